From an optimization exercise on the open Yosys and OpenROAD flow, aimed at small area; shortcuts taken in it are not production practice. Function was checked by simulation only, so behaviour that the tests miss may differ from the original. The runs stand in the order in which they began. Some may have run side by side, so a run need not build on the results above it, and the first need not be the original design. Some runs may be left out. An edit can pass the tests and still lose a function that they never use. Power and IR drop assume default switching activity.

<file path="flow/constraint.sdc">
create_clock -name core_clock -period 25.0 [get_ports {clk}]
set_input_delay 5.0000 -clock core_clock [delete_from_list [all_inputs] [get_ports {clk}]]
set_output_delay 5.0000 -clock core_clock [all_outputs]
set_load 0.01 [all_outputs]
</file>
<file path="flow/run.sh">
#!/bin/bash
# synth_recipe.tcl (not shown) runs the flow's synth.tcl, then flattens the netlist and writes it again
# the make line also repeats each setting of config.mk as NAME=value (left out here)
make -C /OpenROAD-flow-scripts/flow DESIGN_CONFIG=/design/flow/config.mk WORK_HOME=/design/flow/orfs CLKGATE_MAP_FILE= SYNTH_SCRIPT=/design/flow/synth_recipe.tcl finish
</file>
<file path="flow/design.v">
`timescale 1ns / 1ns
module hexDecoder(input [3:0]binIn, output [6:0]HEX);
	wire [0:3]c = binIn;
	assign HEX[0] = ((~c[0] & ~c[1] & ~c[2] & c[3]) | (~c[0] & c[1] & ~c[2] & ~c[3]) | (c[0] & ~c[1] & c[2] & c[3]) | (c[0] & c[1] & ~c[2] & c[3]));
	assign HEX[1] = ((~c[0] & c[1] & ~c[2] & c[3]) | (~c[0] & c[1] & c[2] & ~c[3]) | (c[0] & ~c[1] & c[2] & c[3]) | (c[0] & c[1] & ~c[2] & ~c[3])| (c[0] & c[1] & c[2] & ~c[3]) | (c[0] & c[1] & c[2] & c[3]));
	assign HEX[2] = ((~c[0] & ~c[1] & c[2] & ~c[3]) | (c[0] & c[1] & ~c[2] & ~c[3]) | (c[0] & c[1] & c[2] & ~c[3]) | (c[0] & c[1] & c[2] & c[3]));
	assign HEX[3] = ((~c[0] & ~c[1] & ~c[2] & c[3]) | (~c[0] & c[1] & ~c[2] & ~c[3]) | (~c[0] & c[1] & c[2] & c[3]) | (c[0] & ~c[1] & ~c[2] & c[3])| (c[0] & ~c[1] & c[2] & ~c[3]) | (c[0] & c[1] & c[2] & c[3]));
	assign HEX[4] = ((~c[0] & ~c[1] & ~c[2] & c[3]) | (~c[0] & ~c[1] & c[2] & c[3]) | (~c[0] & c[1] & ~c[2] & ~c[3]) | (~c[0] & c[1] & ~c[2] & c[3])| (~c[0] & c[1] & c[2] & c[3]) | (c[0] & ~c[1] & ~c[2] & c[3]));
	assign HEX[5] = ((~c[0] & ~c[1] & ~c[2] & c[3]) | (~c[0] & ~c[1] & c[2] & ~c[3]) | (~c[0] & ~c[1] & c[2] & c[3]) | (~c[0] & c[1] & c[2] & c[3])| (c[0] & c[1] & ~c[2] & c[3]));
	assign HEX[6] = ((~c[0] & ~c[1] & ~c[2] & ~c[3]) | (~c[0] & ~c[1] & ~c[2] & c[3]) | (~c[0] & c[1] & c[2] & c[3]) | (c[0] & c[1] & ~c[2] & ~c[3]));
endmodule
module binaryToBCD(
    binaryIn,
	Millions,
	HundredThousands,
	TenThousands,
	Thousands,
	Hundreds,
	Tens,
	Ones
    );
    input [39:0] binaryIn;
    output reg[3:0] Ones;
	output reg[3:0] Tens;
	output reg[3:0] Hundreds;
	output reg[3:0] Thousands;
	output reg[3:0] TenThousands;
	output reg[3:0] HundredThousands;
	output reg[3:0] Millions;
    integer i;   
     always @(binaryIn)
        begin
			Millions= 4'd0;
			HundredThousands= 4'd0;
			TenThousands= 4'd0;
			Thousands= 4'd0;
			Hundreds= 4'd0;
			Tens= 4'd0;
			Ones= 4'd0;
            for (i = 21; i >=0; i = i-1)  
            begin
				if(Millions>=5)
					Millions = Millions +3;
				if(HundredThousands>=5)
					HundredThousands = HundredThousands +3;
				if(TenThousands>=5)
					TenThousands = TenThousands +3;
				if(Thousands>=5)
					Thousands = Thousands +3;
				if(Hundreds>=5)
					Hundreds = Hundreds +3;
				if(Tens>=5)
					Tens = Tens +3;
				if(Ones>=5)
					Ones = Ones +3;
				Millions = Millions<<1;
				Millions[0] = HundredThousands[3];
				HundredThousands = HundredThousands<<1;
				HundredThousands[0] = TenThousands[3];
				TenThousands = TenThousands<<1;
				TenThousands[0] = Thousands[3];
				Thousands = Thousands<<1;
				Thousands[0] = Hundreds[3];
				Hundreds = Hundreds<<1;
				Hundreds[0] = Tens[3];
				Tens = Tens<<1;
				Tens[0] = Ones[3];
				Ones = Ones<<1;
				Ones[0] = binaryIn[i];
            end
        end     
endmodule
`timescale 1ns / 1ns
module prevData(clock, reset, received_data_en, received_data, prev_data);
	input clock, reset, received_data_en;
	input [7:0]received_data;
	output reg [7:0] prev_data;
	reg [7:0] current_data;
	always@(posedge clock)begin
		if(reset)begin
			prev_data <= 0;
			current_data <= 0;
		end
		else if(received_data_en)begin
			prev_data <= current_data;
			current_data <= received_data;
		end
		else
			prev_data <= 0;
	end
endmodule
`timescale 1ns / 1ns
module logicController(clock, reset, received_data, received_data_en, click, buy, one, two, three, four, five, six, seven, eight, selection, upgradeClick);
	input clock, reset, received_data_en;
	input [7:0]received_data;
	output reg click, buy, one, two, three, four, five, six, seven, eight, selection, upgradeClick;
	localparam IDLE = 0, CLICK = 1, BUY = 2, ONE = 3, TWO = 4, THREE = 5, FOUR = 6, FIVE = 7, SIX = 8, SEVEN = 9, EIGHT = 10, UPGRADECLICK = 11;
	reg [4:0] currentState;
	reg [4:0] nextState;
	always@(*)begin
		case(currentState)
			IDLE:	begin
						if(received_data_en)begin
							if(received_data == 'h29)
								nextState = CLICK;
							else if(received_data == 'h5A)
								nextState = BUY;
							else if(received_data == 'h16)
								nextState = ONE;
							else if(received_data == 'h1E)
								nextState = TWO;
							else if(received_data == 'h26)
								nextState = THREE;
							else if(received_data == 'h25)
								nextState = FOUR;
							else if(received_data == 'h2E)
								nextState = FIVE;
							else if(received_data == 'h36)
								nextState = SIX;
							else if(received_data == 'h3D)
								nextState = SEVEN;
							else if(received_data == 'h3E)
								nextState = EIGHT;
							else if(received_data == 'h21)
								nextState = UPGRADECLICK;
							else
								nextState = IDLE;
						end
						else
							nextState = IDLE;
					end		
			CLICK: nextState = IDLE;
			BUY: nextState = IDLE;
			ONE: nextState = IDLE;
			TWO: nextState = IDLE;
			THREE: nextState = IDLE;
			FOUR: nextState = IDLE;
			FIVE: nextState = IDLE;
			SIX: nextState = IDLE;
			SEVEN: nextState = IDLE;
			EIGHT: nextState = IDLE;
			UPGRADECLICK: nextState = IDLE;
			default: nextState = IDLE;
		endcase
	end
	always@(*)begin
		click = 0;
		buy = 0; 
		one = 0; 
		two = 0; 
		three = 0; 
		four = 0; 
		five = 0; 
		six = 0; 
		seven = 0; 
		eight = 0;
		selection = 0;
		upgradeClick = 0;
		case(currentState)
			CLICK: click = 1;
			BUY: buy = 1;
			ONE:	begin
						one = 1;
						selection = 1;
					end
			TWO:	begin
						two = 1;
						selection = 1;
					end
			THREE:begin
						three = 1;
						selection = 1;
					end
			FOUR:	begin
						four = 1;
						selection = 1;
					end
			FIVE: begin
						five = 1;
						selection = 1;
					end
			SIX:	begin
						six = 1;
						selection = 1;
					end
			SEVEN:begin 
						seven = 1;
						selection = 1;
					end
			EIGHT:begin 
						eight = 1;
						selection = 1;
					end
			UPGRADECLICK: upgradeClick = 1;
			default: begin
				click = 0;
				buy = 0; 
				one = 0; 
				two = 0; 
				three = 0; 
				four = 0; 
				five = 0; 
				six = 0; 
				seven = 0; 
				eight = 0;
				selection = 0;
				upgradeClick = 0;
			end
		endcase
	end
	always@(posedge clock)begin
		if(reset)
			currentState <= IDLE;
		else
			currentState <= nextState;
	end
endmodule
`timescale 1ns / 1ns
module logicDatapath(clock, reset, pulse, money, prev_data, selectedAsset, click, buy, upgradeClick, one, two, three, four, five, six, seven, eight);
	input clock, reset, pulse, click, buy, upgradeClick, one, two, three, four, five, six, seven, eight;
	input[7:0] prev_data;
	output reg [39:0] money;
	localparam ONE = 0, TWO = 1, THREE = 2, FOUR = 3, FIVE = 4, SIX = 5, SEVEN = 6, EIGHT = 7, BREAK = 'hF0;
	output reg [7:0] selectedAsset;
	reg[29:0] rate; 
	reg[29:0] clickRate;
	reg[29:0] clickRateCost;
	reg[23:0] assetCost[7:0];
	reg[23:0] assetRates[7:0];
	wire enoughMoney = (money>= assetCost[selectedAsset]);
	wire enoughMoneyClick = (money >= clickRateCost);
	always@(*)begin
			assetCost[ONE] = 10;
			assetCost[TWO] = 40;
			assetCost[THREE] = 250;
			assetCost[FOUR] = 2000;
			assetCost[FIVE] = 10000;
			assetCost[SIX] = 100000;
			assetCost[SEVEN] = 1000000;
			assetCost[EIGHT] = 10000000;
			assetRates[ONE] = 1;
			assetRates[TWO] = 5;
			assetRates[THREE] = 15;
			assetRates[FOUR] = 60;
			assetRates[FIVE] = 800;
			assetRates[SIX] = 10000;
			assetRates[SEVEN] = 50000;
			assetRates[EIGHT] = 500000;
	end
	always@(posedge clock)begin
		if(reset)
			selectedAsset <= ONE;
		else if(prev_data == BREAK)
			selectedAsset <= selectedAsset;
		else if(one)
			selectedAsset <= ONE;
		else if(two)
			selectedAsset <= TWO;
		else if(three)
			selectedAsset <= THREE;
		else if(four)
			selectedAsset <= FOUR;
		else if(five)
			selectedAsset <= FIVE;
		else if(six)
			selectedAsset <= SIX;
		else if(seven)
			selectedAsset <= SEVEN;
		else if(eight)
			selectedAsset <= EIGHT;
		else 
			selectedAsset <= selectedAsset;
	end
	always@(posedge clock)begin
		if(reset)
			money <= 10;
		else if(prev_data == BREAK)
			money <= money;
		else if(click)
			money <= money + clickRate;
		else if(buy && enoughMoney)
			money <= money - assetCost[selectedAsset];
		else if(upgradeClick && enoughMoneyClick)
			money <= money - clickRateCost;
		else if(pulse)
			money <= money + rate;
		else
			money <= money;
	end
	always@(posedge clock)begin
		if(reset)
			rate <= 0;
		else if(prev_data == BREAK)
			rate <= rate;
		else if(buy && enoughMoney)
			rate <= rate + assetRates[selectedAsset];
		else
			rate <= rate;
	end
	always@(posedge clock)begin
		if(reset)begin
			clickRate <= 1;
			clickRateCost <= 10;
		end
		else if(prev_data == BREAK)begin
			clickRate <= clickRate;
			clickRateCost <= clickRateCost;
		end
		else if(upgradeClick && enoughMoneyClick)begin
			clickRate <= clickRate * 2;
			clickRateCost <= clickRateCost * 2;
		end
		else begin 
			clickRate <= clickRate;
			clickRateCost <= clickRateCost;
		end
	end
endmodule
`timescale 1ns / 1ns
module money_clicker(clk, rst, key_data, key_valid, tick, money, asset, HEX0, HEX1, HEX2, HEX3, HEX4, HEX5);
	input clk;
	input rst;
	input [7:0] key_data;
	input key_valid;
	input tick;
	output [39:0] money;
	output [7:0] asset;
	output [6:0] HEX0, HEX1, HEX2, HEX3, HEX4, HEX5;
	wire [3:0] Millions;
	wire [3:0] HundredThousands;
	wire [3:0] TenThousands;
	wire [3:0] Thousands;
	wire [3:0] Hundreds;
	wire [3:0] Tens;
	wire [3:0] Ones;
	wire click, buy, upgradeClick, one, two, three, four, five, six, seven, eight;
	wire [7:0] prev_data;
	wire selection;
	binaryToBCD convert (money[39:0], Millions[3:0], HundredThousands[3:0], TenThousands[3:0], Thousands[3:0], Hundreds[3:0], Tens[3:0], Ones[3:0]);
	hexDecoder H0(Ones[3:0], HEX0);
	hexDecoder H1(Tens[3:0], HEX1);
	hexDecoder H2(Hundreds[3:0], HEX2);
	hexDecoder H3(Thousands[3:0], HEX3);
	hexDecoder H4(TenThousands[3:0], HEX4);
	hexDecoder H5(HundredThousands[3:0], HEX5);
	prevData prev(clk, rst, key_valid, key_data, prev_data);
	logicController control(clk, rst, key_data, key_valid, click, buy, one, two, three, four, five, six, seven, eight, selection, upgradeClick);
	logicDatapath datapath(clk, rst, tick, money, prev_data, asset, click, buy, upgradeClick, one, two, three, four, five, six, seven, eight);
endmodule
</file>
<file path="flow/config.mk">
export PLATFORM = sky130hd
export DESIGN_NAME = money_clicker
export DESIGN_NICKNAME = money_clicker
export VERILOG_FILES = /design/flow/design.v
export SDC_FILE = /design/flow/constraint.sdc
export NUM_CORES = 4
export LEC_CHECK = 0
export CAP_MARGIN = 20
export CORE_MARGIN = 2
export CORE_UTILIZATION = 40
export SLEW_MARGIN = 20
</file>
==> results.toml, run 1 <==
[run_status]
run_status = "complete, no violations"

[yosys]
synth_cells = 3572
ys.flop_type = "dfxtp_1"
synth_top_area_share_pct = 12.2
ys_seq_area_share_pct = 12.2
synthTopCellsByArea = "dfxtp_1 (12%), ha_1 (9.1%), a21oi_1 (6.4%)"
synthArstFlopShare_pct = 0
syn_avg_cell_area_um2 = 6.88
ys_types = 140
synth-edff-count = 0
yosys_register_bits = 150
yosysTopAreaCell = "dfxtp_1"
ys_warn_count = 6
synth_common_cells = "nand2_1 (373), nor2_1 (355), a21oi_1 (313)"
synthesis.area_um2 = 24600
post-synth-top-count-cell = "nand2_1"

[clock_tree]
ctsHoldBuffers = 0
cts-root-buf = "clkbuf_16"
insertion_delay_ns = 0.46
numCtsBuffers = 17
clockBufferDepth = 2
cts_sinks = 150
cts_max_level = 4
cts_tree = "done"
clk_pin_slew_ns = 0.07

[timing]
skew_ns = 0.0142
drv_slew = 0
worstMarginPinSlew_ns = 1.03
hold_violations = 0
relSlewSlack_pct = 31.1
whs_ns = 0.459
fmax_mhz = 42.3
period_needed_ns = 23.63
tns_ns = 0
setup_viol = 0
fin_crit_sh_pct = 94.5

[floorplanning]
fp.dieW_um = 252
rows = 90
die_area_um2 = 63400
ioPinCount = 102
start_util_pct = 40.6
core_area_um2 = 60600
die_h_um = 252

[global_route]
grt_overflow_total = 0
grt_pass1_vias = 23300
grt.met1_usage_pct = 28.1
grt_pass1_wl_um = 112000
antenna_found_initial = 0
groute.layer.met3.usage_pct = 1.38
grt_max_degree = 73
track_usage_pct = 20.4
busiest_layer = "met2"
use_met2_pct = 34.6

[run]
cap_violations = 0

[placement]
portBuffers = 96
gp_congestion = 0.899
dp_hpwl_um = 50100

[cells_and_area]
fin_util_pct = 44.5
drive_gt1_share_pct = 8.40
multiInputGateArea_um2 = 20200
diodes = 0
nFillCells = 6245
nets = 3764
seq_area_um2 = 3010
area_growth_pct = 9.77

[route]
drt-initial-drc-count = 2024
vias_per_cell = 5.90
first_pass_iters = 5
vias = 25700
drc = 0
avgRoutedWirePerCell_um = 15.5
ant_nets = 0
drt_wl_total_um = 67800

[critical_path]
worstSetupPathType = "flop to output pin"
max_stage_delay_ns = 0.57
end_kind = "output pin"
arrival_ns = 18.63
startpoint_type = "flop"
crit_top_cell = "ha_1"
required_ns = 20.00
slowest_stage = "clkdlybuf4s50_1"
crit_fanout = 11

[min_path]
hold_class = "flop to flop"
## layout make-up
class	count	share of cell area, %
clock buffers	17	1.58
clock inverters	15	0.561
inverters	247	3.44
multi-input cells	3015	74.9
flip-flops and latches	150	11.1
well taps	782	3.63
repair buffers	138	4.72
## sequential cells by signal, indices dropped and copies added (netlist names)
register                count
datapath.selectedAsset      3
control.currentState        4
datapath.clickRate         30
prev.prev_data              8
datapath.clickRateCost     27
datapath.rate              30
datapath.money             40
prev.current_data           8
## per-stage QoR
stage	cells	setup WS (ns)	instance area (µm²)
after floorplan	3576	2.78	24600
after global placement	4323	0.650	26100
after detailed placement	4323	0.250	26100
after CTS	4355	0.0652	26700
after global routing	4364	-0.0843	27000
final	4364	1.37	27000
## worst max-delay path, delay by kind of cell (launching register included)
family | cells | cell delay [ns]
flip-flops | 1 | 0.39
XOR/XNOR | 3 | 0.62
AO/OA/AOI/OAI | 36 | 6.96
multiplexers | 2 | 0.54
adder cells (fa/ha/maj) | 16 | 3.82
AND/OR/NAND/NOR | 22 | 4.35
buffers and inverters | 10 | 1.48
## path summary, 6_finish.rpt
path,endpoint,slack (ns),depth (start not counted),startpoint
worst max-delay path,HEX5[4],1.37,89,datapath.money[20]
worst min-delay path,datapath.clickRateCost[29],0.46,2,datapath.clickRateCost[29]
worst max register to register,datapath.money[34],16.25,37,datapath.money[2]
worst min register to register,datapath.clickRateCost[29],0.46,2,datapath.clickRateCost[29]
## kinds of logic (layout without fill, tap and decap cells)
| family | Yosys count | in the layout | share of synthesized area, % |
|---|---|---|---|
| buffers and inverters | 411 | 417 | 6.74 |
| adder cells (fa/ha/maj) | 186 | 186 | 9.57 |
| other | 1 | 5 | 0.0153 |
| flip-flops | 150 | 150 | 12.2 |
| AO/OA/AOI/OAI | 1309 | 1309 | 37.2 |
| AND/OR/NAND/NOR | 1299 | 1299 | 25.7 |
| multiplexers | 83 | 83 | 3.62 |
| XOR/XNOR | 133 | 133 | 4.95 |
## metal layers
layer  vias to the layer above  part of all wire [%]
li1                      13300                     -
met1                     11900                    49
met2                       494                    46
met3                        57                   2.8
met4                         0                   1.7
met5                         -                     0
## placed cells by master, fill, tap and decap left out, types with 33 or more instances in the layout
| master | instances |
|---|---|
| o22ai_1 | 33 |
| dfxtp_1 | 149 |
| a21oi_1 | 308 |
| inv_1 | 220 |
| a211oi_1 | 90 |
| o21ai_0 | 233 |
| a21o_1 | 54 |
| nor2b_1 | 38 |
| xor2_1 | 42 |
| nand2b_1 | 58 |
| nor2_1 | 353 |
| and2_1 | 55 |
| mux2i_1 | 58 |
| o211ai_1 | 45 |
| nand2_1 | 372 |
| or3_1 | 35 |
| nand3_1 | 89 |
| o21a_1 | 41 |
| a31oi_1 | 36 |
| nor3_1 | 107 |
| buf_4 | 43 |
| clkdlybuf4s50_1 | 95 |
| a21boi_0 | 45 |
| xnor2_1 | 80 |
| ha_1 | 173 |
## timing repair
action | in CTS | in global routing
setup endpoints to repair | 14 | 35
gates resized for setup | 6 | 46
pin swaps | 0 | 10
buffers inserted | 0 | 9
Power of run 1 is not shown: default switching activity piles up to over one toggle a cycle in this logic, so the estimate is an artifact.
==> run 2, diff against run 1 <==
==> flow/design.v (replaced) <==
`timescale 1ns / 1ns
module hexDecoder(input [3:0] binIn, output reg [6:0] HEX);
	always @(*) begin
		case (binIn)
			4'd0: HEX = 7'b1000000;
			4'd1: HEX = 7'b1111001;
			4'd2: HEX = 7'b0100100;
			4'd3: HEX = 7'b0110000;
			4'd4: HEX = 7'b0011001;
			4'd5: HEX = 7'b0010010;
			4'd6: HEX = 7'b0000010;
			4'd7: HEX = 7'b1111000;
			4'd8: HEX = 7'b0000000;
			default: HEX = 7'b0011000;
		endcase
	end
endmodule
`timescale 1ns / 1ns
module add3(input [3:0] i, output [3:0] o);
	wire a = i[3], b = i[2], c = i[1], d = i[0];
	assign o[3] = a | (b & (c | d));
	assign o[2] = (b & ~c & ~d) | (a & d);
	assign o[1] = (~b & c) | (c & d) | (a & ~d);
	assign o[0] = (~a & ~b & d) | (b & c & ~d) | (a & ~d);
endmodule
module binaryToBCD(binaryIn, bcd);
	input [21:0] binaryIn;
	output [23:0] bcd;
	wire [23:0] st [0:22];
	assign st[0] = 24'd0;
	genvar s, dg;
	generate for (s = 0; s < 22; s = s + 1) begin : stg
		wire [23:0] adj;
		for (dg = 0; dg < 6; dg = dg + 1) begin : dig
			if (s >= 3 + 3*dg) begin : a
				add3 u(st[s][4*dg+3:4*dg], adj[4*dg+3:4*dg]);
			end else begin : n
				assign adj[4*dg+3:4*dg] = st[s][4*dg+3:4*dg];
			end
		end
		assign st[s+1] = {adj[22:0], binaryIn[21-s]};
	end endgenerate
	assign bcd = st[22];
endmodule
`timescale 1ns / 1ns
module prevData(clock, reset, received_data_en, received_data, hold);
	input clock, reset, received_data_en;
	input [7:0] received_data;
	output reg hold;
	reg curBreak;
	always @(posedge clock) begin
		if (reset) begin
			hold <= 1'b0;
			curBreak <= 1'b0;
		end
		else begin
			hold <= received_data_en & curBreak;
			if (received_data_en)
				curBreak <= (received_data == 8'hF0);
		end
	end
endmodule
`timescale 1ns / 1ns
module logicController(clock, reset, received_data, received_data_en, click, buy, upgradeClick, selection, selIndex);
	input clock, reset, received_data_en;
	input [7:0] received_data;
	output click, buy, upgradeClick, selection;
	output [2:0] selIndex;
	reg [3:0] state;
	reg [3:0] decoded;
	always @(*) begin
		case (received_data)
			8'h29: decoded = 4'b0001;
			8'h5A: decoded = 4'b0010;
			8'h21: decoded = 4'b0011;
			8'h16: decoded = 4'b1000;
			8'h1E: decoded = 4'b1001;
			8'h26: decoded = 4'b1010;
			8'h25: decoded = 4'b1011;
			8'h2E: decoded = 4'b1100;
			8'h36: decoded = 4'b1101;
			8'h3D: decoded = 4'b1110;
			8'h3E: decoded = 4'b1111;
			default: decoded = 4'b0000;
		endcase
	end
	wire idle = ~state[3] & ~state[1] & ~state[0];
	always @(posedge clock) begin
		if (reset)
			state <= 4'b0000;
		else if (idle & received_data_en)
			state <= decoded;
		else
			state <= 4'b0000;
	end
	assign selection = state[3];
	assign selIndex = state[2:0];
	assign click = ~state[3] & ~state[1] & state[0];
	assign buy = ~state[3] & state[1] & ~state[0];
	assign upgradeClick = ~state[3] & state[1] & state[0];
endmodule
`timescale 1ns / 1ns
module logicDatapath(clock, reset, pulse, hold, click, buy, upgradeClick, selection, selIndex, money, selectedAsset);
	input clock, reset, pulse, hold, click, buy, upgradeClick, selection;
	input [2:0] selIndex;
	output reg [39:0] money;
	output reg [2:0] selectedAsset;
	reg [29:0] rate;
	reg [4:0] level;
	reg [23:0] assetCost;
	reg [18:0] assetRate;
	always @(*) begin
		case (selectedAsset)
			3'd0: begin assetCost = 24'd10;       assetRate = 19'd1;      end
			3'd1: begin assetCost = 24'd40;       assetRate = 19'd5;      end
			3'd2: begin assetCost = 24'd250;      assetRate = 19'd15;     end
			3'd3: begin assetCost = 24'd2000;     assetRate = 19'd60;     end
			3'd4: begin assetCost = 24'd10000;    assetRate = 19'd800;    end
			3'd5: begin assetCost = 24'd100000;   assetRate = 19'd10000;  end
			3'd6: begin assetCost = 24'd1000000;  assetRate = 19'd50000;  end
			default: begin assetCost = 24'd10000000; assetRate = 19'd500000; end
		endcase
	end
	wire [29:0] clickRate;
	wire [29:0] clickCost;
	genvar i;
	generate for (i = 0; i < 30; i = i + 1) begin : oh
		assign clickRate[i] = (level == i);
	end endgenerate
	assign clickCost = {clickRate[28:0], 1'b0} | {clickRate[26:0], 3'b000};
	wire [40:0] above;    
	assign above[40] = 1'b0;
	generate for (i = 39; i >= 0; i = i - 1) begin : sfx
		assign above[i] = above[i+1] | money[i];
	end endgenerate
	reg enoughClick;
	integer j;
	always @(*) begin
		enoughClick = 1'b0;
		for (j = 0; j <= 26; j = j + 1)
			if (level == j)
				enoughClick = above[j+4] | (money[j+3] & (money[j+2] | money[j+1]));
		if (level == 27) enoughClick = above[28];
		if (level == 28) enoughClick = above[29];
		if (level >= 29) enoughClick = 1'b1;
	end
	wire enoughMoney = above[24] | (money[23:0] >= assetCost);
	wire doClick = ~hold & click;
	wire doBuy = ~hold & buy & enoughMoney;
	wire doUpgrade = ~hold & upgradeClick & enoughClick;
	wire doTick = ~hold & pulse & ~click & ~(buy & enoughMoney) & ~(upgradeClick & enoughClick);
	wire subtract = doBuy | doUpgrade;
	wire [29:0] addLow = ({30{doClick}} & clickRate) | ({30{doBuy}} & ~{6'b0, assetCost}) |
	                     ({30{doUpgrade}} & ~clickCost) | ({30{doTick}} & rate);
	wire [39:0] addend = {{10{subtract}}, addLow};
	wire [40:0] sum = {money, 1'b1} + {addend, subtract};
	always @(posedge clock) begin
		if (reset) begin
			money <= 40'd10;
			rate <= 30'd0;
			level <= 5'd0;
			selectedAsset <= 3'd0;
		end
		else begin
			money <= sum[40:1];
			rate <= rate + ({19{doBuy}} & assetRate);
			if (doUpgrade & ~&level)
				level <= level + 5'd1;
			if (~hold & selection)
				selectedAsset <= selIndex;
		end
	end
endmodule
`timescale 1ns / 1ns
module money_clicker(clk, rst, key_data, key_valid, tick, money, asset, HEX0, HEX1, HEX2, HEX3, HEX4, HEX5);
	input clk;
	input rst;
	input [7:0] key_data;
	input key_valid;
	input tick;
	output [39:0] money;
	output [7:0] asset;
	output [6:0] HEX0, HEX1, HEX2, HEX3, HEX4, HEX5;
	wire [23:0] bcd;
	wire hold;
	wire click, buy, upgradeClick, selection;
	wire [2:0] selIndex;
	wire [2:0] selectedAsset;
	binaryToBCD convert(money[21:0], bcd);
	hexDecoder H0(bcd[3:0], HEX0);
	hexDecoder H1(bcd[7:4], HEX1);
	hexDecoder H2(bcd[11:8], HEX2);
	hexDecoder H3(bcd[15:12], HEX3);
	hexDecoder H4(bcd[19:16], HEX4);
	hexDecoder H5(bcd[23:20], HEX5);
	prevData prev(clk, rst, key_valid, key_data, hold);
	logicController control(clk, rst, key_data, key_valid, click, buy, upgradeClick, selection, selIndex);
	logicDatapath datapath(clk, rst, tick, hold, click, buy, upgradeClick, selection, selIndex, money, selectedAsset);
	assign asset = {5'b00000, selectedAsset};
endmodule
==> run 2 against run 1 <==
Effect of this change:
- synthesized area decreased by 32%
- die area fell by 32%
- non-clock buffer count shrank 20
- critical path depth is 56 lower
- final area down 33%
- synthesized cell count shrank 33%
- clock skew shrank 0.0035 ns
- cell count decreased by 33%
- critical endpoint is now HEX4[3]
==> results.toml, run 2 <==
[placement]
dp_hpwl_um = 37400
dp_slack_ns = 9.26
placed_area_um2 = 17800
gp_congestion = 0.910
portBuffers = 96

[yosys]
synthTopCellsByArea = "dfxtp_1 (10%), ha_1 (7.8%), nor2_1 (6.1%)"
yosysTopAreaCell = "dfxtp_1"
syn_avg_cell_area_um2 = 6.95
ys_types = 133
ys_warn_count = 5
ys_seq_area_share_pct = 10.1
ys.flop_type = "dfxtp_1"
yosys_register_bits = 84
post-synth-top-count-cell = "nor2_1"
synthArstFlopShare_pct = 0
synth_common_cells = "nor2_1 (272), nand2_1 (218), a21oi_1 (163)"
synth-edff-count = 0
synth_top_area_share_pct = 10.1
synth_cells = 2403
synthesis.area_um2 = 16700

[power]
clockPowerShare_pct = 5.3
pwr-share-seq_pct = 5.0
comb_power_share_pct = 89.7
p_leak_nw = 7.10
power_density_nw_per_um2 = 152
p_total_mw = 2.76
internal_power_mw = 1.36
p_sw_mw = 1.40
peakVddDrop_mv = 0.261
p_sw_share_pct = 50.7

[critical_path]
slowest_stage = "dfxtp_1"
startpoint_type = "flop"
crit_fanout = 27
worstSetupPathType = "flop to output pin"
end_kind = "output pin"
arrival_ns = 11.17
required_ns = 20.00
max_stage_delay_ns = 0.98

[global_route]
antenna_found_initial = 0
grt_max_degree = 81
track_usage_pct = 22.1
grt_pass1_wl_um = 83500
grt_pass1_vias = 16900
grt_overflow_total = 0

[clock_tree]
cts_resized = 0
clk_pin_slew_ns = 0.07
clockBufferDepth = 2
cts_sinks = 84
cts-root-buf = "clkbuf_16"
insertion_delay_ns = 0.35
cts_tree = "done"
ctsHoldBuffers = 0
cts_setup_buffers = 0
cts_max_level = 3
numCtsBuffers = 9

[timing]
relSlewSlack_pct = 30.6
hold_violations = 0
worstMarginPinSlew_ns = 1.03
timing.final.ws_setup_ns = 8.83
fmax_mhz = 61.8
setup_viol = 0
period_needed_ns = 16.17
skew_ns = 0.0107
drv_slew = 0
rsz0062_at_grt = "no"
fin_crit_sh_pct = 64.7
tns_ns = 0

[floorplanning]
rows = 74
ioPinCount = 102
fp.dieW_um = 208
start_util_pct = 40.7
core_area_um2 = 41000
die_area_um2 = 43400
die_h_um = 208

[cells_and_area]
drive_gt1_share_pct = 7.10
nets = 2506
largest_reg_flops = 40
area_growth_pct = 8.74
top_regs = "datapath.money x40, datapath.rate x30, datapath.level x5"
final_cell_mix = "nor2_1 (272), nand2_1 (218), a21oi_1 (163)"
diodes = 0
final_common_cell = "nor2_1"
regMostFlops = "datapath.money"
final_area_um2 = 18200

[run_status]
run_status = "complete, no violations"

[route]
drt_wl_total_um = 50200
first_pass_iters = 6
vias_per_cell = 6.30
drt-initial-drc-count = 1542
drc = 0
ant_nets = 0
vias = 18400
avgRoutedWirePerCell_um = 17.2

[min_path]
hold_class = "flop to flop"

[run]
cap_violations = 0
[run 2: cell families after synthesis]
family          count (synthesis)  share of synthesized area, %
simple gates                  936                          27.6
buf+inv                       242                          6.14
compound gates                887                          39.6
xor+xnor                       78                          4.14
mux                            56                          3.57
other cells                     1                        0.0225
fa+ha+maj                     119                          8.86
flops                          84                          10.1
[run 2: area by class of cell]
| type | instances | area (µm²) |
|---|---|---|
| Fill cell | 4222 | 22900 |
| Multi-Input combinational cell | 2081 | 14000 |
| Sequential cell | 84 | 1680 |
| Timing Repair Buffer | 118 | 1120 |
| Tap cell | 532 | 666 |
| Inverter | 94 | 353 |
| Clock buffer | 12 | 256 |
| Clock inverter | 4 | 55.1 |
[run 2: metal layers]
layer,share of wire (%),wire (µm),track usage (%),up-vias
met3,4.5,2240,1.74,52
met1,49,24500,31.7,8761
met4,1.4,724,4.96,0
met2,45,22800,35.8,520
li1,-,-,-,9098
met5,0,0,0,-
[run 2: worst max-delay path: cells and delay by family (launching register included)]
| kind | cells | cell delay (ns) |
|---|---|---|
| AO/OA/AOI/OAI | 18 | 5.63 |
| AND/OR/NAND/NOR | 10 | 2.38 |
| flip-flops | 1 | 0.98 |
| adder cells (fa/ha/maj) | 3 | 0.91 |
| buffers and inverters | 1 | 0.55 |
| multiplexers | 1 | 0.36 |
[run 2: through the flow]
step           std cells  utilization, %  hold WS (ns)
2_1_floorplan       2407               -         0.408
3_3_place_gp        2909            43.5         0.429
3_5_place_dp        2909            43.5         0.426
4_1_cts             2925            44.2         0.439
5_1_grt             2925            44.3         0.478
6_report            2925            44.3         0.432
[run 2: path summary, 6_finish.rpt]
path / start / to / slack (ns) / cells past startpoint
max reg2reg: datapath.money[33] / datapath.money[39] / 13.43 / 52
max: datapath.money[16] / HEX4[3] / 8.83 / 33
min reg2reg: prev.curBreak / prev.hold / 0.43 / 2
min: prev.curBreak / prev.hold / 0.43 / 2
[run 2: power by group through the flow]
stage	clock (mW)	sequential, mW	combinational [mW]
2_1_floorplan	0	0.140	1.70
3_3_place_gp	0	0.142	2.42
3_5_place_dp	0	0.142	2.47
4_1_cts	0.149	0.139	2.48
5_1_grt	0.153	0.139	2.72
6_report	0.147	0.139	2.48
==> run 3, diff against run 2 <==
--- a/flow/design.v
+++ b/flow/design.v
@@ -1,45 +1,204 @@
 `timescale 1ns / 1ns
-module hexDecoder(input [3:0] binIn, output reg [6:0] HEX);
-	always @(*) begin
-		case (binIn)
-			4'd0: HEX = 7'b1000000;
-			4'd1: HEX = 7'b1111001;
-			4'd2: HEX = 7'b0100100;
-			4'd3: HEX = 7'b0110000;
-			4'd4: HEX = 7'b0011001;
-			4'd5: HEX = 7'b0010010;
-			4'd6: HEX = 7'b0000010;
-			4'd7: HEX = 7'b1111000;
-			4'd8: HEX = 7'b0000000;
-			default: HEX = 7'b0011000;
-		endcase
-	end
-endmodule
-`timescale 1ns / 1ns
-module add3(input [3:0] i, output [3:0] o);
-	wire a = i[3], b = i[2], c = i[1], d = i[0];
-	assign o[3] = a | (b & (c | d));
-	assign o[2] = (b & ~c & ~d) | (a & d);
-	assign o[1] = (~b & c) | (c & d) | (a & ~d);
-	assign o[0] = (~a & ~b & d) | (b & c & ~d) | (a & ~d);
-endmodule
-module binaryToBCD(binaryIn, bcd);
-	input [21:0] binaryIn;
-	output [23:0] bcd;
-	wire [23:0] st [0:22];
-	assign st[0] = 24'd0;
-	genvar s, dg;
-	generate for (s = 0; s < 22; s = s + 1) begin : stg
-		wire [23:0] adj;
-		for (dg = 0; dg < 6; dg = dg + 1) begin : dig
-			if (s >= 3 + 3*dg) begin : a
-				add3 u(st[s][4*dg+3:4*dg], adj[4*dg+3:4*dg]);
-			end else begin : n
-				assign adj[4*dg+3:4*dg] = st[s][4*dg+3:4*dg];
-			end
-		end
-		assign st[s+1] = {adj[22:0], binaryIn[21-s]};
-	end endgenerate
-	assign bcd = st[22];
+module hexDecoder(input [2:0] c, input e, output [6:0] h);
+	assign h[0] = (~e & ~c[0] & c[2]) | (e & ~c[0] & ~c[2]);
+	assign h[1] = (~e & c[0] & ~c[1] & c[2]) | (e & ~c[0] & c[2]);
+	assign h[2] = (~e & c[0] & ~c[2]);
+	assign h[3] = (~e & ~c[0] & c[2]) | (e & ~c[0] & ~c[2]) | (e & c[0] & c[2]);
+	assign h[4] = (e) | (~c[0] & c[2]);
+	assign h[5] = (e & c[0] & ~c[1]) | (e & ~c[2]) | (c[0] & ~c[2]);
+	assign h[6] = (e & c[0] & ~c[1] & c[2]) | (~c[0] & ~c[2]);
+endmodule
+`timescale 1ns / 1ns
+module dcell(input [2:0] c, input e, output [2:0] q, output co);
+	assign q[0] = (~e & c[2]) | (e & ~c[2]) | (c[1]);
+	assign q[1] = (~e & ~c[0] & c[2]) | (e & c[1]);
+	assign q[2] = (~e & ~c[0] & c[2]) | (e & c[0]) | (c[0] & ~c[2]) | (c[1]);
+	assign co = (e & c[2]) | (c[0] & c[2]);
+endmodule
+module binaryToBCD(input [21:0] bin, output [41:0] hex);
+	wire [17:0] q0 = {6{3'd0}};
+	wire [5:0] e0 = 6'd0;
+	wire [17:0] q1; wire [5:0] e1, co0;
+	dcell c0_0(q0[2:0], e0[0], q1[2:0], co0[0]);
+	dcell c0_1(q0[5:3], e0[1], q1[5:3], co0[1]);
+	dcell c0_2(q0[8:6], e0[2], q1[8:6], co0[2]);
+	dcell c0_3(q0[11:9], e0[3], q1[11:9], co0[3]);
+	dcell c0_4(q0[14:12], e0[4], q1[14:12], co0[4]);
+	dcell c0_5(q0[17:15], e0[5], q1[17:15], co0[5]);
+	assign e1 = {co0[4:0], bin[21]};
+	wire [17:0] q2; wire [5:0] e2, co1;
+	dcell c1_0(q1[2:0], e1[0], q2[2:0], co1[0]);
+	dcell c1_1(q1[5:3], e1[1], q2[5:3], co1[1]);
+	dcell c1_2(q1[8:6], e1[2], q2[8:6], co1[2]);
+	dcell c1_3(q1[11:9], e1[3], q2[11:9], co1[3]);
+	dcell c1_4(q1[14:12], e1[4], q2[14:12], co1[4]);
+	dcell c1_5(q1[17:15], e1[5], q2[17:15], co1[5]);
+	assign e2 = {co1[4:0], bin[20]};
+	wire [17:0] q3; wire [5:0] e3, co2;
+	dcell c2_0(q2[2:0], e2[0], q3[2:0], co2[0]);
+	dcell c2_1(q2[5:3], e2[1], q3[5:3], co2[1]);
+	dcell c2_2(q2[8:6], e2[2], q3[8:6], co2[2]);
+	dcell c2_3(q2[11:9], e2[3], q3[11:9], co2[3]);
+	dcell c2_4(q2[14:12], e2[4], q3[14:12], co2[4]);
+	dcell c2_5(q2[17:15], e2[5], q3[17:15], co2[5]);
+	assign e3 = {co2[4:0], bin[19]};
+	wire [17:0] q4; wire [5:0] e4, co3;
+	dcell c3_0(q3[2:0], e3[0], q4[2:0], co3[0]);
+	dcell c3_1(q3[5:3], e3[1], q4[5:3], co3[1]);
+	dcell c3_2(q3[8:6], e3[2], q4[8:6], co3[2]);
+	dcell c3_3(q3[11:9], e3[3], q4[11:9], co3[3]);
+	dcell c3_4(q3[14:12], e3[4], q4[14:12], co3[4]);
+	dcell c3_5(q3[17:15], e3[5], q4[17:15], co3[5]);
+	assign e4 = {co3[4:0], bin[18]};
+	wire [17:0] q5; wire [5:0] e5, co4;
+	dcell c4_0(q4[2:0], e4[0], q5[2:0], co4[0]);
+	dcell c4_1(q4[5:3], e4[1], q5[5:3], co4[1]);
+	dcell c4_2(q4[8:6], e4[2], q5[8:6], co4[2]);
+	dcell c4_3(q4[11:9], e4[3], q5[11:9], co4[3]);
+	dcell c4_4(q4[14:12], e4[4], q5[14:12], co4[4]);
+	dcell c4_5(q4[17:15], e4[5], q5[17:15], co4[5]);
+	assign e5 = {co4[4:0], bin[17]};
+	wire [17:0] q6; wire [5:0] e6, co5;
+	dcell c5_0(q5[2:0], e5[0], q6[2:0], co5[0]);
+	dcell c5_1(q5[5:3], e5[1], q6[5:3], co5[1]);
+	dcell c5_2(q5[8:6], e5[2], q6[8:6], co5[2]);
+	dcell c5_3(q5[11:9], e5[3], q6[11:9], co5[3]);
+	dcell c5_4(q5[14:12], e5[4], q6[14:12], co5[4]);
+	dcell c5_5(q5[17:15], e5[5], q6[17:15], co5[5]);
+	assign e6 = {co5[4:0], bin[16]};
+	wire [17:0] q7; wire [5:0] e7, co6;
+	dcell c6_0(q6[2:0], e6[0], q7[2:0], co6[0]);
+	dcell c6_1(q6[5:3], e6[1], q7[5:3], co6[1]);
+	dcell c6_2(q6[8:6], e6[2], q7[8:6], co6[2]);
+	dcell c6_3(q6[11:9], e6[3], q7[11:9], co6[3]);
+	dcell c6_4(q6[14:12], e6[4], q7[14:12], co6[4]);
+	dcell c6_5(q6[17:15], e6[5], q7[17:15], co6[5]);
+	assign e7 = {co6[4:0], bin[15]};
+	wire [17:0] q8; wire [5:0] e8, co7;
+	dcell c7_0(q7[2:0], e7[0], q8[2:0], co7[0]);
+	dcell c7_1(q7[5:3], e7[1], q8[5:3], co7[1]);
+	dcell c7_2(q7[8:6], e7[2], q8[8:6], co7[2]);
+	dcell c7_3(q7[11:9], e7[3], q8[11:9], co7[3]);
+	dcell c7_4(q7[14:12], e7[4], q8[14:12], co7[4]);
+	dcell c7_5(q7[17:15], e7[5], q8[17:15], co7[5]);
+	assign e8 = {co7[4:0], bin[14]};
+	wire [17:0] q9; wire [5:0] e9, co8;
+	dcell c8_0(q8[2:0], e8[0], q9[2:0], co8[0]);
+	dcell c8_1(q8[5:3], e8[1], q9[5:3], co8[1]);
+	dcell c8_2(q8[8:6], e8[2], q9[8:6], co8[2]);
+	dcell c8_3(q8[11:9], e8[3], q9[11:9], co8[3]);
+	dcell c8_4(q8[14:12], e8[4], q9[14:12], co8[4]);
+	dcell c8_5(q8[17:15], e8[5], q9[17:15], co8[5]);
+	assign e9 = {co8[4:0], bin[13]};
+	wire [17:0] q10; wire [5:0] e10, co9;
+	dcell c9_0(q9[2:0], e9[0], q10[2:0], co9[0]);
+	dcell c9_1(q9[5:3], e9[1], q10[5:3], co9[1]);
+	dcell c9_2(q9[8:6], e9[2], q10[8:6], co9[2]);
+	dcell c9_3(q9[11:9], e9[3], q10[11:9], co9[3]);
+	dcell c9_4(q9[14:12], e9[4], q10[14:12], co9[4]);
+	dcell c9_5(q9[17:15], e9[5], q10[17:15], co9[5]);
+	assign e10 = {co9[4:0], bin[12]};
+	wire [17:0] q11; wire [5:0] e11, co10;
+	dcell c10_0(q10[2:0], e10[0], q11[2:0], co10[0]);
+	dcell c10_1(q10[5:3], e10[1], q11[5:3], co10[1]);
+	dcell c10_2(q10[8:6], e10[2], q11[8:6], co10[2]);
+	dcell c10_3(q10[11:9], e10[3], q11[11:9], co10[3]);
+	dcell c10_4(q10[14:12], e10[4], q11[14:12], co10[4]);
+	dcell c10_5(q10[17:15], e10[5], q11[17:15], co10[5]);
+	assign e11 = {co10[4:0], bin[11]};
+	wire [17:0] q12; wire [5:0] e12, co11;
+	dcell c11_0(q11[2:0], e11[0], q12[2:0], co11[0]);
+	dcell c11_1(q11[5:3], e11[1], q12[5:3], co11[1]);
+	dcell c11_2(q11[8:6], e11[2], q12[8:6], co11[2]);
+	dcell c11_3(q11[11:9], e11[3], q12[11:9], co11[3]);
+	dcell c11_4(q11[14:12], e11[4], q12[14:12], co11[4]);
+	dcell c11_5(q11[17:15], e11[5], q12[17:15], co11[5]);
+	assign e12 = {co11[4:0], bin[10]};
+	wire [17:0] q13; wire [5:0] e13, co12;
+	dcell c12_0(q12[2:0], e12[0], q13[2:0], co12[0]);
+	dcell c12_1(q12[5:3], e12[1], q13[5:3], co12[1]);
+	dcell c12_2(q12[8:6], e12[2], q13[8:6], co12[2]);
+	dcell c12_3(q12[11:9], e12[3], q13[11:9], co12[3]);
+	dcell c12_4(q12[14:12], e12[4], q13[14:12], co12[4]);
+	dcell c12_5(q12[17:15], e12[5], q13[17:15], co12[5]);
+	assign e13 = {co12[4:0], bin[9]};
+	wire [17:0] q14; wire [5:0] e14, co13;
+	dcell c13_0(q13[2:0], e13[0], q14[2:0], co13[0]);
+	dcell c13_1(q13[5:3], e13[1], q14[5:3], co13[1]);
+	dcell c13_2(q13[8:6], e13[2], q14[8:6], co13[2]);
+	dcell c13_3(q13[11:9], e13[3], q14[11:9], co13[3]);
+	dcell c13_4(q13[14:12], e13[4], q14[14:12], co13[4]);
+	dcell c13_5(q13[17:15], e13[5], q14[17:15], co13[5]);
+	assign e14 = {co13[4:0], bin[8]};
+	wire [17:0] q15; wire [5:0] e15, co14;
+	dcell c14_0(q14[2:0], e14[0], q15[2:0], co14[0]);
+	dcell c14_1(q14[5:3], e14[1], q15[5:3], co14[1]);
+	dcell c14_2(q14[8:6], e14[2], q15[8:6], co14[2]);
+	dcell c14_3(q14[11:9], e14[3], q15[11:9], co14[3]);
+	dcell c14_4(q14[14:12], e14[4], q15[14:12], co14[4]);
+	dcell c14_5(q14[17:15], e14[5], q15[17:15], co14[5]);
+	assign e15 = {co14[4:0], bin[7]};
+	wire [17:0] q16; wire [5:0] e16, co15;
+	dcell c15_0(q15[2:0], e15[0], q16[2:0], co15[0]);
+	dcell c15_1(q15[5:3], e15[1], q16[5:3], co15[1]);
+	dcell c15_2(q15[8:6], e15[2], q16[8:6], co15[2]);
+	dcell c15_3(q15[11:9], e15[3], q16[11:9], co15[3]);
+	dcell c15_4(q15[14:12], e15[4], q16[14:12], co15[4]);
+	dcell c15_5(q15[17:15], e15[5], q16[17:15], co15[5]);
+	assign e16 = {co15[4:0], bin[6]};
+	wire [17:0] q17; wire [5:0] e17, co16;
+	dcell c16_0(q16[2:0], e16[0], q17[2:0], co16[0]);
+	dcell c16_1(q16[5:3], e16[1], q17[5:3], co16[1]);
+	dcell c16_2(q16[8:6], e16[2], q17[8:6], co16[2]);
+	dcell c16_3(q16[11:9], e16[3], q17[11:9], co16[3]);
+	dcell c16_4(q16[14:12], e16[4], q17[14:12], co16[4]);
+	dcell c16_5(q16[17:15], e16[5], q17[17:15], co16[5]);
+	assign e17 = {co16[4:0], bin[5]};
+	wire [17:0] q18; wire [5:0] e18, co17;
+	dcell c17_0(q17[2:0], e17[0], q18[2:0], co17[0]);
+	dcell c17_1(q17[5:3], e17[1], q18[5:3], co17[1]);
+	dcell c17_2(q17[8:6], e17[2], q18[8:6], co17[2]);
+	dcell c17_3(q17[11:9], e17[3], q18[11:9], co17[3]);
+	dcell c17_4(q17[14:12], e17[4], q18[14:12], co17[4]);
+	dcell c17_5(q17[17:15], e17[5], q18[17:15], co17[5]);
+	assign e18 = {co17[4:0], bin[4]};
+	wire [17:0] q19; wire [5:0] e19, co18;
+	dcell c18_0(q18[2:0], e18[0], q19[2:0], co18[0]);
+	dcell c18_1(q18[5:3], e18[1], q19[5:3], co18[1]);
+	dcell c18_2(q18[8:6], e18[2], q19[8:6], co18[2]);
+	dcell c18_3(q18[11:9], e18[3], q19[11:9], co18[3]);
+	dcell c18_4(q18[14:12], e18[4], q19[14:12], co18[4]);
+	dcell c18_5(q18[17:15], e18[5], q19[17:15], co18[5]);
+	assign e19 = {co18[4:0], bin[3]};
+	wire [17:0] q20; wire [5:0] e20, co19;
+	dcell c19_0(q19[2:0], e19[0], q20[2:0], co19[0]);
+	dcell c19_1(q19[5:3], e19[1], q20[5:3], co19[1]);
+	dcell c19_2(q19[8:6], e19[2], q20[8:6], co19[2]);
+	dcell c19_3(q19[11:9], e19[3], q20[11:9], co19[3]);
+	dcell c19_4(q19[14:12], e19[4], q20[14:12], co19[4]);
+	dcell c19_5(q19[17:15], e19[5], q20[17:15], co19[5]);
+	assign e20 = {co19[4:0], bin[2]};
+	wire [17:0] q21; wire [5:0] e21, co20;
+	dcell c20_0(q20[2:0], e20[0], q21[2:0], co20[0]);
+	dcell c20_1(q20[5:3], e20[1], q21[5:3], co20[1]);
+	dcell c20_2(q20[8:6], e20[2], q21[8:6], co20[2]);
+	dcell c20_3(q20[11:9], e20[3], q21[11:9], co20[3]);
+	dcell c20_4(q20[14:12], e20[4], q21[14:12], co20[4]);
+	dcell c20_5(q20[17:15], e20[5], q21[17:15], co20[5]);
+	assign e21 = {co20[4:0], bin[1]};
+	wire [17:0] q22; wire [5:0] e22, co21;
+	dcell c21_0(q21[2:0], e21[0], q22[2:0], co21[0]);
+	dcell c21_1(q21[5:3], e21[1], q22[5:3], co21[1]);
+	dcell c21_2(q21[8:6], e21[2], q22[8:6], co21[2]);
+	dcell c21_3(q21[11:9], e21[3], q22[11:9], co21[3]);
+	dcell c21_4(q21[14:12], e21[4], q22[14:12], co21[4]);
+	dcell c21_5(q21[17:15], e21[5], q22[17:15], co21[5]);
+	assign e22 = {co21[4:0], bin[0]};
+	hexDecoder s0(q22[2:0], e22[0], hex[6:0]);
+	hexDecoder s1(q22[5:3], e22[1], hex[13:7]);
+	hexDecoder s2(q22[8:6], e22[2], hex[20:14]);
+	hexDecoder s3(q22[11:9], e22[3], hex[27:21]);
+	hexDecoder s4(q22[14:12], e22[4], hex[34:28]);
+	hexDecoder s5(q22[17:15], e22[5], hex[41:35]);
 endmodule
 `timescale 1ns / 1ns
@@ -182,16 +341,16 @@
 	output [7:0] asset;
 	output [6:0] HEX0, HEX1, HEX2, HEX3, HEX4, HEX5;
-	wire [23:0] bcd;
+	wire [41:0] hex;
 	wire hold;
 	wire click, buy, upgradeClick, selection;
 	wire [2:0] selIndex;
 	wire [2:0] selectedAsset;
-	binaryToBCD convert(money[21:0], bcd);
-	hexDecoder H0(bcd[3:0], HEX0);
-	hexDecoder H1(bcd[7:4], HEX1);
-	hexDecoder H2(bcd[11:8], HEX2);
-	hexDecoder H3(bcd[15:12], HEX3);
-	hexDecoder H4(bcd[19:16], HEX4);
-	hexDecoder H5(bcd[23:20], HEX5);
+	binaryToBCD convert(money[21:0], hex);
+	assign HEX0 = hex[6:0];
+	assign HEX1 = hex[13:7];
+	assign HEX2 = hex[20:14];
+	assign HEX3 = hex[27:21];
+	assign HEX4 = hex[34:28];
+	assign HEX5 = hex[41:35];
 	prevData prev(clk, rst, key_valid, key_data, hold);
 	logicController control(clk, rst, key_data, key_valid, click, buy, upgradeClick, selection, selIndex);
--- a/flow/config.mk
+++ b/flow/config.mk
@@ -6,6 +6,7 @@
 export NUM_CORES = 4
 export LEC_CHECK = 0
+export ABC_AREA = 1
 export CAP_MARGIN = 20
 export CORE_MARGIN = 2
-export CORE_UTILIZATION = 40
+export CORE_UTILIZATION = 65
 export SLEW_MARGIN = 20
==> run 3 against run 2 <==
Effect of this change:
- synthesized cell count is 11% lower
- final area shrank 23%
- synthesized area down 25%
- fmax up 11%
- core utilization increased by 30 points
- critical path type unchanged
- sequential share of layout area grew 2.8 points
- global-route usage up 12 points
- non-clock buffer count decreased by 17
- sequential cell count unchanged
- register-to-register slack improved by 0.16 ns
- wire length fell by 30%
- die area is 53% lower
==> results.toml, run 3 <==
[route]
first_pass_iters = 6
vias = 14300
wl_met1_um = 15000
drt_wl_total_um = 35300
met3WireLength_um = 2410
ant_nets = 0
drc = 0
wl_met2_um = 16800
vias_per_cell = 5.77
highest-signal-layer = "met4"
drt-initial-drc-count = 1016
avgRoutedWirePerCell_um = 14.2

[critical_path]
max_stage_delay_ns = 0.56
r2r_setup_slack_ns = 13.59
worstSetupPathType = "flop to output pin"
end_kind = "output pin"
arrival_ns = 9.53
r2r_start = "datapath.money[30]"
rr_worst_depth = 98
crit_fanout = 10
r2r-end = "datapath.money[39]"
startpoint_type = "flop"
setup.worst_path.start = "datapath.money[21]"
endpoint = "HEX4[1]"
slowest_stage = "clkdlybuf4s50_1"
required_ns = 20.00
crit_top_cell = "ha_1"

[yosys]
synthTopCellsByArea = "nand2_1 (15%), ha_1 (14%), dfxtp_1 (13%)"
ys_warn_count = 3
synthesis.area_um2 = 12600
yosys_register_bits = 84
syn_avg_cell_area_um2 = 5.87
ys_types = 60
yosysTopAreaCell = "nand2_1"
synth_cells = 2145
ys.flop_type = "dfxtp_1"
synth_top_area_share_pct = 14.9
synth_common_cells = "nand2_1 (501), inv_1 (344), nor2_1 (252)"
synthArstFlopShare_pct = 0
post-synth-top-count-cell = "nand2_1"
ys_seq_area_share_pct = 13.3
synth-edff-count = 0

[cells_and_area]
final_cell_mix = "nand2_1 (501), inv_1 (344), nor2_1 (252)"
final_common_cell = "nand2_1"
diodes = 0
drive_gt1_share_pct = 7.75
largest_reg_flops = 40
nets = 2372
top_regs = "datapath.money x40, datapath.rate x30, datapath.level x5"
area_growth_pct = 11.0
regMostFlops = "datapath.money"

[floorplanning]
start_util_pct = 66.7
die_h_um = 143
fp.dieW_um = 143
die_area_um2 = 20500
rows = 50
core_area_um2 = 18900
ioPinCount = 102

[clock_tree]
cts-root-buf = "clkbuf_16"
numCtsBuffers = 9
cts_sinks = 84
clockBufferDepth = 2
cts_max_level = 3
cts_tree = "done"
cts_setup_buffers = 0
ctsHoldBuffers = 0
clk_pin_slew_ns = 0.07
insertion_delay_ns = 0.35
cts_resized = 0

[timing]
rsz0062_at_grt = "no"
relSlewSlack_pct = 42.6
worstMarginPinSlew_ns = 0.852
tns_ns = 0
hold_violations = 0
drv_slew = 0
fmax_mhz = 68.8
period_needed_ns = 14.53
fin_crit_sh_pct = 58.1
skew_ns = 0.00964
setup_viol = 0

[global_route]
grt_pass1_vias = 13100
track_usage_pct = 33.9
grt_pass1_wl_um = 57800
grt_max_degree = 51
antenna_found_initial = 0
grt_overflow_total = 0

[min_path]
hold_path.startpoint = "prev.curBreak"
whs_path_depth = 2
hold_class = "flop to flop"

[placement]
dp_hpwl_um = 28700
portBuffers = 96
gp_congestion = 1.00

[run_status]
run_status = "complete, no violations"

[run]
cap_violations = 0
-- run 3: cell families (layout without fill, tap and decap cells) --
family	count (synthesis)	after routing	share of synthesized area, %
AND/OR/NAND/NOR	1042	1042	37.5
AO/OA/AOI/OAI	434	434	20.4
buffers and inverters	433	502	13.7
adder cells (fa/ha/maj)	147	147	14.7
flip-flops	84	84	13.3
XOR/XNOR	4	4	0.278
other	1	5	0.0298
-- run 3: through the flow --
| stage | instance area [µm²] | hold slack (ns) | worst slack (ns) | util (%) | cells |
|---|---|---|---|---|---|
| final | 14000 | 0.428 | 10.47 | 74.0 | 2478 |
| after CTS | 14000 | 0.428 | 10.53 | 74.0 | 2478 |
| after global routing | 14000 | 0.461 | 9.54 | 74.0 | 2478 |
| after floorplan | 12600 | 0.410 | 12.16 | - | 2149 |
| after detailed placement | 13700 | 0.418 | 10.91 | 72.3 | 2462 |
| after global placement | 13700 | 0.419 | 11.32 | 72.3 | 2462 |
-- run 3: layout make-up --
| cell class | count | area (µm²) |
|---|---|---|
| Multi-Input combinational cell | 1632 | 9210 |
| Fill cell | 1709 | 4910 |
| Clock buffer | 10 | 229 |
| Tap cell | 260 | 325 |
| Inverter | 385 | 1450 |
| Sequential cell | 84 | 1680 |
| Clock inverter | 6 | 95.1 |
| Timing Repair Buffer | 101 | 998 |
-- run 3: worst max-delay path: cells and delay by family (launching register included) --
kind            cells  cell delay (ns)
fa+ha+maj          12             3.09
compound gates      6             0.92
buf+inv             9             1.20
simple gates       24             3.43
flops               1             0.55
-- run 3: metal layers --
metal	global-route usage (%)	vias up
met5	0	-
met4	11.8	0
met3	3.62	93
met2	61.7	497
met1	41.4	6511
li1	-	7190
-- run 3: worst min path at each step --
stage	to	slack, ns
floorplan	prev.hold	0.41
detailed placement	prev.hold	0.42
global route	prev.hold	0.46
finish	prev.hold	0.43
CTS	prev.hold	0.43
global placement	prev.hold	0.42
Power of run 3 is not shown: default switching activity piles up to over one toggle a cycle in this logic, so the estimate is an artifact.
==> run 4, diff against run 3 <==
--- a/flow/design.v
+++ b/flow/design.v
@@ -313,5 +313,8 @@
 	                     ({30{doUpgrade}} & ~clickCost) | ({30{doTick}} & rate);
 	wire [39:0] addend = {{10{subtract}}, addLow};
-	wire [40:0] sum = {money, 1'b1} + {addend, subtract};
+	wire [39:0] sum;
+	rippleAdder #(40) moneyAdder(money, addend, subtract, sum);
+	wire [29:0] rateSum;
+	rippleAdder #(30) rateAdder(rate, {11'b0, {19{doBuy}} & assetRate}, 1'b0, rateSum);
 	always @(posedge clock) begin
 		if (reset) begin
@@ -322,6 +325,6 @@
 		end
 		else begin
-			money <= sum[40:1];
-			rate <= rate + ({19{doBuy}} & assetRate);
+			money <= sum;
+			rate <= rateSum;
 			if (doUpgrade & ~&level)
 				level <= level + 5'd1;
@@ -331,4 +334,13 @@
 	end
 endmodule
+module rippleAdder #(parameter W = 8) (input [W-1:0] a, input [W-1:0] b, input cin, output [W-1:0] s);
+	wire [W:0] c;
+	assign c[0] = cin;
+	genvar i;
+	generate for (i = 0; i < W; i = i + 1) begin : fa
+		assign s[i] = a[i] ^ b[i] ^ c[i];
+		assign c[i+1] = (a[i] & b[i]) | (c[i] & (a[i] ^ b[i]));
+	end endgenerate
+endmodule
 `timescale 1ns / 1ns
 module money_clicker(clk, rst, key_data, key_valid, tick, money, asset, HEX0, HEX1, HEX2, HEX3, HEX4, HEX5);
==> flow/flow/run.sh (new file) <==
#!/bin/bash
# Standard synthesis, then the combinational logic re-mapped for area with a
# stronger ABC script (flip-flops untouched), then the standard layout.
set -euo pipefail
W=$PWD
R=$W/orfs/results/$FLOW_PLATFORM/money_clicker/base
bash standard.sh synth > $W/1_standard_synth.log 2>&1
cp $R/1_2_yosys.v $W/standard_netlist.v
export REOPT_LIB=$FLOW_HOME/platforms/$FLOW_PLATFORM/lib/sky130_fd_sc_hd__tt_025C_1v80.lib
export REOPT_DONT_USE="sky130_fd_sc_hd__probe_p_8 sky130_fd_sc_hd__probec_p_8 sky130_fd_sc_hd__lpflow_*"
export REOPT_IN=$W/standard_netlist.v
export REOPT_OUT=$W/reopt_netlist.v
export REOPT_TOP=$FLOW_TOP
export REOPT_SCRIPT=$W/flow/reopt.abc
export REOPT_STAT=$W/reopt_stat.txt
yosys -c $W/flow/reopt.tcl > $W/2_reopt_yosys.log 2>&1
if grep -q "lpflow\|probe" $REOPT_OUT; then echo "reopt used a dont-use cell" >&2; exit 1; fi
cp $REOPT_OUT $R/1_2_yosys.v
rm -f $R/1_synth.odb $R/1_synth.sdc
bash standard.sh > $W/3_standard_layout.log 2>&1
==> flow/flow/reopt.abc (new file) <==
&get -n
&st
&deepsyn -T 60
&dch -f
&nf -a -R 1000 -E 100
&put
==> flow/flow/reopt.tcl (new file) <==
# Re-map the combinational logic of the standard synthesis netlist for area.
# The flip-flops are kept as they are (same instances, names and cells).
yosys -import
set lib $::env(REOPT_LIB)
set dont_use {}
foreach c $::env(REOPT_DONT_USE) { lappend dont_use -dont_use $c }
# every cell as its logic function, except the sequential ones, which stay black boxes
read_liberty -ignore_miss_func $lib
delete sky130_fd_sc_hd__df* sky130_fd_sc_hd__ed* sky130_fd_sc_hd__sdf* sky130_fd_sc_hd__dl* sky130_fd_sc_hd__sdl* sky130_fd_sc_hd__sed*
read_liberty -lib -ignore_redef $lib
read_verilog $::env(REOPT_IN)
hierarchy -top $::env(REOPT_TOP)
flatten
opt_clean -purge
abc -script $::env(REOPT_SCRIPT) -liberty $lib {*}$dont_use
# the cells abc placed, as black boxes again (flatten dropped their modules)
read_liberty -lib -ignore_redef $lib
opt_clean -purge
splitnets
opt_clean -purge
hilomap -singleton -hicell sky130_fd_sc_hd__conb_1 HI -locell sky130_fd_sc_hd__conb_1 LO
insbuf -buf sky130_fd_sc_hd__buf_4 A X
check -assert -mapped
tee -o $::env(REOPT_STAT) stat -liberty $lib
write_verilog -noattr -nohex -nodec $::env(REOPT_OUT)
==> flow/standard.sh (new file) <==
#!/bin/bash
# synth_recipe.tcl (not shown) runs the flow's synth.tcl, then flattens the netlist and writes it again
# the make line also repeats each setting of config.mk as NAME=value (left out here)
make -C /OpenROAD-flow-scripts/flow DESIGN_CONFIG=/design/flow/config.mk WORK_HOME=/design/flow/orfs CLKGATE_MAP_FILE= SYNTH_SCRIPT=/design/flow/synth_recipe.tcl "${@:-finish}"
removed: flow/run.sh
==> run 4 against run 3 <==
Effect of this change:
- highest routed layer unchanged
- cell count shrank 32%
- still clean on timing, DRC and antenna
- via count down 28%
- register-to-register slack worse by 13 ns
- first-iteration DRC count fell by 32%
- die area shrank 23%
- sequential share of layout area rose by 3.2 points
==> results.toml, run 4 <==
[run_status]
run_status = "complete, no violations"

[critical_path]
required_ns = 25.24
worstSetupPathType = "flop to flop"
end_kind = "flop"
startpoint_type = "flop"
slowest_stage = "a2111oi_1"
max_stage_delay_ns = 0.41
arrival_ns = 24.26
crit_fanout = 6
crit_top_cell = "o21a_1"

[placement]
gp_congestion = 0.856
placed_area_um2 = 10200
dp_hpwl_um = 17400
dp_slack_ns = -1.01
portBuffers = 96

[floorplanning]
core_area_um2 = 14500
fp.dieW_um = 126
die_h_um = 126
die_area_um2 = 15800
rows = 44
ioPinCount = 102
start_util_pct = 66.4

[cells_and_area]
drive_gt1_share_pct = 7.55
top_regs = "datapath.money x40, datapath.rate x30, datapath.level x5"
largest_reg_flops = 40
regMostFlops = "datapath.money"
final_common_cell = "nor2_1"
nets = 1503
final_area_um2 = 11100
diodes = 0
area_growth_pct = 14.9
final_cell_mix = "nor2_1 (196), nand2_1 (151), a21oi_1 (99)"

[timing]
fin_crit_sh_pct = 96.1
timing.final.ws_setup_ns = 0.981
fmax_mhz = 41.6
relSlewSlack_pct = 47.0
hold_violations = 0
worstMarginPinSlew_ns = 0.795
skew_ns = 0.00805
setup_viol = 0
drv_slew = 0
period_needed_ns = 24.02
whs_ns = 0.462

[clock_tree]
cts_max_level = 3
clockBufferDepth = 2
numCtsBuffers = 9
cts_sinks = 84
insertion_delay_ns = 0.35
cts-root-buf = "clkbuf_16"
clk_pin_slew_ns = 0.07
ctsHoldBuffers = 0
cts_tree = "done"

[yosys]
synthesis.area_um2 = 9620
ys_warn_count = 3
synth_cells = 1434
syn_avg_cell_area_um2 = 6.71

[route]
ant_nets = 0
vias = 10300
drt-initial-drc-count = 687
vias_per_cell = 6.14
avgRoutedWirePerCell_um = 14.6
first_pass_iters = 6
drc = 0
drt_wl_total_um = 24500

[min_path]
hold_class = "flop to flop"

[global_route]
track_usage_pct = 28.9
grt_overflow_total = 0
grt_max_degree = 82
grt_pass1_vias = 9127
grt_pass1_wl_um = 39800
antenna_found_initial = 0

[run]
cap_violations = 0
-- run 4: changes by cell type in the layout (fill, tap and decap cells not counted), sizes merged, moves of 58 or more --
cell / delta
xnor2: +72
nand2: -360
ha: -145
nor2: -58
a21oi: -98
inv: -385
nand3: -155
-- run 4: critical path, delay by kind of cell (launching register included) --
| family | cells | cell delay, ns |
|---|---|---|
| compound gates | 59 | 9.65 |
| xor+xnor | 4 | 0.71 |
| fa+ha+maj | 11 | 4.10 |
| flops | 1 | 0.36 |
| simple gates | 49 | 9.09 |
-- run 4: layout make-up --
type                       count  area [µm²]
timing repair buffer         132        1230
multi-input combinational   1223        7460
fill                        1204        3430
tap                          184         230
clock inverter                 4        32.5
inverter                      41         154
clock buffer                  12         256
sequential                    84        1690
-- run 4: repair_timing --
item / 4_1_cts / 5_1_grt
pin swaps: 2 / 46
setup buffers: 1 / 23
resized for setup: 19 / 72
endpoints found under the setup margin: 4 / 9
-- run 4: final timing paths --
check                     startpoint                         to  slack [ns]  cells after the start
hold reg to reg     control.state[2]  datapath.selectedAsset[2]        0.46                      2
hold / removal      control.state[2]  datapath.selectedAsset[2]        0.46                      2
setup / recovery  datapath.money[21]         datapath.money[39]        0.98                    123
setup reg to reg  datapath.money[21]         datapath.money[39]        0.98                    123
-- run 4: through the flow --
step           util [%]  TNS (ns)  instances
2_1_floorplan         -         0       1438
3_3_place_gp       70.8         0       1640
3_5_place_dp       70.8     -1.87       1640
4_1_cts            73.4         0       1657
5_1_grt            76.3    -0.596       1680
6_report           76.3         0       1680
-- run 4: layer usage --
layer / track usage (%) / vias up / wire (µm)
li1: - / 5189 / -
met1: 37.1 / 4772 / 10800
met2: 50.5 / 312 / 12000
met3: 2.89 / 46 / 1140
met4: 10.6 / 0 / 570
met5: 0 / - / 0
Power of run 4 is left out for the same reason.
==> run 5, diff against run 4 <==
--- a/flow/design.v
+++ b/flow/design.v
@@ -288,28 +288,21 @@
 	end endgenerate
 	assign clickCost = {clickRate[28:0], 1'b0} | {clickRate[26:0], 3'b000};
-	wire [40:0] above;    
-	assign above[40] = 1'b0;
-	generate for (i = 39; i >= 0; i = i - 1) begin : sfx
-		assign above[i] = above[i+1] | money[i];
+	wire [29:0] cost = upgradeClick ? clickCost : {6'b0, assetCost};
+	wire [40:0] geChain;
+	assign geChain[0] = 1'b1;
+	generate for (i = 0; i < 40; i = i + 1) begin : ge
+		if (i < 30) begin : lo
+			assign geChain[i+1] = (money[i] & ~cost[i]) | ((money[i] | ~cost[i]) & geChain[i]);
+		end else begin : hi
+			assign geChain[i+1] = money[i] | geChain[i];
+		end
 	end endgenerate
-	reg enoughClick;
-	integer j;
-	always @(*) begin
-		enoughClick = 1'b0;
-		for (j = 0; j <= 26; j = j + 1)
-			if (level == j)
-				enoughClick = above[j+4] | (money[j+3] & (money[j+2] | money[j+1]));
-		if (level == 27) enoughClick = above[28];
-		if (level == 28) enoughClick = above[29];
-		if (level >= 29) enoughClick = 1'b1;
-	end
-	wire enoughMoney = above[24] | (money[23:0] >= assetCost);
+	wire enough = geChain[40];
 	wire doClick = ~hold & click;
-	wire doBuy = ~hold & buy & enoughMoney;
-	wire doUpgrade = ~hold & upgradeClick & enoughClick;
-	wire doTick = ~hold & pulse & ~click & ~(buy & enoughMoney) & ~(upgradeClick & enoughClick);
-	wire subtract = doBuy | doUpgrade;
-	wire [29:0] addLow = ({30{doClick}} & clickRate) | ({30{doBuy}} & ~{6'b0, assetCost}) |
-	                     ({30{doUpgrade}} & ~clickCost) | ({30{doTick}} & rate);
+	wire doBuy = ~hold & buy & enough;
+	wire subtract = ~hold & (buy | upgradeClick) & enough;
+	wire doUpgrade = ~hold & upgradeClick & enough;
+	wire doTick = ~hold & pulse & ~click & ~subtract;
+	wire [29:0] addLow = ({30{doClick}} & clickRate) | ({30{subtract}} & ~cost) | ({30{doTick}} & rate);
 	wire [39:0] addend = {{10{subtract}}, addLow};
 	wire [39:0] sum;
--- a/flow/flow/run.sh
+++ b/flow/flow/run.sh
@@ -18,3 +18,3 @@
 cp $REOPT_OUT $R/1_2_yosys.v
 rm -f $R/1_synth.odb $R/1_synth.sdc
-bash standard.sh > $W/3_standard_layout.log 2>&1
+bash standard.sh "BUFFER_PORTS_ARGS=-buffer_cell sky130_fd_sc_hd__buf_1" finish > $W/3_standard_layout.log 2>&1
--- a/flow/config.mk
+++ b/flow/config.mk
@@ -10,3 +10,4 @@
 export CORE_MARGIN = 2
 export CORE_UTILIZATION = 65
+export CTS_BUF_LIST = sky130_fd_sc_hd__clkbuf_8
 export SLEW_MARGIN = 20
==> run 5 against run 4 <==
Effect of this change:
- global-route usage down 0.29 points
- synthesized cell count down 1.5%
- fmax up 39%
- hold slack better by 0.012 ns
- die area down 4.4%
- synthesized area down 4.5%
- largest cell class unchanged
==> results.toml, run 5 <==
[critical_path]
r2r-end = "datapath.money[39]"
r2r_setup_slack_ns = 8.73
worstSetupPathType = "flop to output pin"
crit_fanout = 10
rr_worst_depth = 86
slowest_stage = "dfxtp_1"
max_stage_delay_ns = 0.56
required_ns = 20.00
r2r_start = "datapath.level[0]"
arrival_ns = 12.29
startpoint_type = "flop"
end_kind = "output pin"
crit_top_cell = "nor2_1"

[clock_tree]
cts_resized = 0
ctsHoldBuffers = 0
cts-root-buf = "clkbuf_8"
cts_setup_buffers = 0
insertion_delay_ns = 0.36
cts_max_level = 3
clk_pin_slew_ns = 0.09
cts_tree = "done"
clockBufferDepth = 2
cts_sinks = 84
numCtsBuffers = 9

[timing]
rsz0062_at_grt = "no"
hold_violations = 0
drv_slew = 0
fmax_mhz = 57.8
setup_viol = 0
skew_ns = 0.00844
relSlewSlack_pct = 41.7
worstMarginPinSlew_ns = 0.867
tns_ns = 0
period_needed_ns = 17.29
fin_crit_sh_pct = 69.2
timing.final.ws_setup_ns = 7.71

[cells_and_area]
drive_gt1_share_pct = 1.25
regMostFlops = "datapath.money"
final_cell_mix = "nor2_1 (220), nand2_1 (181), a21oi_1 (115)"
top_regs = "datapath.money x40, datapath.rate x30, datapath.level x5"
fin_util_pct = 67.6
nets = 1449
diodes = 0
largest_reg_flops = 40
area_growth_pct = 1.74
final_common_cell = "nor2_1"
nFillCells = 1334

[floorplanning]
die_h_um = 123
start_util_pct = 66.4
die_area_um2 = 15100
core_area_um2 = 13800
ioPinCount = 102
fp.dieW_um = 123
rows = 43

[min_path]
whs_path_depth = 2
hold_class = "flop to flop"
hold_path.startpoint = "prev.curBreak"
hold_end = "prev.curBreak"

[global_route]
grt_pass1_wl_um = 36400
grt_max_degree = 82
grt_pass1_vias = 8302
antenna_found_initial = 0
track_usage_pct = 28.6
grt_overflow_total = 0

[route]
first_pass_iters = 7
drt-initial-drc-count = 908
vias = 9472
drt_wl_total_um = 21600
drc = 0
vias_per_cell = 5.85
avgRoutedWirePerCell_um = 13.3
ant_nets = 0

[run]
cap_violations = 0

[run_status]
run_status = "complete, no violations"

[placement]
dp_slack_ns = 8.33
dp_hpwl_um = 16600
gp_congestion = 0.995
portBuffers = 96

[yosys]
synthesis.area_um2 = 9180
syn_avg_cell_area_um2 = 6.50
ys_warn_count = 3
synth_cells = 1413
run 5: cell types whose count changed in the layout (fill, tap and decap cells not counted), sizes merged, moves of 19 or more:
cell / delta
buf: +61
nor3: -30
o21ba: -19
and2: +21
nand2: +30
a211oi: -19
clkdlybuf4s50: -95
nor2: +20
a22oi: +19
run 5: area by class of cell:
| class | instances | area (µm²) | share of cell area [%] |
|---|---|---|---|
| Multi-Input combinational cell | 1196 | 6670 | 71.4 |
| Sequential cell | 84 | 1680 | 18.0 |
| Timing Repair Buffer | 99 | 384 | 4.11 |
| Tap cell | 180 | 225 | 2.41 |
| Inverter | 47 | 176 | 1.89 |
| Clock buffer | 9 | 124 | 1.33 |
| Clock inverter | 5 | 80.1 | 0.857 |
run 5: through the flow:
| stage | instances | hold WS (ns) | cell area (µm²) |
|---|---|---|---|
| CTS | 1620 | 0.471 | 9340 |
| global placement | 1606 | 0.455 | 9140 |
| finish | 1620 | 0.473 | 9340 |
| global route | 1620 | 0.496 | 9340 |
| detailed placement | 1606 | 0.457 | 9140 |
| floorplan | 1417 | 0.435 | 9200 |
run 5: how the worst max path moves through the flow:
stage | end | depth (start not counted) | slack, ns | from
floorplan | datapath.money[39] | 62 | 9.75 | tick
global placement | HEX1[4] | 61 | 8.63 | datapath.money[18]
detailed placement | HEX1[4] | 60 | 8.33 | datapath.money[21]
CTS | HEX1[4] | 60 | 7.85 | datapath.money[21]
global route | HEX3[4] | 59 | 6.25 | datapath.money[19]
finish | HEX1[4] | 60 | 7.71 | datapath.money[21]
run 5: layer usage:
| layer | share of wire (%) | vias to the layer above | wire length, µm | global-route usage (%) |
|---|---|---|---|---|
| met5 | 0 | - | 0 | 0 |
| met4 | 1.4 | 0 | 308 | 6.11 |
| met3 | 5.5 | 38 | 1200 | 4.28 |
| met2 | 45 | 267 | 9710 | 48.2 |
| met1 | 48 | 4224 | 10400 | 38.8 |
| li1 | - | 4943 | - | - |
run 5: critical path, delay by kind of cell (launching register included):
family,cells,cell delay [ns]
XOR/XNOR,9,1.64
AND/OR/NAND/NOR,38,7.33
flip-flops,1,0.56
AO/OA/AOI/OAI,10,2.03
buffers and inverters,3,0.31
Power of run 5 is left out for the same reason.
==> run 6, diff against run 5 <==
--- a/flow/config.mk
+++ b/flow/config.mk
@@ -11,3 +11,4 @@
 export CORE_UTILIZATION = 65
 export CTS_BUF_LIST = sky130_fd_sc_hd__clkbuf_8
+export GPL_TIMING_DRIVEN = 0
 export SLEW_MARGIN = 20
==> run 6 against run 5 <==
Effect of this change:
- global-route usage grew 0.60 points
- final area up 7.6%
- first-iteration DRC count is 25% lower
- critical path depth is 1 higher
- sequential cell count unchanged
- clock-buffer cell count unchanged
- hold slack better by 0.0087 ns
- synthesized area is the same
- worst setup slack gained 0.047 ns
- largest cell class unchanged
==> results.toml, run 6 <==
[route]
vias = 9972
drc = 0
drt_wl_total_um = 22300
avgRoutedWirePerCell_um = 13.0
first_pass_iters = 5
vias_per_cell = 5.83
drt-initial-drc-count = 678
ant_nets = 0

[clock_tree]
cts_max_level = 3
cts_setup_buffers = 0
cts_tree = "done"
cts_resized = 0
insertion_delay_ns = 0.37
clockBufferDepth = 2
cts-root-buf = "clkbuf_8"
clk_pin_slew_ns = 0.09
cts_sinks = 84
numCtsBuffers = 9
ctsHoldBuffers = 0

[floorplanning]
die_h_um = 123
core_area_um2 = 13800
ioPinCount = 102
die_area_um2 = 15100
fp.dieW_um = 123
rows = 43
start_util_pct = 66.4

[critical_path]
worstSetupPathType = "flop to output pin"
critPathBufInv = 4
arrival_ns = 12.24
startpoint_type = "flop"
max_stage_delay_ns = 0.55
crit_fanout = 10
required_ns = 20.00
crit_family = "simple AND/OR/NAND/NOR gates"
r2r_setup_slack_ns = 8.00
crit_top_cell = "nor2_1"
slowest_stage = "dfxtp_1"
end_kind = "output pin"

[run]
cap_violations = 0

[timing]
skew_ns = 0.0130
drv_slew = 0
rsz0062_at_grt = "no"
fin_crit_sh_pct = 69.0
fmax_mhz = 58.0
setup_viol = 0
period_needed_ns = 17.24
whs_ns = 0.482
relSlewSlack_pct = 33.6
tns_ns = 0
worstMarginPinSlew_ns = 0.988
hold_violations = 0

[cells_and_area]
drive_gt1_share_pct = 7.12
area_growth_pct = 9.46
regMostFlops = "datapath.money"
final_area_um2 = 10000
final_cell_mix = "nor2_1 (220), nand2_1 (181), a21oi_1 (115)"
top_regs = "datapath.money x40, datapath.rate x30, datapath.level x5"
diodes = 0
largest_reg_flops = 40
nets = 1539
stdcell_count = 1711
final_common_cell = "nor2_1"

[placement]
place_inst = 1696
placed_area_um2 = 9870
gp_congestion = 0.978
dp_hpwl_um = 17300
portBuffers = 96

[yosys]
synth_cells = 1413
ys_warn_count = 3
syn_avg_cell_area_um2 = 6.50
synthesis.area_um2 = 9180

[global_route]
antenna_found_initial = 0
grt_max_degree = 44
track_usage_pct = 29.2
grt_pass1_vias = 8519
grt_pass1_wl_um = 36900
grt_overflow_total = 0

[run_status]
run_status = "complete, no violations"

[min_path]
hold_class = "flop to flop"
## run 6: layer usage
| layer | GRT usage [%] | routed length, µm | up-vias |
|---|---|---|---|
| met5 | 0 | 0 | - |
| met4 | 6.39 | 246 | 0 |
| met3 | 3.62 | 1330 | 23 |
| met2 | 51.1 | 10400 | 296 |
| met1 | 38.4 | 10300 | 4508 |
| li1 | - | - | 5145 |
## run 6: worst paths after layout
path / depth (start not counted) / endpoint / from
max reg2reg: 85 / datapath.money[39] / datapath.level[0]
min: 2 / prev.curBreak / prev.curBreak
max: 61 / HEX3[4] / datapath.money[21]
min reg2reg: 2 / prev.curBreak / prev.curBreak
## run 6: area by class of cell
class	count	area (µm²)
multi-input combinational	1196	6670
fill	1226	3780
inverter	47	176
clock buffer	9	124
sequential	84	1680
timing repair buffer	99	437
buffer	90	676
tap	180	225
clock inverter	6	58.8
## run 6: through the flow
| step | worst slack, ns | util, % |
|---|---|---|
| 4_1_cts | 7.83 | 72.7 |
| 2_1_floorplan | 9.75 | - |
| 6_report | 7.76 | 72.7 |
| 3_5_place_dp | 8.28 | 71.4 |
| 5_1_grt | 6.18 | 72.7 |
| 3_3_place_gp | 6.05 | 70.7 |
## run 6: worst register-to-register path, delay by kind of cell, from the launching register on
kind / cells / cell delay [ns]
AO/OA/AOI/OAI: 53 / 8.81
buffers and inverters: 1 / 0.33
AND/OR/NAND/NOR: 27 / 5.75
adder cells (fa/ha/maj): 3 / 1.24
flip-flops: 1 / 0.68
XOR/XNOR: 1 / 0.14
Power of run 6 is left out for the same reason.
==> run 7, diff against run 6 <==
--- a/flow/design.v
+++ b/flow/design.v
@@ -1,18 +1,18 @@
 `timescale 1ns / 1ns
 module hexDecoder(input [2:0] c, input e, output [6:0] h);
-	assign h[0] = (~e & ~c[0] & c[2]) | (e & ~c[0] & ~c[2]);
-	assign h[1] = (~e & c[0] & ~c[1] & c[2]) | (e & ~c[0] & c[2]);
-	assign h[2] = (~e & c[0] & ~c[2]);
-	assign h[3] = (~e & ~c[0] & c[2]) | (e & ~c[0] & ~c[2]) | (e & c[0] & c[2]);
-	assign h[4] = (e) | (~c[0] & c[2]);
-	assign h[5] = (e & c[0] & ~c[1]) | (e & ~c[2]) | (c[0] & ~c[2]);
-	assign h[6] = (e & c[0] & ~c[1] & c[2]) | (~c[0] & ~c[2]);
+	assign h[0] = (~e & ~c[0] & c[1]) | (e & ~c[0] & ~c[1]);
+	assign h[1] = (~e & c[0] & c[1]) | (e & ~c[0] & c[1]);
+	assign h[2] = (~e & c[0] & ~c[1] & ~c[2]);
+	assign h[3] = (~e & ~c[0] & c[1]) | (e & ~c[0] & ~c[1]) | (e & c[0] & c[1]) | (e & c[2]);
+	assign h[4] = (e) | (~c[0] & c[1]);
+	assign h[5] = (e & ~c[0] & ~c[1]) | (e & c[0] & c[1]) | (c[0] & ~c[1] & ~c[2]);
+	assign h[6] = (e & c[0] & c[1]) | (~c[0] & ~c[1]);
 endmodule
 `timescale 1ns / 1ns
 module dcell(input [2:0] c, input e, output [2:0] q, output co);
-	assign q[0] = (~e & c[2]) | (e & ~c[2]) | (c[1]);
-	assign q[1] = (~e & ~c[0] & c[2]) | (e & c[1]);
-	assign q[2] = (~e & ~c[0] & c[2]) | (e & c[0]) | (c[0] & ~c[2]) | (c[1]);
-	assign co = (e & c[2]) | (c[0] & c[2]);
+	assign q[0] = (~e & c[1]) | (e & ~c[1]) | (c[2]);
+	assign q[1] = (~e & c[0] & ~c[1]) | (e & c[0] & ~c[2]);
+	assign q[2] = (~e & ~c[0] & c[1]) | (e & c[2]);
+	assign co = (e & c[1]) | (c[0] & c[1]) | (c[2]);
 endmodule
 module binaryToBCD(input [21:0] bin, output [41:0] hex);
--- a/flow/flow/run.sh
+++ b/flow/flow/run.sh
@@ -18,3 +18,3 @@
 cp $REOPT_OUT $R/1_2_yosys.v
 rm -f $R/1_synth.odb $R/1_synth.sdc
-bash standard.sh "BUFFER_PORTS_ARGS=-buffer_cell sky130_fd_sc_hd__buf_1" finish > $W/3_standard_layout.log 2>&1
+bash standard.sh "BUFFER_PORTS_ARGS=-buffer_cell sky130_fd_sc_hd__buf_1" "CTS_ARGS=-sink_clustering_enable -repair_clock_nets -dont_use_dummy_load -buf_list sky130_fd_sc_hd__clkbuf_8" finish > $W/3_standard_layout.log 2>&1
--- a/flow/config.mk
+++ b/flow/config.mk
@@ -11,4 +11,3 @@
 export CORE_UTILIZATION = 65
 export CTS_BUF_LIST = sky130_fd_sc_hd__clkbuf_8
-export GPL_TIMING_DRIVEN = 0
 export SLEW_MARGIN = 20
==> run 7 against run 6 <==
Effect of this change:
- core utilization shrank 6.0 points
- critical path type unchanged
- synthesized cell count shrank 0.71%
- via count shrank 6.8%
- cell count shrank 6.1%
- register-to-register slack gained 2.1 ns
- clock-buffer cell count is the same
==> results.toml, run 7 <==
[timing]
skew_ns = 0.0362
fmax_mhz = 62.1
setup_viol = 0
hold_violations = 0
rsz0062_at_grt = "no"
tns_ns = 0
fin_crit_sh_pct = 64.4
worstMarginPinSlew_ns = 0.948
relSlewSlack_pct = 36.3
drv_slew = 0
period_needed_ns = 16.09

[global_route]
grt_pass1_vias = 7808
grt_max_degree = 82
grt.met1_usage_pct = 38.7
use_met2_pct = 43.7
busiest_layer = "met2"
track_usage_pct = 27.2
groute.layer.met3.usage_pct = 4.69
grt_pass1_wl_um = 34500
antenna_found_initial = 0
grt_overflow_total = 0

[yosys]
ys_warn_count = 3
syn_avg_cell_area_um2 = 6.48
synthesis.area_um2 = 9100
synth_cells = 1403

[min_path]
hold_class = "flop to flop"

[critical_path]
r2r_setup_slack_ns = 10.07
setup.worst_path.start = "datapath.money[19]"
required_ns = 20.00
arrival_ns = 11.09
slowest_stage = "dfxtp_1"
rr_worst_depth = 95
r2r_start = "control.state[3]"
r2r-end = "datapath.money[39]"
worstSetupPathType = "flop to output pin"
endpoint = "HEX5[1]"
end_kind = "output pin"
crit_fanout = 9
startpoint_type = "flop"
max_stage_delay_ns = 0.50

[placement]
gp_congestion = 0.913
portBuffers = 96
dp_hpwl_um = 15800

[run_status]
run_status = "complete, no violations"

[floorplanning]
ioPinCount = 102
die_h_um = 122
start_util_pct = 66.0
fp.dieW_um = 122
die_area_um2 = 15000
core_area_um2 = 13800
rows = 43

[cells_and_area]
final_common_cell = "nor2_1"
nFillCells = 1368
regMostFlops = "datapath.money"
drive_gt1_share_pct = 1.12
nets = 1440
diodes = 0
top_regs = "datapath.money x40, datapath.rate x30, datapath.level x5"
largest_reg_flops = 40
final_cell_mix = "nor2_1 (217), nand2_1 (185), o21ai_0 (99)"
area_growth_pct = 0.990

[route]
vias = 9295
avgRoutedWirePerCell_um = 12.9
drc = 0
first_pass_iters = 6
ant_nets = 0
drt-initial-drc-count = 765
vias_per_cell = 5.79
drt_wl_total_um = 20700

[clock_tree]
cts_sinks = 84
cts_setup_buffers = 0
cts_max_level = 3
ctsHoldBuffers = 0
clk_pin_slew_ns = 0.10
clockBufferDepth = 2
cts_resized = 0
cts_tree = "done"
numCtsBuffers = 9
insertion_delay_ns = 0.38
cts-root-buf = "clkbuf_8"

[run]
cap_violations = 0
-- run 7: layout make-up --
class	instances	area [µm²]	share of cell area (%)
Multi-Input combinational cell	1176	6550	71.3
Clock buffer	9	124	1.35
Inverter	57	214	2.33
Tap cell	180	225	2.45
Timing Repair Buffer	100	392	4.26
Sequential cell	84	1680	18.3
-- run 7: how the worst min path moves through the flow --
stage,start,end,slack (ns),cells after the start
floorplan,datapath.rate[8],datapath.rate[8],0.44,2
detailed placement,control.state[2],datapath.selectedAsset[2],0.46,2
global placement,control.state[2],datapath.selectedAsset[2],0.45,2
global route,control.state[2],datapath.selectedAsset[2],0.51,2
finish,control.state[2],datapath.selectedAsset[2],0.48,2
CTS,datapath.rate[8],datapath.rate[8],0.47,2
-- run 7: metal layers --
layer	routed length, µm	vias to the layer above
li1	-	4887
met2	8960	247
met3	1150	18
met5	0	-
met4	144	0
met1	10400	4143
-- run 7: through the flow --
step	instances	utilization [%]	hold slack (ns)	setup WS (ns)	cell area, µm²
6_report	1606	66.7	0.476	8.91	9190
5_1_grt	1606	66.7	0.508	7.49	9190
4_1_cts	1606	66.7	0.472	8.95	9190
3_5_place_dp	1597	65.8	0.458	9.37	9060
3_3_place_gp	1597	65.8	0.446	9.85	9060
2_1_floorplan	1407	-	0.439	7.85	9110
-- run 7: critical path: cells and delay by family (launching register included) --
family / cells / cell delay, ns
AND/OR/NAND/NOR: 32 / 6.29
AO/OA/AOI/OAI: 16 / 3.16
multiplexers: 1 / 0.32
flip-flops: 1 / 0.50
buffers and inverters: 5 / 0.46
Power of run 7 is left out for the same reason.
==> run 8, diff against run 7 <==
==> flow/flow/reopt.abc (replaced) <==
&get -n
&st
&deepsyn -T 60
&put
strash
dch
amap -F 20 -A 20
==> run 8 against run 7 <==
Effect of this change:
- highest routed layer unchanged
- still clean
- critical path depth rose by 9
- wire length is 1.9% higher
- synthesized cell count up 1.4%
- die area shrank 4.7%
- core utilization is 0.068 points lower
- first-iteration DRC count decreased by 12%
- final area decreased by 4.7%
- global-route usage increased by 2.5 points
- register-to-register slack better by 0.60 ns
- largest cell class unchanged
==> results.toml, run 8 <==
[timing]
drv_slew = 0
fmax_mhz = 59.5
rsz0062_at_grt = "no"
setup_viol = 0
period_needed_ns = 16.82
tns_ns = 0
hold_violations = 0
worstMarginPinSlew_ns = 1.05
fin_crit_sh_pct = 67.3
skew_ns = 0.0227
relSlewSlack_pct = 29.8

[route]
first_pass_iters = 6
vias = 9571
vias_per_cell = 5.89
ant_nets = 0
drt-initial-drc-count = 674
avgRoutedWirePerCell_um = 13.0
drc = 0
drt_wl_total_um = 21100

[floorplanning]
rows = 42
fp.dieW_um = 119
core_area_um2 = 13100
ioPinCount = 102
die_h_um = 119
die_area_um2 = 14200
start_util_pct = 65.8

[critical_path]
crit_fanout = 7
startpoint_type = "flop"
r2r_start = "control.state[0]"
max_stage_delay_ns = 0.46
arrival_ns = 11.82
end_kind = "output pin"
setup.worst_path.start = "datapath.money[21]"
r2r-end = "datapath.money[39]"
rr_worst_depth = 87
endpoint = "HEX4[6]"
worstSetupPathType = "flop to output pin"
required_ns = 20.00
crit_top_cell = "o21ai_0"
r2r_setup_slack_ns = 10.67
slowest_stage = "dfxtp_1"

[global_route]
antenna_found_initial = 0
grt_max_degree = 50
track_usage_pct = 29.7
grt_pass1_vias = 8363
grt_overflow_total = 0
grt_pass1_wl_um = 36200

[cells_and_area]
largest_reg_flops = 40
diodes = 0
final_cell_mix = "nor2_1 (326), o21ai_0 (173), clkinv_1 (139)"
area_growth_pct = 1.19
regMostFlops = "datapath.money"
nFillCells = 1344
top_regs = "datapath.money x40, datapath.rate x30, datapath.level x5"
final_common_cell = "nor2_1"
nets = 1463
drive_gt1_share_pct = 1.24

[min_path]
hold_class = "flop to flop"

[placement]
portBuffers = 96
gp_congestion = 0.986
dp_hpwl_um = 16600

[clock_tree]
ctsHoldBuffers = 0
cts_setup_buffers = 0
insertion_delay_ns = 0.37
cts_sinks = 84
numCtsBuffers = 9
cts_max_level = 3
cts_tree = "done"
cts_resized = 0
cts-root-buf = "clkbuf_8"
clk_pin_slew_ns = 0.09
clockBufferDepth = 2

[run_status]
run_status = "complete, no violations"

[yosys]
ys_warn_count = 3
synthesis.area_um2 = 8650
synth_cells = 1423
syn_avg_cell_area_um2 = 6.08

[run]
cap_violations = 0
## run 8: worst min path at each step
stage,to,cells past startpoint,slack [ns],from
floorplan,prev.hold,2,0.40,prev.curBreak
global placement,prev.hold,2,0.41,prev.curBreak
detailed placement,prev.hold,2,0.42,prev.curBreak
CTS,prev.hold,2,0.43,prev.curBreak
global route,prev.hold,2,0.45,prev.curBreak
finish,prev.hold,2,0.43,prev.curBreak
## run 8: area by class of cell
type | count | area [µm²] | area share (%)
Tap cell | 176 | 220 | 2.52
Multi-Input combinational cell | 1114 | 5790 | 66.2
Sequential cell | 84 | 1680 | 19.2
Timing Repair Buffer | 103 | 414 | 4.73
Inverter | 139 | 522 | 5.96
Clock buffer | 9 | 124 | 1.42
## run 8: stage by stage
step | std cells | instance area (µm²) | setup slack [ns] | util, % | hold WS, ns
2_1_floorplan | 1427 | 8670 | 10.28 | - | 0.402
3_3_place_gp | 1616 | 8630 | 9.38 | 65.7 | 0.409
3_5_place_dp | 1616 | 8630 | 8.71 | 65.7 | 0.419
4_1_cts | 1625 | 8750 | 8.28 | 66.6 | 0.433
5_1_grt | 1625 | 8750 | 6.12 | 66.6 | 0.455
6_report | 1625 | 8750 | 8.18 | 66.6 | 0.435
## run 8: worst max-delay path, delay by kind of cell (launching register included)
| family | cells | cell delay (ns) |
|---|---|---|
| buffers and inverters | 12 | 1.49 |
| AO/OA/AOI/OAI | 19 | 3.75 |
| flip-flops | 1 | 0.46 |
| AND/OR/NAND/NOR | 32 | 5.71 |
## run 8: per-layer routing
layer	global-route usage, %	vias up	wire [µm]
li1	-	5061	-
met2	53.9	210	10100
met5	0	-	0
met3	3.98	26	1010
met4	8.82	0	315
met1	36.6	4274	9620
Power of run 8 is left out for the same reason.
==> run 9, diff against run 8 <==
--- a/flow/design.v
+++ b/flow/design.v
@@ -1,18 +1,18 @@
 `timescale 1ns / 1ns
 module hexDecoder(input [2:0] c, input e, output [6:0] h);
-	assign h[0] = (~e & ~c[0] & c[1]) | (e & ~c[0] & ~c[1]);
-	assign h[1] = (~e & c[0] & c[1]) | (e & ~c[0] & c[1]);
-	assign h[2] = (~e & c[0] & ~c[1] & ~c[2]);
-	assign h[3] = (~e & ~c[0] & c[1]) | (e & ~c[0] & ~c[1]) | (e & c[0] & c[1]) | (e & c[2]);
-	assign h[4] = (e) | (~c[0] & c[1]);
-	assign h[5] = (e & ~c[0] & ~c[1]) | (e & c[0] & c[1]) | (c[0] & ~c[1] & ~c[2]);
-	assign h[6] = (e & c[0] & c[1]) | (~c[0] & ~c[1]);
+	assign h[0] = (~e & c[0] & c[1]) | (e & ~c[0] & ~c[2]);
+	assign h[1] = (~e & ~c[1] & c[2]) | (e & c[0] & c[1]);
+	assign h[2] = (~e & c[0] & ~c[1]);
+	assign h[3] = (~e & c[0] & c[1]) | (e & ~c[0]);
+	assign h[4] = (e) | (c[0] & c[1]);
+	assign h[5] = (e & ~c[1]) | (c[0] & ~c[1]);
+	assign h[6] = (e & ~c[0] & ~c[1]) | (~c[0] & ~c[2]);
 endmodule
 `timescale 1ns / 1ns
 module dcell(input [2:0] c, input e, output [2:0] q, output co);
-	assign q[0] = (~e & c[1]) | (e & ~c[1]) | (c[2]);
-	assign q[1] = (~e & c[0] & ~c[1]) | (e & c[0] & ~c[2]);
-	assign q[2] = (~e & ~c[0] & c[1]) | (e & c[2]);
-	assign co = (e & c[1]) | (c[0] & c[1]) | (c[2]);
+	assign q[0] = (~e & c[0] & ~c[1]) | (e & ~c[0] & ~c[1]) | (~c[1] & c[2]);
+	assign q[1] = (~e & c[0]) | (e & c[2]);
+	assign q[2] = (~e & c[1]) | (e & c[0] & ~c[1]) | (~c[0] & c[1]);
+	assign co = (e & c[1]) | (c[2]);
 endmodule
 module binaryToBCD(input [21:0] bin, output [41:0] hex);
--- a/flow/flow/run.sh
+++ b/flow/flow/run.sh
@@ -2,4 +2,5 @@
 # Standard synthesis, then the combinational logic re-mapped for area with a
 # stronger ABC script (flip-flops untouched), then the standard layout.
+# The re-mapping runs from four random seeds in parallel; the smallest result is used.
 set -euo pipefail
 W=$PWD
@@ -10,9 +11,22 @@
 export REOPT_DONT_USE="sky130_fd_sc_hd__probe_p_8 sky130_fd_sc_hd__probec_p_8 sky130_fd_sc_hd__lpflow_*"
 export REOPT_IN=$W/standard_netlist.v
-export REOPT_OUT=$W/reopt_netlist.v
 export REOPT_TOP=$FLOW_TOP
-export REOPT_SCRIPT=$W/flow/reopt.abc
-export REOPT_STAT=$W/reopt_stat.txt
-yosys -c $W/flow/reopt.tcl > $W/2_reopt_yosys.log 2>&1
+pids=()
+for S in 0 3 6 9; do
+  REOPT_SCRIPT=$W/flow/reopt_s$S.abc REOPT_OUT=$W/reopt_netlist_s$S.v REOPT_STAT=$W/reopt_stat_s$S.txt \
+    yosys -c $W/flow/reopt.tcl > $W/2_reopt_yosys_s$S.log 2>&1 &
+  pids+=($!)
+done
+for p in "${pids[@]}"; do wait $p || true; done
+best=""; bestArea=""
+for S in 0 3 6 9; do
+  f=$W/reopt_stat_s$S.txt
+  [[ -f $f && -f $W/reopt_netlist_s$S.v ]] || continue
+  a=$(grep "Chip area" $f | awk '{print $NF}')
+  if [[ -z "$best" ]] || awk -v a=$a -v b=$bestArea 'BEGIN{exit !(a<b)}'; then best=$S; bestArea=$a; fi
+done
+[[ -n "$best" ]] || { echo "no re-mapping finished" >&2; exit 1; }
+echo "re-mapping used: seed $best, area $bestArea" > $W/reopt_choice.txt
+REOPT_OUT=$W/reopt_netlist_s$best.v
 if grep -q "lpflow\|probe" $REOPT_OUT; then echo "reopt used a dont-use cell" >&2; exit 1; fi
 cp $REOPT_OUT $R/1_2_yosys.v
==> flow/flow/reopt_s0.abc (new file) <==
&get -n
&st
&deepsyn -T 60 -S 0
&put
strash
dch
amap -F 20 -A 20
==> flow/flow/reopt_s3.abc (new file) <==
&get -n
&st
&deepsyn -T 60 -S 3
&put
strash
dch
amap -F 20 -A 20
==> flow/flow/reopt_s6.abc (new file) <==
&get -n
&st
&deepsyn -T 60 -S 6
&put
strash
dch
amap -F 20 -A 20
==> flow/flow/reopt_s9.abc (new file) <==
&get -n
&st
&deepsyn -T 60 -S 9
&put
strash
dch
amap -F 20 -A 20
removed: flow/flow/reopt.abc
==> run 9 against run 8 <==
Effect of this change:
- still clean
- worst setup slack improved by 0.79 ns
- fmax increased by 4.9%
- wire length increased by 0.79%
- die area decreased by 2.5%
- global-route usage increased by 0.81 points
==> results.toml, run 9 <==
[run_status]
run_status = "complete, no violations"

[critical_path]
slowest_stage = "nor2_1"
arrival_ns = 16.32
end_kind = "flop"
max_stage_delay_ns = 0.47
startpoint_type = "flop"
required_ns = 25.29
crit_fanout = 29
crit_top_cell = "a21o_1"
worstSetupPathType = "flop to flop"

[clock_tree]
cts_sinks = 84
clk_pin_slew_ns = 0.08
numCtsBuffers = 9
ctsHoldBuffers = 0
clockBufferDepth = 2
cts-root-buf = "clkbuf_8"
cts_tree = "done"
insertion_delay_ns = 0.38
cts_setup_buffers = 0
cts_max_level = 3
cts_resized = 0

[global_route]
track_usage_pct = 30.5
grt_max_degree = 51
grt_pass1_wl_um = 36600
grt_overflow_total = 0
grt_pass1_vias = 8199
antenna_found_initial = 0

[timing]
hold_violations = 0
drv_slew = 0
fmax_mhz = 62.4
worstMarginPinSlew_ns = 0.798
setup_viol = 0
period_needed_ns = 16.03
rsz0062_at_grt = "no"
skew_ns = 0.0287
tns_ns = 0
relSlewSlack_pct = 46.6
fin_crit_sh_pct = 64.1

[cells_and_area]
final_area_um2 = 8520
final_cell_mix = "nor2_1 (295), o21ai_0 (220), a21oi_1 (127)"
nets = 1435
top_regs = "datapath.money x40, datapath.rate x30, datapath.level x5"
regMostFlops = "datapath.money"
final_common_cell = "nor2_1"
diodes = 0
largest_reg_flops = 40
area_growth_pct = 1.08
drive_gt1_share_pct = 1.06

[floorplanning]
rows = 41
fp.dieW_um = 118
start_util_pct = 66.8
die_h_um = 118
ioPinCount = 102
die_area_um2 = 13900
core_area_um2 = 12600

[placement]
gp_congestion = 0.999
dp_hpwl_um = 16800
placed_area_um2 = 8380
portBuffers = 96

[route]
avgRoutedWirePerCell_um = 13.3
drc = 0
ant_nets = 0
first_pass_iters = 8
drt-initial-drc-count = 1150
vias_per_cell = 5.96
drt_wl_total_um = 21200
vias = 9488

[yosys]
syn_avg_cell_area_um2 = 6.04
synth_cells = 1396
ys_warn_count = 3
synthesis.area_um2 = 8430

[min_path]
hold_class = "flop to flop"

[run]
cap_violations = 0
## run 9: per-layer routing
layer  part of all wire (%)  wire, µm  GRT usage, %  up-vias
met5                      0         0             0        -
met4                    1.9       405          8.51        0
met3                    8.3      1750          5.43       46
met2                     41      8790          46.4      364
met1                     48     10300          44.2     4098
li1                       -         -             -     4980
## run 9: cell type report
type	instances	area, µm²
Inverter	124	465
Fill cell	1219	4100
Timing Repair Buffer	102	413
Sequential cell	84	1680
Clock buffer	9	124
Multi-Input combinational cell	1102	5620
Tap cell	172	215
## run 9: stage by stage
| stage | util, % | hold WS, ns | setup slack, ns | std cells |
|---|---|---|---|---|
| after CTS | 67.4 | 0.439 | 8.89 | 1592 |
| after floorplan | - | 0.425 | 10.26 | 1400 |
| after global placement | 66.4 | 0.447 | 9.44 | 1583 |
| after detailed placement | 66.4 | 0.451 | 8.97 | 1583 |
| final | 67.5 | 0.433 | 8.97 | 1593 |
| after global routing | 67.5 | 0.465 | 7.19 | 1593 |
## run 9: final timing paths
| check | slack, ns | end | from | depth (start not counted) |
|---|---|---|---|---|
| min reg2reg | 0.43 | datapath.selectedAsset[2] | control.state[2] | 2 |
| max | 8.97 | datapath.money[39] | control.state[0] | 93 |
| min | 0.43 | datapath.selectedAsset[2] | control.state[2] | 2 |
| max reg2reg | 8.97 | datapath.money[39] | control.state[0] | 93 |
## run 9: critical path, delay by kind of cell, from the launching register on
family / cells / cell delay, ns
AOI/OAI and AO/OA: 60 / 10.37
buffers and inverters: 6 / 1.58
DFF: 1 / 0.37
and+or+nand+nor: 27 / 3.64
Power of run 9 is left out for the same reason.
==> run 10, diff against run 9 <==
--- a/flow/flow/run.sh
+++ b/flow/flow/run.sh
@@ -32,3 +32,3 @@
 cp $REOPT_OUT $R/1_2_yosys.v
 rm -f $R/1_synth.odb $R/1_synth.sdc
-bash standard.sh "BUFFER_PORTS_ARGS=-buffer_cell sky130_fd_sc_hd__buf_1" "CTS_ARGS=-sink_clustering_enable -repair_clock_nets -dont_use_dummy_load -buf_list sky130_fd_sc_hd__clkbuf_8" finish > $W/3_standard_layout.log 2>&1
+bash standard.sh "BUFFER_PORTS_ARGS=-buffer_cell sky130_fd_sc_hd__buf_1" "CTS_ARGS=-sink_clustering_enable -repair_clock_nets -dont_use_dummy_load -buf_list sky130_fd_sc_hd__clkbuf_8 -sink_clustering_size 20" finish > $W/3_standard_layout.log 2>&1
==> run 10 against run 9 <==
Effect of this change:
- hold slack did not move
- global-route usage did not move
- largest cell class unchanged
- non-clock buffer count did not move
- final area did not move
- critical path depth did not move
- synthesized cell count did not move
- wire length did not move
- first-iteration DRC count did not move
==> results.toml, run 10 <==
[timing]
hold_violations = 0
tns_ns = 0
setup_viol = 0
period_needed_ns = 16.03
skew_ns = 0.0287
drv_slew = 0
worstMarginPinSlew_ns = 0.798
rsz0062_at_grt = "no"
timing.final.ws_setup_ns = 8.97
fin_crit_sh_pct = 64.1
fmax_mhz = 62.4
relSlewSlack_pct = 46.6

[route]
vias_per_cell = 5.96
avgRoutedWirePerCell_um = 13.3
ant_nets = 0
drt-initial-drc-count = 1150
drt_wl_total_um = 21200
drc = 0
first_pass_iters = 8
vias = 9488

[placement]
dp_slack_ns = 8.97
placed_area_um2 = 8380
dp_hpwl_um = 16800
portBuffers = 96
gp_congestion = 0.999

[run_status]
run_status = "complete, no violations"

[cells_and_area]
nets = 1435
regMostFlops = "datapath.money"
largest_reg_flops = 40
fin_util_pct = 67.5
nFillCells = 1219
multiInputGateArea_um2 = 5620
seq_area_um2 = 1680
final_common_cell = "nor2_1"
final_area_um2 = 8520
diodes = 0
final_cell_mix = "nor2_1 (295), o21ai_0 (220), a21oi_1 (127)"
top_regs = "datapath.money x40, datapath.rate x30, datapath.level x5"
drive_gt1_share_pct = 1.06
area_growth_pct = 1.08

[critical_path]
r2r-end = "datapath.money[39]"
cp_num_cells = 93
crit_fanout = 29
crit_top_cell = "a21o_1"
required_ns = 25.29
arrival_ns = 16.32
max_stage_delay_ns = 0.47
critPathBufInv = 6
worstSetupPathType = "flop to flop"
end_kind = "flop"
r2r_start = "control.state[0]"
startpoint_type = "flop"
slowest_stage = "nor2_1"
crit_family = "compound AO/OA/AOI/OAI gates"
r2r_setup_slack_ns = 8.97
rr_worst_depth = 93

[clock_tree]
cts_setup_buffers = 0
cts_sinks = 84
cts_tree = "done"
clk_pin_slew_ns = 0.08
cts_resized = 0
numCtsBuffers = 9
ctsHoldBuffers = 0
cts-root-buf = "clkbuf_8"
clockBufferDepth = 2
insertion_delay_ns = 0.38
cts_max_level = 3

[min_path]
hold_end = "datapath.selectedAsset[2]"
hold_path.startpoint = "control.state[2]"
whs_path_depth = 2
hold_class = "flop to flop"

[yosys]
syn_avg_cell_area_um2 = 6.04
ys_warn_count = 3
synth_cells = 1396
synthesis.area_um2 = 8430

[floorplanning]
fp.dieW_um = 118
die_area_um2 = 13900
ioPinCount = 102
start_util_pct = 66.8
die_h_um = 118
core_area_um2 = 12600
rows = 41

[run]
cap_violations = 0

[global_route]
track_usage_pct = 30.5
antenna_found_initial = 0
grt_overflow_total = 0
grt_pass1_wl_um = 36600
grt_max_degree = 51
grt_pass1_vias = 8199
## run 10: final cells by class
type | count | area share (%)
inverter | 124 | 5.46
sequential | 84 | 19.7
tap | 172 | 2.53
timing repair buffer | 102 | 4.85
multi-input combinational | 1102 | 66.0
clock buffer | 9 | 1.45
## run 10: stage by stage
step | hold WS, ns | std cells
after floorplan | 0.425 | 1400
after global placement | 0.447 | 1583
after detailed placement | 0.451 | 1583
after CTS | 0.439 | 1592
after global routing | 0.465 | 1593
final | 0.433 | 1593
## run 10: worst max path at each step
| stage | startpoint | endpoint | slack [ns] |
|---|---|---|---|
| 6_report | control.state[0] | datapath.money[39] | 8.97 |
| 5_1_grt | control.state[0] | datapath.money[39] | 7.19 |
| 4_1_cts | control.state[0] | datapath.money[39] | 8.89 |
| 3_5_place_dp | control.state[0] | datapath.money[39] | 8.97 |
| 3_3_place_gp | control.state[0] | datapath.money[39] | 9.44 |
| 2_1_floorplan | control.state[0] | datapath.money[39] | 10.26 |
## run 10: layer usage
metal	vias to the layer above	wire, µm	GRT usage (%)
met1	4098	10300	44.2
met3	46	1750	5.43
met4	0	405	8.51
li1	4980	-	-
met5	-	0	0
met2	364	8790	46.4
## run 10: worst reg2reg max path, delay by kind of cell, from the launching register on
kind                   cells  cell delay (ns)
AOI/OAI and AO/OA         60            10.39
DFF                        1             0.37
buffers and inverters      6             1.58
and+or+nand+nor           27             3.64
Power of run 10 is left out for the same reason.
==> run 11, diff against run 10 <==
--- a/flow/flow/run.sh
+++ b/flow/flow/run.sh
@@ -2,5 +2,5 @@
 # Standard synthesis, then the combinational logic re-mapped for area with a
 # stronger ABC script (flip-flops untouched), then the standard layout.
-# The re-mapping runs from four random seeds in parallel; the smallest result is used.
+# The re-mapping runs from eight random seeds, four at a time; the smallest result is used.
 set -euo pipefail
 W=$PWD
@@ -12,13 +12,16 @@
 export REOPT_IN=$W/standard_netlist.v
 export REOPT_TOP=$FLOW_TOP
-pids=()
-for S in 0 3 6 9; do
-  REOPT_SCRIPT=$W/flow/reopt_s$S.abc REOPT_OUT=$W/reopt_netlist_s$S.v REOPT_STAT=$W/reopt_stat_s$S.txt \
-    yosys -c $W/flow/reopt.tcl > $W/2_reopt_yosys_s$S.log 2>&1 &
-  pids+=($!)
+SEEDS="0 3 6 9 12 15 18 21"
+for batch in "0 3 6 9" "12 15 18 21"; do
+  pids=()
+  for S in $batch; do
+    REOPT_SCRIPT=$W/flow/reopt_s$S.abc REOPT_OUT=$W/reopt_netlist_s$S.v REOPT_STAT=$W/reopt_stat_s$S.txt \
+      yosys -c $W/flow/reopt.tcl > $W/2_reopt_yosys_s$S.log 2>&1 &
+    pids+=($!)
+  done
+  for p in "${pids[@]}"; do wait $p || true; done
 done
-for p in "${pids[@]}"; do wait $p || true; done
 best=""; bestArea=""
-for S in 0 3 6 9; do
+for S in $SEEDS; do
   f=$W/reopt_stat_s$S.txt
   [[ -f $f && -f $W/reopt_netlist_s$S.v ]] || continue
@@ -32,3 +35,3 @@
 cp $REOPT_OUT $R/1_2_yosys.v
 rm -f $R/1_synth.odb $R/1_synth.sdc
-bash standard.sh "BUFFER_PORTS_ARGS=-buffer_cell sky130_fd_sc_hd__buf_1" "CTS_ARGS=-sink_clustering_enable -repair_clock_nets -dont_use_dummy_load -buf_list sky130_fd_sc_hd__clkbuf_8 -sink_clustering_size 20" finish > $W/3_standard_layout.log 2>&1
+bash standard.sh "BUFFER_PORTS_ARGS=-buffer_cell sky130_fd_sc_hd__buf_1" "CTS_ARGS=-sink_clustering_enable -repair_clock_nets -dont_use_dummy_load -buf_list sky130_fd_sc_hd__clkbuf_8" finish > $W/3_standard_layout.log 2>&1
==> flow/flow/reopt_s0.abc (replaced) <==
&get -n
&st
&deepsyn -T 60 -S 0
&deepsyn -T 60 -S 50
&put
strash
dch
amap -F 20 -A 20
==> flow/flow/reopt_s12.abc (new file) <==
&get -n
&st
&deepsyn -T 60 -S 12
&deepsyn -T 60 -S 62
&put
strash
dch
amap -F 20 -A 20
==> flow/flow/reopt_s15.abc (new file) <==
&get -n
&st
&deepsyn -T 60 -S 15
&deepsyn -T 60 -S 65
&put
strash
dch
amap -F 20 -A 20
==> flow/flow/reopt_s18.abc (new file) <==
&get -n
&st
&deepsyn -T 60 -S 18
&deepsyn -T 60 -S 68
&put
strash
dch
amap -F 20 -A 20
==> flow/flow/reopt_s21.abc (new file) <==
&get -n
&st
&deepsyn -T 60 -S 21
&deepsyn -T 60 -S 71
&put
strash
dch
amap -F 20 -A 20
==> flow/flow/reopt_s3.abc (replaced) <==
&get -n
&st
&deepsyn -T 60 -S 3
&deepsyn -T 60 -S 53
&put
strash
dch
amap -F 20 -A 20
==> flow/flow/reopt_s6.abc (replaced) <==
&get -n
&st
&deepsyn -T 60 -S 6
&deepsyn -T 60 -S 56
&put
strash
dch
amap -F 20 -A 20
==> flow/flow/reopt_s9.abc (replaced) <==
&get -n
&st
&deepsyn -T 60 -S 9
&deepsyn -T 60 -S 59
&put
strash
dch
amap -F 20 -A 20
==> run 11 against run 10 <==
Effect of this change:
- still clean on timing, DRC and antenna
- critical path depth down 6
- fmax up 5.4%
- clock skew up 0.0092 ns
- synthesized area down 0.73%
- global-route usage about the same
- wire length up 0.77%
- final area down 0.65%
- cell count down 1.7%
- sequential share of layout area up 0.13 points
- via count down 1.2%
- worst setup slack better by 0.82 ns
- core utilization down 0.16 points
==> results.toml, run 11 <==
[route]
ant_nets = 0
vias_per_cell = 5.99
drt-initial-drc-count = 997
first_pass_iters = 8
avgRoutedWirePerCell_um = 13.7
drc = 0
drt_wl_total_um = 21400
vias = 9375

[critical_path]
crit_family = "compound AO/OA/AOI/OAI gates"
r2r_setup_slack_ns = 9.80
end_kind = "flop"
crit_fanout = 30
arrival_ns = 15.48
required_ns = 25.28
critPathBufInv = 4
rr_worst_depth = 87
worstSetupPathType = "flop to flop"
max_stage_delay_ns = 0.69
r2r-end = "datapath.money[39]"
r2r_start = "datapath.level[4]"
crit_top_cell = "a21o_1"
startpoint_type = "flop"
slowest_stage = "dfxtp_1"

[global_route]
grt_max_degree = 34
grt_pass1_vias = 8077
grt_overflow_total = 0
antenna_found_initial = 0
grt_pass1_wl_um = 36400
track_usage_pct = 30.6

[clock_tree]
clockBufferDepth = 2
cts_max_level = 3
cts_resized = 0
cts-root-buf = "clkbuf_8"
numCtsBuffers = 9
cts_tree = "done"
cts_setup_buffers = 0
insertion_delay_ns = 0.37
ctsHoldBuffers = 0
cts_sinks = 84
clk_pin_slew_ns = 0.08

[timing]
fin_crit_sh_pct = 60.8
drv_slew = 0
fmax_mhz = 65.8
rsz0062_at_grt = "no"
worstMarginPinSlew_ns = 0.804
relSlewSlack_pct = 46.0
skew_ns = 0.0379
tns_ns = 0
period_needed_ns = 15.20
setup_viol = 0
hold_violations = 0

[cells_and_area]
largest_reg_flops = 40
top_regs = "datapath.money x40, datapath.rate x30, datapath.level x5"
regMostFlops = "datapath.money"
final_cell_mix = "nor2_1 (292), o21ai_0 (202), nand2_1 (116)"
nets = 1408
seq_area_um2 = 1680
multiInputGateArea_um2 = 5600
drive_gt1_share_pct = 1.22
fin_util_pct = 67.3
nFillCells = 1162
final_common_cell = "nor2_1"
area_growth_pct = 1.17
diodes = 0

[floorplanning]
die_h_um = 117
start_util_pct = 66.6
die_area_um2 = 13800
rows = 41
core_area_um2 = 12600
ioPinCount = 102
fp.dieW_um = 117

[run]
cap_violations = 0

[yosys]
ys_warn_count = 3
syn_avg_cell_area_um2 = 6.12
synth_cells = 1368
synthesis.area_um2 = 8370

[placement]
portBuffers = 96
dp_hpwl_um = 17000
gp_congestion = 0.994

[min_path]
hold_end = "datapath.selectedAsset[2]"
hold_path.startpoint = "control.state[2]"
whs_path_depth = 2
hold_class = "flop to flop"

[run_status]
run_status = "complete, no violations"
run 11: changes by cell type in the layout (fill, tap and decap cells not counted), moves of 7 or more:
cell	change
a21oi_1	-23
nand2_1	-8
nor3_1	+8
clkinv_1	-9
or2_0	+8
o21ai_0	-18
o21a_1	+7
run 11: how the worst max path moves through the flow:
stage / startpoint / to / slack [ns] / cells after the start
2_1_floorplan: control.state[1] / datapath.money[39] / 8.95 / 85
3_3_place_gp: datapath.level[4] / datapath.money[39] / 10.51 / 87
3_5_place_dp: control.state[1] / datapath.money[39] / 10.14 / 89
4_1_cts: control.state[1] / datapath.money[39] / 10.05 / 89
5_1_grt: datapath.money[19] / HEX5[0] / 8.37 / 50
6_report: datapath.level[4] / datapath.money[39] / 9.80 / 87
run 11: area by class of cell:
type                            count  share of cell area [%]
Clock buffer                        9                    1.46
Inverter                          115                    5.10
Multi-Input combinational cell   1083                    66.1
Sequential cell                    84                    19.9
Tap cell                          172                    2.54
Timing Repair Buffer              103                    4.88
run 11: routing by layer:
layer,vias to the layer above,share of wire [%],track usage [%]
met5,-,0,0
met4,0,1.2,6.10
li1,4908,-,-
met3,28,8.1,5.28
met1,4100,48,43.9
met2,339,42,48.3
run 11: per-stage QoR:
step,hold slack (ns),instances,instance area (µm²),setup slack (ns)
3_5_place_dp,0.431,1557,8340,10.14
5_1_grt,0.446,1566,8460,8.37
3_3_place_gp,0.446,1557,8340,10.51
2_1_floorplan,0.422,1372,8380,8.95
6_report,0.423,1566,8460,9.80
4_1_cts,0.428,1566,8460,10.05
run 11: worst register-to-register path: cells and delay by family (launching register included):
family / cells / cell delay (ns)
AO/OA/AOI/OAI: 56 / 10.05
buffers and inverters: 4 / 1.20
flip-flops: 1 / 0.69
AND/OR/NAND/NOR: 27 / 3.22
Power of run 11 is left out for the same reason.

port drivers added, routing unchanged:
How much do the figures lean on ideal ports? The routed layouts below were timed once more, with nothing changed but the port constraints. Step 1: set_driving_cell puts a clkbuf_16 on clk and a buf_2 on each other input, an assumption about the parent block. Step 2 adds t to the input delays and takes it off the output delays; t is the mean of the earliest and latest rising clock arrival at the registers after step 1. Input paths then give back, and output paths get back, about the clock's delay inside the block. a / b / c = no drivers / after step 1 / after step 2; a / b = the first two.
run | t (ns) | setup WS [ns] | hold WS [ns] | worst setup path at the end | cell pins on the clock port's net
run 1 | 0.504 | 1.374 / 1.323 / 1.827 | 0.459 / 0.459 / 0.459 | register to output | 1
run 2 | 0.388 | 8.829 / 8.789 / 9.177 | 0.432 / 0.432 / 0.432 | register to output | 1
run 3 | 0.387 | 10.465 / 10.420 / 10.807 | 0.428 / 0.428 / 0.428 | register to output | 1
run 4 | 0.387 | 0.981 / 0.981 / 0.981 | 0.462 / 0.462 / 0.462 | register to register | 1
run 5 | 0.397 | 7.711 / 7.674 / 8.071 | 0.473 / 0.473 / 0.473 | register to output | 1
run 6 | 0.398 | 7.758 / 7.724 / 8.003 | 0.482 / 0.482 / 0.482 | register to register | 1
run 7 | 0.399 | 8.905 / 8.870 / 9.269 | 0.476 / 0.476 / 0.476 | register to output | 1
run 8 | 0.394 | 8.181 / 8.146 / 8.540 | 0.435 / 0.435 / 0.435 | register to output | 1
run 9 | 0.398 | 8.973 / 8.973 / 8.973 | 0.433 / 0.433 / 0.433 | register to register | 1
run 10 | 0.398 | 8.973 / 8.973 / 8.973 | 0.433 / 0.433 / 0.433 | register to register | 1
run 11 | 0.382 | 9.796 / 9.796 / 9.796 | 0.423 / 0.423 / 0.423 | register to register | 1
After both steps every run listed still meets setup and hold.
